Background: an optimization exercise with open tools, aiming at small area, a short achievable clock period and few clock cycles. Do not read the settings as production practice. In this exercise RTL edits were held to simulation tests only and were not proved equivalent to the original. Runs are listed by start time; runs that overlapped did not see each other's results, and the first one shown may already differ from the original design. Not every run is shown, and edits may drop behaviour that the tests do not exercise. Power and IR drop assume default switching activity.

### flow/design.v
`timescale 1ns / 1ps
module decoder#(
    parameter input_width = 2,
    parameter output_width = 2**input_width
    )(
    input [input_width - 1:0] data_in,
    output [output_width - 1:0] data_out
    );
    genvar i;
    generate
        for (i=0;i<output_width;i=i+1) begin: one_hot
                assign data_out[i] = (data_in==i);
        end
    endgenerate
endmodule
`timescale 1ns / 1ps
module StoreMask(
    input memwrite,
    input [1:0] addr,
    input [2:0] funct3,
    output [3:0] mask
    );
    wire [3:0] mask_Byte;
    wire [3:0] mask_Half = addr[1]? 4'b1100 : 4'b0011;
    decoder d2_4(.data_in(addr), .data_out(mask_Byte));
    assign mask = memwrite ? (
        (funct3 == 3'b000) ? mask_Byte :  
        (funct3 == 3'b001) ? mask_Half :  
        4'b1111) : 4'b0000;  
endmodule
`timescale 1ns / 1ps
module LoadMask(
    input [31:0] mem_data_raw,
    input [1:0] addr,
    input [2:0] funct3,
    output reg [31:0] mem_data
    );
    wire [7:0] byte_data = 
        (addr == 2'b00)? mem_data_raw[7:0] :
        (addr == 2'b01)? mem_data_raw[15:8] :
        (addr == 2'b10)? mem_data_raw[23:16] : mem_data_raw[31:24];
    wire [15:0] half_data = addr[1] ? mem_data_raw[31:16] : mem_data_raw[15:0];
    always@ (*) begin
        case (funct3)
            3'b000: mem_data = {{24{byte_data[7]}}, byte_data};
            3'b001: mem_data = {{16{half_data[15]}}, half_data};
            3'b100: mem_data = {24'b0, byte_data};
            3'b101: mem_data = {16'b0, half_data};
            default: mem_data = mem_data_raw;
        endcase
    end
endmodule
`timescale 1ns / 1ps
module ProgramCounter(
    input clk,
    input reset,
    input stall,
    input j_br,
    input [31:0]bta,
    output reg [31:0] PC_IF,
    output [31:0] PC_next
    );
    assign PC_next = j_br? bta : (stall||reset)? PC_IF : (PC_IF+4);
    always@(posedge clk or posedge reset) begin
        if (reset) begin
            PC_IF <= 32'b0;
        end else begin
            PC_IF <= PC_next;
        end
    end
endmodule
`timescale 1ns / 1ps
module IF_ID_stage(
    input clk,
    input reset,
    input stall,
    input flush,
    input [31:0] PC_IF,
    input [31:0] Instr_IF,
    output reg [31:0] PC_ID,
    output reg [31:0] Instr_ID,
    output reg WBFF
    );
    always@(posedge clk) begin
        if (~stall) begin
            PC_ID <= PC_IF;
            Instr_ID <= Instr_IF;
        end
    end
    always@(posedge clk or posedge reset) begin
        if (reset) begin
            WBFF <= 1;
        end else begin
            if (flush) begin
                WBFF <= 1;
            end else begin
                WBFF <= 0;
            end
        end
    end
endmodule
`timescale 1ns / 1ps
module DecodingUnit(
    input [31:0]Instr_ID,
    output DU_rs1_valid,
    output DU_rs2_valid,
    output [4:0]DU_rs1,
    output [4:0]DU_rs2,
    output [4:0]DU_rd,
    output DU_memread,
    output DU_memwrite,
    output DU_regwrite,
    output DU_j,
    output DU_br,
    output DU_jalr,
    output DU_sub,
    output DU_sra,
    output DU_shdir,
    output DU_Asrc,
    output DU_Bsrc,
    output [2:0]DU_funct3,
    output [2:0]DU_ALUOP,
    output reg [31:0]DU_imm
    );
    reg raw_regwrite;
    wire[6:0] opcode = Instr_ID[6:0];
    wire[6:0] funct7 = Instr_ID[31:25];
    wire[2:0] funct3 = Instr_ID[14:12];
    wire LUI = opcode == 7'b0110111;
    wire AUIPC = opcode == 7'b0010111;
    wire JAL = opcode == 7'b1101111;
    wire JALR = opcode == 7'b1100111;
    wire B_type = opcode == 7'b1100011;
    wire R_type = opcode == 7'b0110011;
    wire I_type = opcode == 7'b0010011;  
    wire L_type = opcode == 7'b0000011;
    wire S_type = opcode == 7'b0100011;
    assign DU_ALUOP[2:0] = (I_type || R_type)? funct3 : 3'b0;  
    assign DU_rd = Instr_ID[11:7];
    assign DU_rs1 = LUI? 5'b0 : Instr_ID[19:15];
    assign DU_rs2 = Instr_ID[24:20];
    assign DU_rs1_valid = ~(LUI || AUIPC || JAL);
    assign DU_rs2_valid = (B_type || S_type || R_type);
    assign DU_sra = funct7 == 7'b0100000;
    assign DU_shdir = funct3 == 3'b001;  
    assign DU_sub = (funct7 == 7'b0100000) & R_type;
    assign DU_memread = L_type;
    assign DU_memwrite = S_type;
    assign DU_j = JAL || JALR;
    assign DU_jalr = JALR;
    assign DU_br = B_type;
    assign DU_regwrite = raw_regwrite && (DU_rd != 5'b0);
    assign DU_Asrc = AUIPC || JAL || JALR;  
    assign DU_Bsrc = ~(R_type || B_type);  
    assign DU_funct3 = funct3;
    always@(*) begin
        raw_regwrite = 0;
        DU_imm = {Instr_ID[31:12], 12'b0};
        if (LUI || AUIPC) begin  
            raw_regwrite = 1;
        end else if (JAL) begin  
            raw_regwrite = 1;
            DU_imm = {{12{Instr_ID[31]}}, Instr_ID[19:12], Instr_ID[20], Instr_ID[30:25], Instr_ID[24:21], 1'b0};
        end else if (B_type) begin  
            DU_imm = {{20{Instr_ID[31]}}, Instr_ID[7], Instr_ID[30:25], Instr_ID[11:8], 1'b0};
        end else if (S_type) begin  
            DU_imm = {{20{Instr_ID[31]}}, Instr_ID[31:25], Instr_ID[11:7]};
        end else if (L_type || I_type || JALR) begin  
            raw_regwrite = 1;
            DU_imm = {{20{Instr_ID[31]}}, Instr_ID[31:20]};
        end else if (R_type) begin  
            raw_regwrite = 1;
        end
    end
endmodule
`timescale 1ns / 1ps
module RegFile(
    input clk,
    input [4:0] rs1,
    input [4:0] rs2,
    input [4:0] rd,
    input [4:0] addr_e,
    input regwrite,
    input [31:0] rd_data,
    output [31:0] rs1_data,
    output [31:0] rs2_data,
    output [31:0] data_e
    );
    reg [31:0] regs [1:31];
    assign rs1_data = (rs1 == 5'b0)? 32'b0 : ((rd == rs1) && regwrite) ? rd_data : regs[rs1];
    assign rs2_data = (rs2 == 5'b0)? 32'b0 : ((rd == rs2) && regwrite) ? rd_data : regs[rs2];
    assign data_e = (addr_e == 5'b0)? 32'b0 : regs[addr_e];
    always@(posedge clk) begin
        if (regwrite)
            regs[rd] <= rd_data;
    end
endmodule
`timescale 1ns / 1ps
module HDU(
    input [4:0] rs1_ID,
    input [4:0] rs2_ID,
    input rs1_valid,
    input rs2_valid,
    input [4:0] rd_EX,
    input memread_EX,
    input regwrite_EX,
    output stall
    );
    assign stall = 
    ( memread_EX && regwrite_EX && rs1_valid && (rs1_ID == rd_EX) )
    ||
    ( memread_EX && regwrite_EX && rs2_valid && (rs2_ID == rd_EX) );
endmodule
`timescale 1ns / 1ps
module ID_EX_stage(
    input clk,
    input reset,
    input stall,
    input flush,
    input WBFF,
    input memread_ID,
    input memwrite_ID,
    input regwrite_ID,
    input j_ID,
    input br_ID,
    input [31:0] PC_ID,
    input [4:0] rs1_ID,
    input [4:0] rs2_ID,
    input [4:0] rd_ID,
    input [31:0] rs1_data_ID,
    input [31:0] rs2_data_ID,
    input jalr_ID,
    input sub_ID,
    input sra_ID,
    input shdir_ID,
    input [2:0] funct3_ID,
    input Asrc_ID,
    input Bsrc_ID,
    input [2:0] ALUOP_ID,
    input [31:0] imm_ID,
    output reg memread_EX,
    output reg memwrite_EX,
    output reg regwrite_EX,
    output reg j_EX,
    output reg br_EX,
    output reg [31:0] PC_EX,
    output reg [4:0] rs1_EX,
    output reg [4:0] rs2_EX,
    output reg [4:0] rd_EX,
    output reg [31:0] rs1_data_EX,
    output reg [31:0] rs2_data_EX,
    output reg jalr_EX,
    output reg sub_EX,
    output reg sra_EX,
    output reg shdir_EX,
    output reg [2:0] funct3_EX,
    output reg Asrc_EX,
    output reg Bsrc_EX,
    output reg [2:0] ALUOP_EX,
    output reg [31:0] imm_EX
    );
    always@(posedge clk or posedge reset) begin
        if (reset) begin
            memread_EX <= 0;
            memwrite_EX <= 0;
            regwrite_EX <= 0;
            j_EX <= 0;
            br_EX <= 0;
        end else begin
            if (flush || WBFF || stall) begin
                memread_EX <= 0;
                memwrite_EX <= 0;
                regwrite_EX <= 0;
                j_EX <= 0;
                br_EX <= 0;
            end else begin
                memread_EX <= memread_ID;
                memwrite_EX <= memwrite_ID;
                regwrite_EX <= regwrite_ID;
                j_EX <= j_ID;
                br_EX <= br_ID;
            end
        end
    end
    always@(posedge clk) begin
        if (~stall) begin
            PC_EX <= PC_ID;
            rs1_EX <= rs1_ID;
            rs2_EX <= rs2_ID;
            rd_EX <= rd_ID;
            rs1_data_EX <= rs1_data_ID;
            rs2_data_EX <= rs2_data_ID;
            jalr_EX <= jalr_ID;
            sub_EX <= sub_ID;
            sra_EX <= sra_ID;
            shdir_EX <= shdir_ID;
            Asrc_EX <= Asrc_ID;
            Bsrc_EX <= Bsrc_ID;
            funct3_EX <= funct3_ID;
            ALUOP_EX <= ALUOP_ID;
            imm_EX <= imm_ID;
        end
    end
endmodule
`timescale 1ns / 1ps
module FU(
    input [4:0] rs1_EX,
    input [4:0] rs2_EX,
    input [31:0] rs1_data_raw,
    input [31:0] rs2_data_raw,
    input regwrite_MEM,
    input regwrite_WB,
    input [4:0] rd_MEM,
    input [4:0] rd_WB,
    input [31:0] rd_data_MEM,
    input [31:0] rd_data_WB,
    output reg [31:0] rs1_data_EX,
    output reg [31:0] rs2_data_EX
    );
    always@ (*) begin
        if (regwrite_MEM && (rs1_EX == rd_MEM)) begin
            rs1_data_EX = rd_data_MEM;
        end else if (regwrite_WB && (rs1_EX == rd_WB)) begin
            rs1_data_EX = rd_data_WB;
        end else begin
            rs1_data_EX = rs1_data_raw;
        end
        if (regwrite_MEM && (rs2_EX == rd_MEM)) begin
            rs2_data_EX = rd_data_MEM;
        end else if (regwrite_WB && (rs2_EX == rd_WB)) begin
            rs2_data_EX = rd_data_WB;
        end else begin
            rs2_data_EX = rs2_data_raw;
        end
    end
endmodule
`timescale 1ns / 1ps
module ALU(
    input [31:0] rs1_data,
    input [31:0] rs2_data,
    input [31:0] PC,
    input [31:0] imm,
    input [2:0] ALUOP,
    input Asrc,
    input Bsrc,
    input sra,
    input shdir,
    input sub,
    input jalr,
    input j,
    input memwrite,
    input memread,
    output [31:0] BTA,
    output EQ,
    output LT,
    output LTU,
    output reg[31:0] Z
    );
    wire [31:0] A_in_PC, B_in_PC, A_in, B_in, Z_add_sub, Z_shift, Z_and, Z_or, Z_xor, Z_slt, Z_sltu;
    assign EQ = A_in == B_in;
    assign LT = $signed(A_in) < $signed(B_in);
    assign LTU = A_in < B_in;
    assign A_in = Asrc? PC : rs1_data;
    assign B_in = j? 32'h4 : Bsrc? imm : rs2_data;
    assign Z_add_sub = sub? (A_in - B_in) : (A_in + B_in);
    assign Z_shift = shdir? (rs1_data << B_in[4:0]) : sra? $signed($signed(rs1_data) >>> B_in[4:0]) : (rs1_data >> B_in[4:0]);
    assign Z_and = A_in & B_in;
    assign Z_or = A_in | B_in;
    assign Z_xor = A_in ^ B_in;
    assign Z_slt = LT? 32'b1 : 32'b0;
    assign Z_sltu = LTU? 32'b1 : 32'b0;
    assign A_in_PC = (jalr||memwrite||memread)? rs1_data : PC;
    assign B_in_PC = imm;
    assign BTA = (A_in_PC + B_in_PC) & {{31{1'b1}}, ~jalr};
    always@(*)begin
        case (ALUOP)
            3'b000: Z = Z_add_sub;
            3'b001: Z = Z_shift;
            3'b010: Z = Z_slt;
            3'b011: Z = Z_sltu;
            3'b100: Z = Z_xor;
            3'b101: Z = Z_shift; 
            3'b110: Z = Z_or;
            3'b111: Z = Z_and;
        endcase 
    end
endmodule
`timescale 1ns / 1ps
module BranchUnit(
    input j,
    input br,
    input [2:0] funct3,
    input EQ,
    input LT,
    input LTU,
    output reg j_br
    );
    always@ (*) begin
        j_br = 0;
        if (j) 
            j_br = 1;
        else if (br) begin
            case (funct3)
                3'b000: j_br = EQ;  
                3'b001: j_br = ~EQ;  
                3'b100: j_br = LT;  
                3'b101: j_br = ~LT;  
                3'b110: j_br = LTU;  
                3'b111: j_br = ~LTU;  
                default: j_br = 0; 
            endcase 
        end
    end
endmodule
`timescale 1ns / 1ps
module EX_MEM_stage(
    input clk,
    input reset,
    input memread_EX,
    input regwrite_EX,
    input [2:0] funct3_EX,
    input [4:0] rd_EX,
    input [31:0] ALU_data_EX,
    output reg memread_MEM,
    output reg regwrite_MEM,
    output reg [2:0] funct3_MEM,
    output reg [4:0] rd_MEM,
    output reg [31:0] ALU_data_MEM
    );
    always@(posedge clk or posedge reset) begin
        if (reset) begin
            memread_MEM <= 0;
            regwrite_MEM <= 0;
        end else begin
            memread_MEM <= memread_EX;
            regwrite_MEM <= regwrite_EX;
        end
    end
    always@(posedge clk) begin
        funct3_MEM <= funct3_EX;
        rd_MEM <= rd_EX;
        ALU_data_MEM <= ALU_data_EX;
    end
endmodule
`timescale 1ns / 1ps
module MEM_WB_stage(
    input clk,
    input reset,
    input regwrite_MEM,
    input [4:0] rd_MEM,
    input memread_MEM,
    input [31:0] ALU_data_MEM,
    input [31:0] mem_data_MEM,
    output reg regwrite_WB,
    output reg [4:0] rd_WB,
    output reg memread_WB, 
    output reg [31:0] mem_data_WB,
    output reg [31:0] ALU_data_WB
    );
    always@(posedge clk or posedge reset) begin
        if (reset) begin
            regwrite_WB <= 0;
        end else begin
            regwrite_WB <= regwrite_MEM;
        end
    end
    always@(posedge clk) begin
        rd_WB <= rd_MEM;
        memread_WB <= memread_MEM;
        ALU_data_WB <= ALU_data_MEM;
        mem_data_WB <= mem_data_MEM;
    end
endmodule
`timescale 1ns / 1ps
module CPU_top(
    input clk,
    input reset,
    output [29:0] imem_waddr,
    input [31:0] imem_rdata,
    output dmem_en,
    output [3:0] dmem_we,
    output [29:0] dmem_waddr,
    output [31:0] dmem_wdata,
    input [31:0] dmem_rdata,
    input [4:0] dbg_addr,
    output [31:0] dbg_data
    );
    wire [31:0] PC_next, PC_IF, Instr_IF;
    wire stall, WBFF, rs1_valid, rs2_valid, memread_ID, memwrite_ID, regwrite_ID;
    wire j_ID, br_ID, jalr_ID, sub_ID, sra_ID, shdir_ID, Asrc_ID, Bsrc_ID;
    wire [2:0] funct3_ID, ALUOP_ID;
    wire [4:0] rs1_ID, rs2_ID, rd_ID;
    wire [31:0] PC_ID, Instr_ID, rs1_data_ID, rs2_data_ID, imm_ID;
    wire j_br, memread_EX, memwrite_EX, regwrite_EX, j_EX, br_EX;
    wire jalr_EX, sub_EX, sra_EX, shdir_EX, Asrc_EX, Bsrc_EX, EQ, LT, LTU;
    wire [2:0] funct3_EX, ALUOP_EX;
    wire [3:0] mask_EX;
    wire [4:0] rs1_EX, rs2_EX, rd_EX;
    wire [31:0] PC_EX, rs1_data_EX_raw, rs2_data_EX_raw, rs1_data_EX, rs2_data_EX, imm_EX, BTA, ALU_data_EX;
    wire memread_MEM, regwrite_MEM;
    wire [2:0] funct3_MEM;
    wire [4:0] rd_MEM;
    wire [31:0] mem_data_raw, ALU_data_MEM, mem_data_MEM;
    wire regwrite_WB, memread_WB;
    wire [4:0] rd_WB;
    wire [31:0] mem_data_WB, ALU_data_WB, rd_data_WB;
    ProgramCounter PC_0 (
    .clk(clk),
    .reset(reset),
    .stall(stall),
    .j_br(j_br),
    .bta(BTA),
    .PC_IF(PC_IF),
    .PC_next(PC_next)
    );
    assign imem_waddr = PC_next[31:2];
    assign Instr_IF = imem_rdata;
    IF_ID_stage IF_ID_stage_0 (
    .clk(clk),
    .reset(reset),
    .stall(stall),
    .flush(j_br),
    .PC_IF(PC_IF),
    .Instr_IF(Instr_IF),
    .PC_ID(PC_ID),
    .Instr_ID(Instr_ID),
    .WBFF(WBFF)
    );
    DecodingUnit DU_0 (
    .Instr_ID(Instr_ID),
    .DU_rs1_valid(rs1_valid),
    .DU_rs2_valid(rs2_valid),
    .DU_rs1(rs1_ID),
    .DU_rs2(rs2_ID),
    .DU_rd(rd_ID),
    .DU_memread(memread_ID),
    .DU_memwrite(memwrite_ID),
    .DU_regwrite(regwrite_ID),
    .DU_j(j_ID),
    .DU_br(br_ID),
    .DU_jalr(jalr_ID),
    .DU_sub(sub_ID),
    .DU_sra(sra_ID),
    .DU_shdir(shdir_ID),
    .DU_funct3(funct3_ID),
    .DU_Asrc(Asrc_ID),
    .DU_Bsrc(Bsrc_ID),
    .DU_ALUOP(ALUOP_ID),
    .DU_imm(imm_ID)
    );
    RegFile RegFile_0 (
        .clk(clk),
        .rs1(rs1_ID),
        .rs2(rs2_ID),
        .rd(rd_WB),
        .addr_e(dbg_addr),
        .regwrite(regwrite_WB),
        .rd_data(rd_data_WB),
        .rs1_data(rs1_data_ID),
        .rs2_data(rs2_data_ID),
        .data_e(dbg_data)
    );
    HDU HDU_0 (
    .rs1_ID(rs1_ID),
    .rs2_ID(rs2_ID),
    .rs1_valid(rs1_valid),
    .rs2_valid(rs2_valid),
    .rd_EX(rd_EX),
    .memread_EX(memread_EX),
    .regwrite_EX(regwrite_EX),
    .stall(stall)
    );
    ID_EX_stage ID_EX_stage_0 (
    .clk(clk),
    .reset(reset),
    .stall(stall),
    .flush(j_br),
    .WBFF(WBFF),
    .memread_ID(memread_ID),
    .memwrite_ID(memwrite_ID),
    .regwrite_ID(regwrite_ID),
    .j_ID(j_ID),
    .br_ID(br_ID),
    .PC_ID(PC_ID),
    .rs1_ID(rs1_ID),
    .rs2_ID(rs2_ID),
    .rd_ID(rd_ID),
    .rs1_data_ID(rs1_data_ID),
    .rs2_data_ID(rs2_data_ID),
    .jalr_ID(jalr_ID),
    .sub_ID(sub_ID),
    .sra_ID(sra_ID),
    .shdir_ID(shdir_ID),
    .funct3_ID(funct3_ID),
    .Asrc_ID(Asrc_ID),
    .Bsrc_ID(Bsrc_ID),
    .ALUOP_ID(ALUOP_ID),
    .imm_ID(imm_ID),
    .memread_EX(memread_EX),
    .memwrite_EX(memwrite_EX),
    .regwrite_EX(regwrite_EX),
    .j_EX(j_EX),
    .br_EX(br_EX),
    .PC_EX(PC_EX),
    .rs1_EX(rs1_EX),
    .rs2_EX(rs2_EX),
    .rd_EX(rd_EX),
    .rs1_data_EX(rs1_data_EX_raw),
    .rs2_data_EX(rs2_data_EX_raw),
    .jalr_EX(jalr_EX),
    .sub_EX(sub_EX),
    .sra_EX(sra_EX),
    .shdir_EX(shdir_EX),
    .funct3_EX(funct3_EX),
    .Asrc_EX(Asrc_EX),
    .Bsrc_EX(Bsrc_EX),
    .ALUOP_EX(ALUOP_EX),
    .imm_EX(imm_EX)
    );
    FU FU_0 (
    .rs1_EX(rs1_EX),
    .rs2_EX(rs2_EX),
    .rs1_data_raw(rs1_data_EX_raw),
    .rs2_data_raw(rs2_data_EX_raw),
    .regwrite_MEM(regwrite_MEM),
    .regwrite_WB(regwrite_WB),
    .rd_MEM(rd_MEM),
    .rd_WB(rd_WB),
    .rd_data_MEM(ALU_data_MEM),
    .rd_data_WB(rd_data_WB),
    .rs1_data_EX(rs1_data_EX),
    .rs2_data_EX(rs2_data_EX)
    );
    ALU ALU_0 (
    .rs1_data(rs1_data_EX),
    .rs2_data(rs2_data_EX),
    .PC(PC_EX),
    .imm(imm_EX),
    .ALUOP(ALUOP_EX),
    .Asrc(Asrc_EX),
    .Bsrc(Bsrc_EX),
    .sra(sra_EX),
    .shdir(shdir_EX),
    .sub(sub_EX),
    .jalr(jalr_EX),
    .j(j_EX),
    .memwrite(memwrite_EX),
    .memread(memread_EX),
    .BTA(BTA),
    .EQ(EQ),
    .LT(LT),
    .LTU(LTU),
    .Z(ALU_data_EX)
    );
    BranchUnit BU_0 (
    .j(j_EX),
    .br(br_EX),
    .funct3(funct3_EX),
    .EQ(EQ),
    .LT(LT),
    .LTU(LTU),
    .j_br(j_br)
    );
    StoreMask StoreMask_0 (
    .memwrite(memwrite_EX),
    .addr(BTA[1:0]),
    .funct3(funct3_EX),
    .mask(mask_EX)
    );
    EX_MEM_stage EX_MEM_stage_0 (
    .clk(clk),
    .reset(reset),
    .memread_EX(memread_EX),
    .regwrite_EX(regwrite_EX),
    .funct3_EX(funct3_EX),
    .rd_EX(rd_EX),
    .ALU_data_EX(ALU_data_EX),
    .memread_MEM(memread_MEM),
    .regwrite_MEM(regwrite_MEM),
    .funct3_MEM(funct3_MEM),
    .rd_MEM(rd_MEM),
    .ALU_data_MEM(ALU_data_MEM)
    );
    assign dmem_en = memread_EX || memwrite_EX;
    assign dmem_we = mask_EX;
    assign dmem_waddr = BTA[31:2];
    assign dmem_wdata = (funct3_EX[1:0] == 2'b00) ? {4{rs2_data_EX[7:0]}} :
                        (funct3_EX[1:0] == 2'b01) ? {2{rs2_data_EX[15:0]}} : rs2_data_EX;
    assign mem_data_raw = dmem_rdata;
    LoadMask LoadMask_0 (
    .mem_data_raw(mem_data_raw),
    .addr(ALU_data_MEM[1:0]),
    .funct3(funct3_MEM),
    .mem_data(mem_data_MEM)
    );
    MEM_WB_stage MEM_WB_stage_0 (
    .clk(clk),
    .reset(reset),
    .regwrite_MEM(regwrite_MEM),
    .rd_MEM(rd_MEM),
    .memread_MEM(memread_MEM),
    .ALU_data_MEM(ALU_data_MEM),
    .mem_data_MEM(mem_data_MEM),
    .regwrite_WB(regwrite_WB),
    .rd_WB(rd_WB),
    .memread_WB(memread_WB),
    .ALU_data_WB(ALU_data_WB),
    .mem_data_WB(mem_data_WB)
    );
    assign rd_data_WB = memread_WB? mem_data_WB : ALU_data_WB;
endmodule
### flow/run.sh
#!/bin/bash
# synth_recipe.tcl (not shown) runs the flow's synth.tcl, then flattens the netlist and writes it again
# the make line also repeats each setting of config.mk as NAME=value (left out here)
make -C /OpenROAD-flow-scripts/flow DESIGN_CONFIG=/design/flow/config.mk WORK_HOME=/design/flow/orfs CLKGATE_MAP_FILE= SYNTH_SCRIPT=/design/flow/synth_recipe.tcl finish
### flow/config.mk
export PLATFORM = sky130hd
export DESIGN_NAME = CPU_top
export DESIGN_NICKNAME = CPU_top
export VERILOG_FILES = /design/flow/design.v
export SDC_FILE = /design/flow/constraint.sdc
export NUM_CORES = 4
export LEC_CHECK = 0
export CAP_MARGIN = 20
export CORE_MARGIN = 2
export CORE_UTILIZATION = 40
export SLEW_MARGIN = 20
### flow/constraint.sdc
create_clock -name core_clock -period 10.5 [get_ports {clk}]
set_input_delay 2.1000 -clock core_clock [delete_from_list [all_inputs] [get_ports {clk}]]
set_output_delay 2.1000 -clock core_clock [all_outputs]
set_load 0.01 [all_outputs]
==> results of run 1 <==
-- worst paths after layout --
| kind | slack [ns] | cells past startpoint | endpoint |
|---|---|---|---|
| min | 0.38 | 0 | MEM_WB_stage_0.rd_WB[3] |
| max in group asynchronous | 8.00 | 2 | EX_MEM_stage_0.memread_MEM |
| min in group asynchronous | 1.87 | 2 | PC_0.PC_IF[12] |
| max | 0.46 | 20 | imem_waddr[20] |
| min reg2reg | 0.38 | 0 | MEM_WB_stage_0.rd_WB[3] |
| max reg2reg | 2.61 | 17 | EX_MEM_stage_0.ALU_data_MEM[31] |
-- area by class of cell --
type                    count  share of cell area
diodes                      6           0.0001646
clock buffers             186             0.04506
clock inverters            98             0.01310
inverters                 151            0.006461
multi-input cells        5031              0.4223
flip-flops and latches   1362              0.4341
well taps                2672             0.03665
repair buffers            423             0.04216
-- cells in the final DEF (no fill, tap or decap), drive strengths merged, types with 20 or more instances in the layout --
cell type / instances
edfxtp: 1211
nand2: 772
a21oi: 558
o21ai: 427
mux2i: 382
nor2: 370
mux4: 353
nor3: 252
o22ai: 249
buf: 226
mux2: 197
clkdlybuf4s50: 195
clkbuf: 188
a211oi: 167
o221ai: 160
inv: 149
ha: 128
a31oi: 120
dfxtp: 110
xnor2: 85
nand3: 81
and3: 79
clkinv: 70
a311oi: 69
a221oi: 63
o31ai: 62
nor2b: 47
xor2: 41
dfrtp: 40
or2: 39
a21o: 37
o211ai: 24
bufinv: 22
a22oi: 21
and2: 20
-- Yosys cell counts, types with 12 or more instances --
cell type	n	area share
buf_4	38	0.0035
buf_2	64	0.0040
a211oi_1	166	0.015
nor2_1	370	0.017
a21o_1	37	0.0034
ha_1	128	0.020
o31ai_1	50	0.0046
nand3_1	80	0.0049
dfrtp_1	40	0.012
xnor2_1	85	0.0092
clkbuf_1	435	0.020
a311oi_1	69	0.0075
nor2b_1	47	0.0036
and3_1	79	0.0061
inv_1	140	0.0065
a22oi_1	21	0.0019
edfxtp_1	1211	0.45
mux4_2	353	0.098
o22ai_1	249	0.019
and2_1	18	0.0014
buf_1	100	0.0046
dfxtp_1	110	0.027
o21a_1	19	0.0018
or3_1	12	0.00093
mux2i_1	382	0.047
a21oi_1	554	0.034
o221ai_1	160	0.017
o21ai_1	13	0.00080
mux2_2	196	0.027
nand2_1	772	0.036
a221oi_1	63	0.0068
nor3_1	242	0.015
o211ai_1	23	0.0021
o21ai_0	412	0.025
nor4_1	13	0.0010
or2_2	37	0.0029
xor2_1	41	0.0044
nand2b_1	16	0.0012
a31oi_1	119	0.0092
nand4_1	14	0.0011
-- power groups by stage --
stage               clock network (mW)  registers [mW]  logic, mW
finish                            5.70            7.04       4.15
global route                      5.92            7.05       4.32
global placement                     0            7.15       3.99
CTS                               5.71            7.04       4.02
floorplan                            0            6.89       2.29
detailed placement                   0            7.14       4.00
-- sequential cells by signal, indices dropped and copies added, names as in the netlist, 32 cells and up --
name / cells
EX_MEM_stage_0.ALU_data_MEM: 32
ID_EX_stage_0.PC_EX: 32
ID_EX_stage_0.imm_EX: 32
ID_EX_stage_0.rs1_data_EX: 32
ID_EX_stage_0.rs2_data_EX: 32
IF_ID_stage_0.Instr_ID: 32
IF_ID_stage_0.PC_ID: 32
MEM_WB_stage_0.ALU_data_WB: 32
MEM_WB_stage_0.mem_data_WB: 32
PC_0.PC_IF: 32
RegFile_0.regs: 992
-- per-layer routing --
metal | wire (um) | up-vias | global-route usage
li1 | - | 27970 | -
met3 | 43050 | 1437 | 0.08258
met2 | 157500 | 5337 | 0.5150
met5 | 127 | - | 0
met1 | 131500 | 33630 | 0.4339
met4 | 30640 | 20 | 0.2396
-- stage by stage --
step | worst slack (ns) | instance area, um2 | power, mW | std cells
after floorplan | 3.087 | 80940 | 9.179 | 7188
after global placement | 1.565 | 85780 | 11.14 | 9635
after detailed placement | 1.386 | 85840 | 11.15 | 9637
after CTS | 0.5146 | 91150 | 16.77 | 9921
after global routing | 0.1941 | 91190 | 17.29 | 9923
final | 0.4643 | 91210 | 16.88 | 9929
-- critical path, stage by stage, from the launching register on --
cell and delay, ns:
dfxtp_2 0.59, buf_4 0.42, mux2_2 0.78, mux2i_1 0.17, o21ai_0 0.88, mux2i_1 0.36
or2_2 0.41, ha_1 0.42, o21ai_1 0.18, nand2b_1 0.07, a31o_2 0.30, a2111oi_4 0.44
o31ai_2 0.08, buf_4 0.18, a21oi_2 0.20, xnor2_1 0.14, nand3_1 0.10, nand3_2 0.15
buf_4 0.32, mux2_2 0.39, clkdlybuf4s50_1 0.49
-- cells by family after synthesis --
family | after synthesis | synth area share
simple gates | 1745 | 0.09628
flops | 1362 | 0.4892
fa+ha+maj | 131 | 0.02053
xor+xnor | 126 | 0.01363
buf+inv | 795 | 0.04027
compound gates | 2097 | 0.1672
mux | 932 | 0.1729
==> results.cfg, run 1 <==
[cts]
cts_resized = 0
cts_buffers = 153
clk_pin_slew_ns = 0.06
clockRootBuffer = clkbuf_16
clk_latency_ns = 0.83
clockBufferDepth = 3
cts_tree = built
post_cts_buffers = 0
clock-sinks = 1362
postCtsHoldBufs = 0
cts_max_level = 4

[sta]
worst_pin_slew_ns = 1.274
finalSetupTns_ns = 0
setup_violations = 0
hold_viol = 0
final.min_clock_period_ns = 10.04
maxSlewViolCount = 0
clock.fmax_mhz = 99.64
fin_crit_sh = 0.9558
holdWs_ns = 0.3824
maxSlewHeadroom = 0.1453
fin_skew_ns = 0.03927
rsz0062_at_grt = false

[critical_path]
arrival_ns = 7.94
endpoint_kind = primary output
start_kind = register
critical_path_class = reg2out
rr_startpoint = MEM_WB_stage_0.memread_WB
crit_start = MEM_WB_stage_0.memread_WB
path_max_fanout = 35
crit_required_ns = 8.40

[die]
die_y_um = 453.8
initial_core_util = 0.4013
die_w_um = 453.8
rows = 165
core-area_mm2 = 0.2017
die-area_mm2 = 0.2060
ios = 200

[global_route]
grt_pass1_wl_um = 501000
track_usage = 0.3422
overflow = 0
grt_start_max_net_pins = 158
antenna_found_initial = 19
grt_pass1_vias = 65570

[route]
wl_per_cell_um = 36.54
wl_um = 362800
drc = 0
vias_per_cell = 6.888
antenna_left = 0
drt_pass1_iterations = 8
drt_iter0_drc = 10300
num_vias = 68390

[pwr]
sw_frac_of_total = 0.3237
p_clk_frac = 0.337
p_switching_mw = 5.464
pwr-share-seq = 0.417
ir_worst_vdd_mv = 0.1305
p_leak_nw = 31.26
p_comb_frac = 0.246
internal_power_mw = 11.42
powerDensity_mw_per_mm2 = 185.1

[synthesis]
synth_nets = 7390
yosysWarnings = 11
synth.avg_cell_area_um2 = 11.26
ys_ff_latch = 1362
synth_cell_type_count = 102
synth_edf_count = 1211
ys_seq_area_frac = 0.4892
postSynthCellCount = 7188
synthArstFlopShare = 0.03010
synth-main-ff-cell = edfxtp_1
synth_area_mm2 = 0.08094

[place]
place_hpwl_um = 232900
place.gp.congestion = 1.018
io_buffers = 199

[layout]
seq_area_mm2 = 0.03960
utilization = 0.4522
fill_cells = 18310
drive_gt1_frac = 0.1633
layout-area-overhead-vs-synth_pct = 12.69
final_nets = 7324
multi_input_area_mm2 = 0.03851

[hold_path]
hp-start = EX_MEM_stage_0.rd_MEM[3]
worstHoldPathType = reg2reg

[status]
outcome = timing/DRC/antenna clean

[flow_run]
cap_violations = 0
Testbench counts, summed over its fixed seeds: cycles 137,665.
==> run 2, diff against run 1 <==
==> flow/design.v (replaced) <==
module StoreMask(
    input [1:0] f3,
    input [1:0] addr,
    input [31:0] data,
    output [3:0] mask,
    output [31:0] wdata
    );
    assign mask = f3[1] ? 4'b1111 :
                  f3[0] ? (addr[1] ? 4'b1100 : 4'b0011) :
                  (4'b0001 << addr);
    assign wdata = f3[1] ? data : f3[0] ? {2{data[15:0]}} : {4{data[7:0]}};
endmodule
module LoadMask(
    input [31:0] raw,
    input [1:0] addr,
    input [2:0] f3,
    output [31:0] data
    );
    wire [15:0] half = addr[1] ? raw[31:16] : raw[15:0];
    wire [7:0]  bt = addr[0] ? half[15:8] : half[7:0];
    assign data = f3[1] ? raw :
                  f3[0] ? {{16{half[15] & ~f3[2]}}, half} :
                          {{24{bt[7] & ~f3[2]}}, bt};
endmodule
module RegFile(
    input clk,
    input [4:0] ra1,
    input [4:0] ra2,
    input [4:0] ra3,
    input we,
    input [4:0] wa,
    input [31:0] wd,
    output [31:0] rd1,
    output [31:0] rd2,
    output [31:0] rd3
    );
    reg [31:0] regs [1:31];
    always @(posedge clk) begin
        if (we)
            regs[wa] <= wd;
    end
    wire [31:1] sel1, sel2, sel3;
    wire [31:0] t1 [0:31];
    wire [31:0] t2 [0:31];
    wire [31:0] t3 [0:31];
    assign t1[0] = 32'd0;
    assign t2[0] = 32'd0;
    assign t3[0] = 32'd0;
    genvar i;
    generate
        for (i = 1; i < 32; i = i + 1) begin : rd
            assign sel1[i] = ra1 == i;
            assign sel2[i] = ra2 == i;
            assign sel3[i] = ra3 == i;
            assign t1[i] = t1[i-1] | ({32{sel1[i]}} & regs[i]);
            assign t2[i] = t2[i-1] | ({32{sel2[i]}} & regs[i]);
            assign t3[i] = t3[i-1] | ({32{sel3[i]}} & regs[i]);
        end
    endgenerate
    assign rd1 = t1[31];
    assign rd2 = t2[31];
    assign rd3 = t3[31];
endmodule
module ALU(
    input [31:0] a,
    input [31:0] b,
    input [31:0] link,
    input sub,
    input sra,
    input s_add, s_slt, s_sltu, s_xor, s_or, s_and, s_sll, s_sr, s_link,
    output [31:0] res
    );
    wire [31:0] sum;
    wire co;
    assign {co, sum} = {1'b0, a} + {1'b0, b ^ {32{sub}}} + {32'd0, sub};
    wire ltu = ~co;
    wire lt  = (a[31] ^ b[31]) ? a[31] : sum[31];
    wire [31:0] sll = a << b[4:0];
    wire [31:0] sr  = $signed({sra & a[31], a}) >>> b[4:0];
    assign res = ({32{s_add}} & sum) |
                 ({32{s_slt}} & {31'd0, lt}) |
                 ({32{s_sltu}} & {31'd0, ltu}) |
                 ({32{s_xor}} & (a ^ b)) |
                 ({32{s_or}} & (a | b)) |
                 ({32{s_and}} & (a & b)) |
                 ({32{s_sll}} & sll) |
                 ({32{s_sr}} & sr) |
                 ({32{s_link}} & link);
endmodule
module BranchUnit(
    input [31:0] a,
    input [31:0] b,
    input k_eq,
    input k_lt,
    input k_ltu,
    output cond
    );
    wire eq = a == b;
    wire ltu = a < b;
    wire lt  = $signed(a) < $signed(b);
    assign cond = (k_eq & eq) | (k_lt & lt) | (k_ltu & ltu);
endmodule
module CPU_top(
    input clk,
    input reset,
    output [29:0] imem_waddr,
    input [31:0] imem_rdata,
    output dmem_en,
    output [3:0] dmem_we,
    output [29:0] dmem_waddr,
    output [31:0] dmem_wdata,
    input [31:0] dmem_rdata,
    input [4:0] dbg_addr,
    output [31:0] dbg_data
    );
    reg  [29:0] pc_d;       
    wire [31:0] ins = imem_rdata;
    wire [4:0] op  = ins[6:2];
    wire [2:0] f3  = ins[14:12];
    wire [4:0] rd  = ins[11:7];
    wire [4:0] rs1 = ins[19:15];
    wire [4:0] rs2 = ins[24:20];
    wire is_lui   = op == 5'b01101;
    wire is_auipc = op == 5'b00101;
    wire is_jal   = op == 5'b11011;
    wire is_jalr  = op == 5'b11001;
    wire is_br    = op == 5'b11000;
    wire is_load  = op == 5'b00000;
    wire is_store = op == 5'b01000;
    wire is_opi   = op == 5'b00100;
    wire is_op    = op == 5'b01100;
    wire use1 = is_jalr | is_br | is_load | is_store | is_opi | is_op;
    wire use2 = is_br | is_store | is_op;
    wire wr   = (is_lui | is_auipc | is_jal | is_jalr | is_load | is_opi | is_op) & (rd != 5'd0);
    wire early1 = is_jalr | is_br | is_load | is_store;
    wire early2 = is_br | is_store;
    reg        e_we, e_load, e_store, e_br, e_jalr;
    reg  [4:0] e_rd;
    reg        m_we, m_load;
    reg  [4:0] m_rd;
    wire m1e = rs1 == e_rd, m2e = rs2 == e_rd;
    wire m1m = rs1 == m_rd, m2m = rs2 == m_rd;
    wire e_ldw = e_we & e_load;
    wire stall = e_ldw & ((early1 & m1e) | (early2 & m2e));
    wire redirect;
    wire [29:0] rtarget;
    wire [31:0] rf1, rf2;
    wire [31:0] wdata;
    RegFile RF (
        .clk(clk),
        .ra1(rs1), .ra2(rs2), .ra3(dbg_addr),
        .we(m_we), .wa(m_rd), .wd(wdata),
        .rd1(rf1), .rd2(rf2), .rd3(dbg_data)
    );
    wire [31:0] r1 = (m_we & m1m) ? wdata : rf1;
    wire [31:0] r2 = (m_we & m2m) ? wdata : rf2;
    wire [31:0] imm_i = {{20{ins[31]}}, ins[31:20]};
    wire [31:0] imm_s = {{20{ins[31]}}, ins[31:25], ins[11:7]};
    wire [31:0] imm_u = {ins[31:12], 12'b0};
    wire [31:0] imm   = (is_lui | is_auipc) ? imm_u : is_store ? imm_s : imm_i;
    wire pred_b = is_br & ins[31];
    wire pred   = is_jal | pred_b;
    wire [10:0] boff = {ins[31], ins[7], ins[30:25], ins[11:9]};
    wire [10:0] blo;
    wire        bc;
    assign {bc, blo} = pc_d[10:0] + boff;
    wire [18:0] bhi_m1 = pc_d[29:11] - 19'd1;
    wire [29:0] btarget = {({19{bc}} & pc_d[29:11]) | ({19{~bc}} & bhi_m1), blo};
    wire [18:0] joff = {ins[31], ins[19:12], ins[20], ins[30:22]};
    wire [18:0] jlo;
    wire        jc;
    assign {jc, jlo} = pc_d[18:0] + joff;
    wire [10:0] jhi_p1 = pc_d[29:19] + 11'd1;
    wire [10:0] jhi_m1 = pc_d[29:19] - 11'd1;
    wire [29:0] jtarget = {({11{jc ^~ ins[31]}} & pc_d[29:19]) | ({11{jc & ~ins[31]}} & jhi_p1) |
                           ({11{~jc & ins[31]}} & jhi_m1), jlo};
    wire [29:0] pc_inc = pc_d + 30'd1;
    wire n_r = ~reset & redirect;
    wire n_s = ~reset & ~redirect & stall;
    wire n_b = ~reset & ~redirect & ~stall & pred_b;
    wire n_j = ~reset & ~redirect & is_jal;
    wire n_i = ~reset & ~redirect & ~stall & ~pred;
    wire [29:0] npc = ({30{n_r}} & rtarget) | ({30{n_s}} & pc_d) | ({30{n_b}} & btarget) |
                      ({30{n_j}} & jtarget) | ({30{n_i}} & pc_inc);
    assign imem_waddr = npc;
    always @(posedge clk or posedge reset) begin
        if (reset) pc_d <= 30'd0;
        else       pc_d <= npc;
    end
    wire alu_op = is_op | is_opi;
    wire sub_d  = (alu_op & (f3 == 3'b010 | f3 == 3'b011)) | (is_op & f3 == 3'b000 & ins[30]);
    reg [31:0] ea, eb, es;
    reg        e_sub, e_sra;
    reg        s_add, s_slt, s_sltu, s_xor, s_or, s_and, s_sll, s_sr, s_link;
    reg        k_eq, k_lt, k_ltu, k_inv;
    reg [1:0]  e_sz;
    reg        e_lu;
    reg        fa, fb, fs;
    wire mv = ~stall & ~redirect;
    always @(posedge clk or posedge reset) begin
        if (reset) begin
            e_we <= 1'b0; e_load <= 1'b0; e_store <= 1'b0; e_br <= 1'b0; e_jalr <= 1'b0;
        end else begin
            e_we    <= mv & wr;
            e_load  <= mv & is_load;
            e_store <= mv & is_store;
            e_br    <= mv & is_br;
            e_jalr  <= mv & is_jalr;
        end
    end
    always @(posedge clk) begin
        e_rd   <= rd;
        e_sz   <= f3[1:0];
        e_lu   <= f3[2];
        k_eq   <= ~f3[2];
        k_lt   <= f3[2] & ~f3[1];
        k_ltu  <= f3[2] & f3[1];
        k_inv  <= f3[0] ^ ins[31];
        e_sub  <= sub_d;
        e_sra  <= ins[30];
        s_add  <= alu_op ? f3 == 3'b000 : ~(is_jal | is_jalr);
        s_slt  <= alu_op & f3 == 3'b010;
        s_sltu <= alu_op & f3 == 3'b011;
        s_xor  <= alu_op & f3 == 3'b100;
        s_or   <= alu_op & f3 == 3'b110;
        s_and  <= alu_op & f3 == 3'b111;
        s_sll  <= alu_op & f3 == 3'b001;
        s_sr   <= alu_op & f3 == 3'b101;
        s_link <= is_jal | is_jalr;
        ea <= use1 ? r1 : is_auipc ? {pc_d, 2'b00} : 32'd0;
        eb <= (is_op | is_br) ? r2 : imm;
        es <= is_store ? r2 : (is_jal | is_jalr | pred_b) ? {pc_inc, 2'b00} : {btarget_fwd, 2'b00};
        fa <= use1 & e_we & m1e;
        fb <= (is_op | is_br) & e_we & m2e;
        fs <= is_store & e_we & m2e;
    end
    wire [18:0] fhi_p1 = pc_d[29:11] + 19'd1;
    wire [29:0] btarget_fwd = {bc ? fhi_p1 : pc_d[29:11], blo};
    reg  [31:0] m_res;
    wire [31:0] ae = fa ? m_res : ea;
    wire [31:0] be = fb ? m_res : eb;
    wire [31:0] se = fs ? m_res : es;
    wire [31:0] al = fa ? wdata : ea;
    wire [31:0] bl = fb ? wdata : eb;
    wire [31:0] res;
    ALU ALU0 (
        .a(al), .b(bl), .link(es), .sub(e_sub), .sra(e_sra),
        .s_add(s_add), .s_slt(s_slt), .s_sltu(s_sltu), .s_xor(s_xor), .s_or(s_or),
        .s_and(s_and), .s_sll(s_sll), .s_sr(s_sr), .s_link(s_link),
        .res(res)
    );
    wire [31:0] addr;
    assign addr = ae + eb;
    wire cond;
    BranchUnit BU (.a(ae), .b(be), .k_eq(k_eq), .k_lt(k_lt), .k_ltu(k_ltu), .cond(cond));
    assign redirect = e_jalr | (e_br & (cond ^ k_inv));
    assign rtarget  = e_jalr ? addr[31:2] : es[31:2];
    wire [3:0]  st_mask;
    wire [31:0] st_data;
    StoreMask SM (.f3(e_sz), .addr(addr[1:0]), .data(se), .mask(st_mask), .wdata(st_data));
    assign dmem_en    = e_load | e_store;
    assign dmem_we    = e_store ? st_mask : 4'd0;
    assign dmem_waddr = addr[31:2];
    assign dmem_wdata = st_data;
    reg [1:0]  m_sz;
    reg        m_lu;
    always @(posedge clk or posedge reset) begin
        if (reset) begin
            m_we <= 1'b0; m_load <= 1'b0;
        end else begin
            m_we   <= e_we;
            m_load <= e_load;
        end
    end
    always @(posedge clk) begin
        m_res <= res;
        m_rd  <= e_rd;
        m_sz  <= e_sz;
        m_lu  <= e_lu;
    end
    wire [31:0] ld_data;
    LoadMask LM (.raw(dmem_rdata), .addr(m_res[1:0]), .f3({m_lu, m_sz}), .data(ld_data));
    assign wdata = m_load ? ld_data : m_res;
endmodule
--- a/flow/config.mk
+++ b/flow/config.mk
@@ -6,6 +6,8 @@
 export NUM_CORES = 4
 export LEC_CHECK = 0
+export ABC_AREA = 1
 export CAP_MARGIN = 20
 export CORE_MARGIN = 2
 export CORE_UTILIZATION = 40
+export SETUP_SLACK_MARGIN = 3
 export SLEW_MARGIN = 20
==> results.cfg, run 2 <==
[status]
outcome = timing/DRC/antenna clean

[synthesis]
synth_edf_count = 992
synth.largest_area_cell = edfxtp_1
postSynthCellCount = 8661
synth_most_common_cell = nand2_1
synth_cell_type_count = 72
synth_top_area_share = 0.4095
ys_ff_latch = 1191
synth_nets = 8926
synth_common_cells = 1653 x nand2_1, 1187 x inv_1, 992 x edfxtp_1, 629 x o22ai_1, 564 x nand3_1
synth.area.top_cells = edfxtp_1 41%, nand2_1 8.5%, inv_1 6.1%
synth.avg_cell_area_um2 = 8.399
synth-main-ff-cell = edfxtp_1
yosysWarnings = 2
ys_seq_area_frac = 0.4668
synthArstFlopShare = 0.03107
synth_area_mm2 = 0.07275

[route]
num_vias = 79880
wl_per_cell_um = 39.45
wl_um = 454900
drt_iter0_drc = 16250
antenna_left = 0
vias_per_cell = 6.928
drc = 0
drt_pass1_iterations = 10

[cts]
clockBufferDepth = 3
cts_max_level = 4
clk_latency_ns = 0.87
cts_tree = built
clock-sinks = 1191
clk_pin_slew_ns = 0.06
cts_buffers = 142
clockRootBuffer = clkbuf_16

[critical_path]
slowest_delay_ns = 0.65
r2r_setup_slack_ns = 4.19
arrival_ns = 5.63
path_max_fanout = 8
reg2reg_to = m_res[18]
start_kind = input port
critical_path_class = in2out
crit_start = dbg_addr[1]
crit_required_ns = 8.40
endpoint_kind = primary output
crit_slowest_cell = clkdlybuf4s50_1
rr_startpoint = m_load
cp_cell_sequence = clkdlybuf4s50_1 > inv_1 > nor2_1 > nand2_1 > nor2_1 > buf_4 > inv_1 > buf_4 > o22ai_1 > a21oi_1 > o221ai_1 > a21oi_1 > o21ai_0 > nor3_1 > nand4_1 > clkdlybuf4s50_1
reg2regPathDepth = 19

[layout]
largest-register = RF.regs
fill_cells = 17540
layout_commonest_cell = nand2_1
seq_area_mm2 = 0.03397
final_nets = 9249
utilization = 0.4737
final_cell_mix = 1629 x nand2_1, 1160 x inv_1, 992 x edfxtp_1
drive_gt1_frac = 0.1063
largest_register_ffs = 992
multi_input_area_mm2 = 0.03363
layout-area-overhead-vs-synth_pct = 17.69

[pwr]
pwr-share-seq = 0.418
ir_worst_vdd_mv = 0.1672
p_switching_mw = 4.494
powerDensity_mw_per_mm2 = 156.2
sw_frac_of_total = 0.3361
p_comb_frac = 0.207
p_clk_frac = 0.375
finalPower_mw = 13.37
internal_power_mw = 8.878
p_leak_nw = 35.00

[sta]
clock.fmax_mhz = 129.3
fin_crit_sh = 0.7365
final.min_clock_period_ns = 7.733
worst_pin_slew_ns = 1.431
holdWs_ns = 0.3523
fin_skew_ns = 0.05350
finalSetupTns_ns = 0
setup_violations = 0
hold_viol = 0
maxSlewHeadroom = 0.03578
maxSlewViolCount = 0
rsz0062_at_grt = true

[global_route]
grt_pass1_vias = 71530
track_usage = 0.4731
overflow = 0
grt_pass1_wl_um = 601300
grt_start_max_net_pins = 70
antenna_found_initial = 60

[place]
io_buffers = 197
place.gp.congestion = 1.079
place_hpwl_um = 328200

[flow_run]
cap_violations = 0

[hold_path]
hold_end = m_lu
worstHoldPathType = reg2reg
hp-start = e_lu
min_path_cells = 0

[die]
ios = 200
die_w_um = 430.5
core-area_mm2 = 0.1807
initial_core_util = 0.4025
rows = 156
die_y_um = 430.5
die-area_mm2 = 0.1853
run 2: power groups by stage:
stage / clock network (mW) / logic (mW) / registers, mW
final: 5.01 / 2.77 / 5.59
after global routing: 5.16 / 2.82 / 5.58
after CTS: 4.98 / 2.60 / 5.57
after detailed placement: 0 / 2.56 / 5.66
after global placement: 0 / 2.56 / 5.67
after floorplan: 0 / 1.25 / 5.58
run 2: worst max-delay path: cells and delay by family:
| family | cells | cell delay (ns) |
|---|---|---|
| buffers and inverters | 6 | 1.92 |
| AND/OR/NAND/NOR | 5 | 0.90 |
| AO/OA/AOI/OAI | 5 | 0.72 |
run 2: per-stage QoR:
stage	cells	cell area, um2	worst slack, ns
after global routing	11480	85480	2.824
final	11530	85610	2.767
after detailed placement	11120	78890	1.796
after global placement	11120	78890	1.810
after CTS	11440	84830	2.877
after floorplan	8661	72750	3.892
run 2: cells by family (layout without fill, tap and decap cells):
family / Yosys count / after routing / synth area share
multiplexers: 9 / 9 / 0.001238
XOR/XNOR: 147 / 147 / 0.01770
buffers and inverters: 1672 / 2114 / 0.08896
other: 0 / 56 / 0
adder cells (fa/ha/maj): 194 / 194 / 0.03378
AO/OA/AOI/OAI: 2332 / 2332 / 0.2071
flip-flops: 1191 / 1191 / 0.4668
AND/OR/NAND/NOR: 3116 / 3117 / 0.1844
run 2: worst max-delay path by stage:
stage | end | cells past startpoint | slack, ns
CTS | imem_waddr[8] | 22 | 2.88
finish | dbg_data[5] | 16 | 2.77
global route | dbg_data[5] | 16 | 2.82
detailed placement | imem_waddr[26] | 16 | 1.80
floorplan | imem_waddr[25] | 16 | 3.89
global placement | imem_waddr[26] | 16 | 1.81
run 2: layer usage:
layer,GRT usage,share of wire
met1,0.6218,0.37
met2,0.6344,0.38
met3,0.1878,0.16
met4,0.3166,0.085
met5,0,0.00070
run 2: layout make-up:
type,count,area share
well taps,2370,0.03464
diodes,56,0.001637
repair buffers,612,0.06505
clock inverters,80,0.008900
clock buffers,184,0.04457
flip-flops and latches,1191,0.3968
multi-input cells,5799,0.3928
inverters,1236,0.05546
repair inverters,2,0.0001754
run 2: what timing repair did:
action / CTS / global route
pin swaps: 18 / 22
setup endpoints to repair: 63 / 60
setup buffers: 49 / 26
hold buffers: 0 / 0
cloned: 7 / 1
resized for setup: 292 / 120
Testbench counts for the RTL of run 2, summed over its fixed seeds: cycles 104,565.
==> run 3, diff against run 2 <==
--- a/flow/design.v
+++ b/flow/design.v
@@ -76,6 +76,15 @@
     wire ltu = ~co;
     wire lt  = (a[31] ^ b[31]) ? a[31] : sum[31];
-    wire [31:0] sll = a << b[4:0];
-    wire [31:0] sr  = $signed({sra & a[31], a}) >>> b[4:0];
+    wire [31:0] ar, sr, srr;
+    genvar k;
+    generate
+        for (k = 0; k < 32; k = k + 1) begin : rv
+            assign ar[k]  = a[31-k];
+            assign srr[k] = sr[31-k];
+        end
+    endgenerate
+    wire [31:0] sin = s_sll ? ar : a;
+    assign sr = $signed({sra & a[31] & ~s_sll, sin}) >>> b[4:0];
+    wire [31:0] sll = srr;
     assign res = ({32{s_add}} & sum) |
                  ({32{s_slt}} & {31'd0, lt}) |
@@ -91,13 +100,11 @@
     input [31:0] a,
     input [31:0] b,
-    input k_eq,
-    input k_lt,
-    input k_ltu,
-    output cond
-    );
-    wire eq = a == b;
-    wire ltu = a < b;
-    wire lt  = $signed(a) < $signed(b);
-    assign cond = (k_eq & eq) | (k_lt & lt) | (k_ltu & ltu);
+    output eq,
+    output lt,
+    output ltu
+    );
+    assign eq  = a == b;
+    assign ltu = a < b;
+    assign lt  = $signed(a) < $signed(b);
 endmodule
 module CPU_top(
@@ -135,5 +142,5 @@
     wire early1 = is_jalr | is_br | is_load | is_store;
     wire early2 = is_br | is_store;
-    reg        e_we, e_load, e_store, e_br, e_jalr;
+    reg        e_we, e_load, e_store, e_br, e_jalr, e_jl;
     reg  [4:0] e_rd;
     reg        m_we, m_load;
@@ -159,28 +166,33 @@
     wire [31:0] imm_u = {ins[31:12], 12'b0};
     wire [31:0] imm   = (is_lui | is_auipc) ? imm_u : is_store ? imm_s : imm_i;
-    wire pred_b = is_br & ins[31];
-    wire pred   = is_jal | pred_b;
+    wire [18:0] hi    = pc_d[29:11];
+    wire [18:0] hi_p1 = pc_d[29:11] + 19'd1;
+    wire [18:0] hi_m1 = pc_d[29:11] - 19'd1;
     wire [10:0] boff = {ins[31], ins[7], ins[30:25], ins[11:9]};
     wire [10:0] blo;
     wire        bc;
     assign {bc, blo} = pc_d[10:0] + boff;
-    wire [18:0] bhi_m1 = pc_d[29:11] - 19'd1;
-    wire [29:0] btarget = {({19{bc}} & pc_d[29:11]) | ({19{~bc}} & bhi_m1), blo};
+    wire [29:0] btarget = {({19{bc}} & hi) | ({19{~bc}} & hi_m1), blo};
+    wire [29:0] btarget_fwd = {({19{bc}} & hi_p1) | ({19{~bc}} & hi), blo};
     wire [18:0] joff = {ins[31], ins[19:12], ins[20], ins[30:22]};
-    wire [18:0] jlo;
+    wire jshort = (ins[31] & (&ins[19:12])) | (~ins[31] & ~(|ins[19:12]));
+    wire [10:0] jlo;
     wire        jc;
-    assign {jc, jlo} = pc_d[18:0] + joff;
-    wire [10:0] jhi_p1 = pc_d[29:19] + 11'd1;
-    wire [10:0] jhi_m1 = pc_d[29:19] - 11'd1;
-    wire [29:0] jtarget = {({11{jc ^~ ins[31]}} & pc_d[29:19]) | ({11{jc & ~ins[31]}} & jhi_p1) |
-                           ({11{~jc & ins[31]}} & jhi_m1), jlo};
+    assign {jc, jlo} = pc_d[10:0] + joff[10:0];
+    wire [29:0] jtarget_s = {({19{jc ^~ ins[31]}} & hi) | ({19{jc & ~ins[31]}} & hi_p1) |
+                             ({19{~jc & ins[31]}} & hi_m1), jlo};
+    wire [29:0] jtarget = pc_d + {{11{ins[31]}}, joff};
+    wire pred_b = is_br & ins[31];
+    wire pred_j = is_jal & jshort;
+    wire pred   = pred_j | pred_b;
+    wire jlong  = is_jal & ~jshort;
     wire [29:0] pc_inc = pc_d + 30'd1;
     wire n_r = ~reset & redirect;
     wire n_s = ~reset & ~redirect & stall;
     wire n_b = ~reset & ~redirect & ~stall & pred_b;
-    wire n_j = ~reset & ~redirect & is_jal;
+    wire n_j = ~reset & ~redirect & pred_j;
     wire n_i = ~reset & ~redirect & ~stall & ~pred;
     wire [29:0] npc = ({30{n_r}} & rtarget) | ({30{n_s}} & pc_d) | ({30{n_b}} & btarget) |
-                      ({30{n_j}} & jtarget) | ({30{n_i}} & pc_inc);
+                      ({30{n_j}} & jtarget_s) | ({30{n_i}} & pc_inc);
     assign imem_waddr = npc;
     always @(posedge clk or posedge reset) begin
@@ -197,8 +209,11 @@
     reg        e_lu;
     reg        fa, fb, fs;
+    reg        f_ee, f_me, f_em;
+    wire fa_d = use1 & e_we & m1e;
+    wire fb_d = (is_op | is_br) & e_we & m2e;
     wire mv = ~stall & ~redirect;
     always @(posedge clk or posedge reset) begin
         if (reset) begin
-            e_we <= 1'b0; e_load <= 1'b0; e_store <= 1'b0; e_br <= 1'b0; e_jalr <= 1'b0;
+            e_we <= 1'b0; e_load <= 1'b0; e_store <= 1'b0; e_br <= 1'b0; e_jalr <= 1'b0; e_jl <= 1'b0;
         end else begin
             e_we    <= mv & wr;
@@ -207,4 +222,5 @@
             e_br    <= mv & is_br;
             e_jalr  <= mv & is_jalr;
+            e_jl    <= mv & jlong;
         end
     end
@@ -219,5 +235,5 @@
         e_sub  <= sub_d;
         e_sra  <= ins[30];
-        s_add  <= alu_op ? f3 == 3'b000 : ~(is_jal | is_jalr);
+        s_add  <= alu_op ? f3 == 3'b000 : ~(pred_j | is_jalr);
         s_slt  <= alu_op & f3 == 3'b010;
         s_sltu <= alu_op & f3 == 3'b011;
@@ -227,17 +243,16 @@
         s_sll  <= alu_op & f3 == 3'b001;
         s_sr   <= alu_op & f3 == 3'b101;
-        s_link <= is_jal | is_jalr;
-        ea <= use1 ? r1 : is_auipc ? {pc_d, 2'b00} : 32'd0;
-        eb <= (is_op | is_br) ? r2 : imm;
-        es <= is_store ? r2 : (is_jal | is_jalr | pred_b) ? {pc_inc, 2'b00} : {btarget_fwd, 2'b00};
-        fa <= use1 & e_we & m1e;
-        fb <= (is_op | is_br) & e_we & m2e;
+        s_link <= pred_j | is_jalr;
+        ea <= use1 ? r1 : (is_auipc | jlong) ? {pc_d, 2'b00} : 32'd0;
+        eb <= (is_op | is_br) ? r2 : jlong ? 32'd4 : imm;
+        es <= is_store ? r2 : (pred_j | is_jalr | pred_b) ? {pc_inc, 2'b00} : jlong ? {jtarget, 2'b00} : {btarget_fwd, 2'b00};
+        f_ee <= ~fa_d & ~fb_d;
+        f_me <= fa_d & ~fb_d;
+        f_em <= ~fa_d & fb_d;
+        fa <= fa_d;
+        fb <= fb_d;
         fs <= is_store & e_we & m2e;
     end
-    wire [18:0] fhi_p1 = pc_d[29:11] + 19'd1;
-    wire [29:0] btarget_fwd = {bc ? fhi_p1 : pc_d[29:11], blo};
     reg  [31:0] m_res;
-    wire [31:0] ae = fa ? m_res : ea;
-    wire [31:0] be = fb ? m_res : eb;
     wire [31:0] se = fs ? m_res : es;
     wire [31:0] al = fa ? wdata : ea;
@@ -250,9 +265,16 @@
         .res(res)
     );
-    wire [31:0] addr;
-    assign addr = ae + eb;
-    wire cond;
-    BranchUnit BU (.a(ae), .b(be), .k_eq(k_eq), .k_lt(k_lt), .k_ltu(k_ltu), .cond(cond));
-    assign redirect = e_jalr | (e_br & (cond ^ k_inv));
+    wire [31:0] addr_e = ea + eb;
+    wire [31:0] addr_m = m_res + eb;
+    wire [31:0] addr = fa ? addr_m : addr_e;
+    wire eq_ee, lt_ee, ltu_ee, eq_me, lt_me, ltu_me, eq_em, lt_em, ltu_em;
+    BranchUnit c_ee (.a(ea), .b(eb), .eq(eq_ee), .lt(lt_ee), .ltu(ltu_ee));
+    BranchUnit c_me (.a(m_res), .b(eb), .eq(eq_me), .lt(lt_me), .ltu(ltu_me));
+    BranchUnit c_em (.a(ea), .b(m_res), .eq(eq_em), .lt(lt_em), .ltu(ltu_em));
+    wire eq  = (f_ee & eq_ee) | (f_me & eq_me) | (f_em & eq_em) | (fa & fb);
+    wire lt  = (f_ee & lt_ee) | (f_me & lt_me) | (f_em & lt_em);
+    wire ltu = (f_ee & ltu_ee) | (f_me & ltu_me) | (f_em & ltu_em);
+    wire cond = (k_eq & eq) | (k_lt & lt) | (k_ltu & ltu);
+    assign redirect = e_jalr | e_jl | (e_br & (cond ^ k_inv));
     assign rtarget  = e_jalr ? addr[31:2] : es[31:2];
     wire [3:0]  st_mask;
==> flow/flow/run.sh (new file) <==
#!/bin/bash
set -euo pipefail
export BUFFER_PORTS_ARGS="-buffer_cell sky130_fd_sc_hd__buf_4"
bash standard.sh > standard.log 2>&1
==> flow/standard.sh (new file) <==
#!/bin/bash
# synth_recipe.tcl (not shown) runs the flow's synth.tcl, then flattens the netlist and writes it again
# the make line also repeats each setting of config.mk as NAME=value (left out here)
make -C /OpenROAD-flow-scripts/flow DESIGN_CONFIG=/design/flow/config.mk WORK_HOME=/design/flow/orfs CLKGATE_MAP_FILE= SYNTH_SCRIPT=/design/flow/synth_recipe.tcl "${@:-finish}"
--- a/flow/config.mk
+++ b/flow/config.mk
@@ -10,4 +10,4 @@
 export CORE_MARGIN = 2
 export CORE_UTILIZATION = 40
-export SETUP_SLACK_MARGIN = 3
+export SETUP_SLACK_MARGIN = 4
 export SLEW_MARGIN = 20
removed: flow/run.sh
==> results.cfg, run 3 <==
[status]
outcome = failed layout checks
checkFailReasons = max-capacitance violations, max-slew violations

[die]
die_y_um = 434.2
initial_core_util = 0.4035
ios = 200
rows = 157
core-area_mm2 = 0.1835
die-area_mm2 = 0.1885
die_w_um = 434.2

[layout]
drive_gt1_frac = 0.1745
layout-area-overhead-vs-synth_pct = 22.87
final_cell_mix = 1557 x nand2_1, 1118 x inv_1, 992 x edfxtp_1
final_cells = 11860
largest_register_ffs = 992
layout_commonest_cell = nand2_1
design_area_mm2 = 0.09095
largest-register = RF.regs
final_nets = 9576

[synthesis]
synth.largest_area_cell = edfxtp_1
ys_ff_latch = 1195
synthArstFlopShare = 0.03180
synth_common_cells = 1608 x nand2_1, 1167 x inv_1, 992 x edfxtp_1, 623 x nand3_1, 565 x o22ai_1
synth_most_common_cell = nand2_1
synth_edf_count = 992
postSynthCellCount = 8736
synth-main-ff-cell = edfxtp_1
synth.area.top_cells = edfxtp_1 40%, nand2_1 8.2%, inv_1 5.9%
synth_nets = 9072
yosysWarnings = 2
synth_top_area_share = 0.4024
synth_cell_type_count = 74
ys_seq_area_frac = 0.4599
synth_area_mm2 = 0.07403
synth.avg_cell_area_um2 = 8.474

[critical_path]
rr_startpoint = m_sz[1]
start_kind = input port
crit_start = dbg_addr[4]
path_max_fanout = 9
critical_path_class = in2out
arrival_ns = 5.05
crit_required_ns = 8.40
endpoint_kind = primary output

[sta]
worst_pin_slew_ns = 1.700
clock.fmax_mhz = 139.9
fin_skew_ns = 0.07580
maxSlewViolCount = 3
rsz0062_at_grt = true
hold_viol = 0
final.min_clock_period_ns = 7.149
maxSlewHeadroom = -0.1392
setup_violations = 0
fin_crit_sh = 0.6809
finalSetupTns_ns = 0

[place]
dpl_cell_area_mm2 = 0.07995
io_buffers = 197
placedCellCount = 11300
place.gp.congestion = 1.128
place_hpwl_um = 348600

[cts]
postCtsHoldBufs = 0
clk_pin_slew_ns = 0.07
cts_max_level = 4
clockBufferDepth = 3
cts_buffers = 145
cts_tree = built
clockRootBuffer = clkbuf_16
clk_latency_ns = 0.87
clock-sinks = 1195

[route]
wl_per_cell_um = 42.71
num_vias = 82670
vias_per_cell = 6.972
drt_pass1_iterations = 17
drt_iter0_drc = 14940
antenna_left = 0
drc = 0
wl_um = 506400

[flow_run]
cap_violations = 2

[global_route]
grt_pass1_wl_um = 657400
track_usage = 0.5194
grt_start_max_net_pins = 65
grt_pass1_vias = 73820
overflow = 0
antenna_found_initial = 73

[pwr]
p_leak_nw = 36.78
powerDensity_mw_per_mm2 = 157.1
ir_worst_vdd_mv = 0.1558
finalPower_mw = 14.29

[hold_path]
hp-start = e_lu
worstHoldPathType = reg2reg
[run 3: cell count changes after synthesis, moves of 17 or more]
cell | before | now
nor2_1 | 509 | 453
inv_2 | 23 | 40
a21oi_1 | 457 | 421
a2111oi_0 | 76 | 113
o22ai_1 | 629 | 565
o221ai_1 | 134 | 180
nand3_1 | 564 | 623
nand2_1 | 1653 | 1608
a211oi_1 | 56 | 35
inv_1 | 1187 | 1167
a221oi_1 | 214 | 239
nor4_1 | 75 | 57
o21ai_0 | 463 | 539
ha_1 | 190 | 261
[run 3: cell families (layout without fill, tap and decap cells)]
logic type / count (synthesis) / count (layout) / share of synthesized area
compound gates: 2392 / 2392 / 0.2109
xor+xnor: 145 / 145 / 0.01716
fa+ha+maj: 265 / 265 / 0.04520
buf+inv: 1669 / 2284 / 0.08725
flops: 1195 / 1195 / 0.4599
mux: 1 / 1 / 0.0001352
other cells: 0 / 42 / 0
simple gates: 3069 / 3070 / 0.1795
[run 3: through the flow]
step	setup WS (ns)	util	hold slack, ns
2_1_floorplan	4.041	-	0.3096
3_3_place_gp	2.247	0.4356	0.3185
3_5_place_dp	2.173	0.4357	0.3233
4_1_cts	3.767	0.4805	0.3342
5_1_grt	3.589	0.4952	0.3345
6_report	3.351	0.4957	0.3358
[run 3: final cells by class]
cell class | instances | area [um2]
clock inverter | 90 | 1094
inverter | 1236 | 4805
antenna | 42 | 105.1
multi-input combinational | 5873 | 36490
timing repair buffer | 787 | 7430
sequential | 1195 | 34130
timing repair inverter | 2 | 13.76
tap | 2464 | 3083
clock buffer | 169 | 3801
fill | 17710 | 92520
[run 3: worst max-delay path: stages]
cell and delay (ns):
buf_16 0.10, buf_4 0.20, buf_12 0.21, nor2_2 0.09, buf_12 0.16, clkinvlp_4 0.10, buf_12 0.15, o21ai_0 0.16
nor4_4 0.92, nand4_1 0.47, buf_4 0.30
[run 3: repair_timing]
item / 4_1_cts / 5_1_grt
gates resized for setup: 468 / 311
endpoints found under the setup margin: 86 / 72
buffers inserted: 118 / 103
pin swaps: 74 / 159
gates cloned: 14 / 9
[run 3: final timing paths]
kind / to / slack (ns) / cells after the start
min reg2reg: m_lu / 0.34 / 0
max reg2reg: m_res[25] / 4.33 / 18
min: m_lu / 0.34 / 0
max in group asynchronous: pc_d[27] / 8.12 / 3
max: dbg_data[17] / 3.35 / 11
min in group asynchronous: e_jl / 1.21 / 2
[run 3: where the power goes]
group	switching [mW]	internal, mW
combinational	2.43	0.828
sequential	0.220	5.47
clock	2.32	3.02
[run 3: per-layer routing]
metal | track usage | wire length (um) | up-vias
met5 | 0.01743 | 565 | -
met4 | 0.5063 | 65010 | 54
met3 | 0.2255 | 72780 | 2657
met2 | 0.7387 | 204200 | 7740
met1 | 0.5703 | 163800 | 39470
li1 | - | - | 32750
Testbench counts for the RTL of run 3, summed over its fixed seeds: cycles 104,565.
==> run 4, diff against run 3 <==
--- a/flow/design.v
+++ b/flow/design.v
@@ -55,10 +55,23 @@
             assign t1[i] = t1[i-1] | ({32{sel1[i]}} & regs[i]);
             assign t2[i] = t2[i-1] | ({32{sel2[i]}} & regs[i]);
-            assign t3[i] = t3[i-1] | ({32{sel3[i]}} & regs[i]);
         end
     endgenerate
     assign rd1 = t1[31];
     assign rd2 = t2[31];
-    assign rd3 = t3[31];
+    wire [31:0] r [0:31];
+    assign r[0] = 32'd0;
+    wire [31:0] grp [0:7];
+    wire [31:0] acc [0:8];
+    assign acc[0] = 32'd0;
+    generate
+        for (i = 1; i < 32; i = i + 1) begin : rr
+            assign r[i] = regs[i];
+        end
+        for (i = 0; i < 8; i = i + 1) begin : gp
+            assign grp[i] = ra3[1] ? (ra3[0] ? r[4*i+3] : r[4*i+2]) : (ra3[0] ? r[4*i+1] : r[4*i]);
+            assign acc[i+1] = acc[i] | ({32{ra3[4:2] == i}} & grp[i]);
+        end
+    endgenerate
+    assign rd3 = acc[8];
 endmodule
 module ALU(
@@ -104,7 +117,8 @@
     output ltu
     );
+    wire [32:0] d = {1'b0, a} + {1'b0, ~b} + 33'd1;
     assign eq  = a == b;
-    assign ltu = a < b;
-    assign lt  = $signed(a) < $signed(b);
+    assign ltu = ~d[32];
+    assign lt  = (a[31] ^ b[31]) ? a[31] : ltu;
 endmodule
 module CPU_top(
@@ -166,22 +180,27 @@
     wire [31:0] imm_u = {ins[31:12], 12'b0};
     wire [31:0] imm   = (is_lui | is_auipc) ? imm_u : is_store ? imm_s : imm_i;
-    wire [18:0] hi    = pc_d[29:11];
-    wire [18:0] hi_p1 = pc_d[29:11] + 19'd1;
-    wire [18:0] hi_m1 = pc_d[29:11] - 19'd1;
+    wire [22:0] hi    = pc_d[29:7];
+    wire [22:0] hi_p1 = pc_d[29:7] + 23'd1;
+    wire [22:0] hi_m1 = pc_d[29:7] - 23'd1;
+    wire [22:0] up_c1_s1 = hi,    up_c1_s0 = hi_p1;
+    wire [22:0] up_c0_s1 = hi_m1, up_c0_s0 = hi;
     wire [10:0] boff = {ins[31], ins[7], ins[30:25], ins[11:9]};
-    wire [10:0] blo;
+    wire bshort = &boff[10:6];                      
+    wire [6:0]  blo;
     wire        bc;
-    assign {bc, blo} = pc_d[10:0] + boff;
-    wire [29:0] btarget = {({19{bc}} & hi) | ({19{~bc}} & hi_m1), blo};
-    wire [29:0] btarget_fwd = {({19{bc}} & hi_p1) | ({19{~bc}} & hi), blo};
+    assign {bc, blo} = pc_d[6:0] + boff[6:0];
+    wire [22:0] bup = ({23{bc}} & up_c1_s1) | ({23{~bc}} & up_c0_s1);
+    wire [29:0] btarget = {bup, blo};
+    wire [29:0] btarget_full = pc_d + {{19{boff[10]}}, boff};
     wire [18:0] joff = {ins[31], ins[19:12], ins[20], ins[30:22]};
-    wire jshort = (ins[31] & (&ins[19:12])) | (~ins[31] & ~(|ins[19:12]));
-    wire [10:0] jlo;
+    wire jshort = (ins[31] & (&joff[17:6])) | (~ins[31] & ~(|joff[17:6]));
+    wire [6:0]  jlo;
     wire        jc;
-    assign {jc, jlo} = pc_d[10:0] + joff[10:0];
-    wire [29:0] jtarget_s = {({19{jc ^~ ins[31]}} & hi) | ({19{jc & ~ins[31]}} & hi_p1) |
-                             ({19{~jc & ins[31]}} & hi_m1), jlo};
-    wire [29:0] jtarget = pc_d + {{11{ins[31]}}, joff};
-    wire pred_b = is_br & ins[31];
+    assign {jc, jlo} = pc_d[6:0] + joff[6:0];
+    wire [22:0] jup1 = ({23{ins[31]}} & up_c1_s1) | ({23{~ins[31]}} & up_c1_s0);
+    wire [22:0] jup0 = ({23{ins[31]}} & up_c0_s1) | ({23{~ins[31]}} & up_c0_s0);
+    wire [22:0] jup  = ({23{jc}} & jup1) | ({23{~jc}} & jup0);
+    wire [29:0] jtarget_s = {jup, jlo};
+    wire pred_b = is_br & bshort;
     wire pred_j = is_jal & jshort;
     wire pred   = pred_j | pred_b;
@@ -232,8 +251,8 @@
         k_lt   <= f3[2] & ~f3[1];
         k_ltu  <= f3[2] & f3[1];
-        k_inv  <= f3[0] ^ ins[31];
+        k_inv  <= f3[0] ^ bshort;
         e_sub  <= sub_d;
         e_sra  <= ins[30];
-        s_add  <= alu_op ? f3 == 3'b000 : ~(pred_j | is_jalr);
+        s_add  <= alu_op ? f3 == 3'b000 : ~(is_jal | is_jalr);
         s_slt  <= alu_op & f3 == 3'b010;
         s_sltu <= alu_op & f3 == 3'b011;
@@ -243,8 +262,8 @@
         s_sll  <= alu_op & f3 == 3'b001;
         s_sr   <= alu_op & f3 == 3'b101;
-        s_link <= pred_j | is_jalr;
+        s_link <= is_jal | is_jalr;
         ea <= use1 ? r1 : (is_auipc | jlong) ? {pc_d, 2'b00} : 32'd0;
-        eb <= (is_op | is_br) ? r2 : jlong ? 32'd4 : imm;
-        es <= is_store ? r2 : (pred_j | is_jalr | pred_b) ? {pc_inc, 2'b00} : jlong ? {jtarget, 2'b00} : {btarget_fwd, 2'b00};
+        eb <= (is_op | is_br) ? r2 : jlong ? {{11{ins[31]}}, joff, 2'b00} : imm;
+        es <= is_store ? r2 : (is_jal | is_jalr | pred_b) ? {pc_inc, 2'b00} : {btarget_full, 2'b00};
         f_ee <= ~fa_d & ~fb_d;
         f_me <= fa_d & ~fb_d;
@@ -277,5 +296,5 @@
     wire cond = (k_eq & eq) | (k_lt & lt) | (k_ltu & ltu);
     assign redirect = e_jalr | e_jl | (e_br & (cond ^ k_inv));
-    assign rtarget  = e_jalr ? addr[31:2] : es[31:2];
+    assign rtarget  = (e_jalr | e_jl) ? addr[31:2] : es[31:2];
     wire [3:0]  st_mask;
     wire [31:0] st_data;
--- a/flow/config.mk
+++ b/flow/config.mk
@@ -10,4 +10,6 @@
 export CORE_MARGIN = 2
 export CORE_UTILIZATION = 40
+export CTS_CLUSTER_DIAMETER = 80
+export CTS_CLUSTER_SIZE = 18
 export SETUP_SLACK_MARGIN = 4
 export SLEW_MARGIN = 20
==> results.cfg, run 4 <==
[status]
outcome = timing/DRC/antenna clean

[route]
drc = 0
highest-signal-layer = met5
wl_um = 450800
antenna_left = 0
num_vias = 82240
wl_met1_um = 150000
wl_per_cell_um = 36.96
wl_met3_um = 62620
drt_pass1_iterations = 10
drt_iter0_drc = 14520
vias_per_cell = 6.743
dr_wl_met2_um = 185100

[place]
dpl_cell_area_mm2 = 0.08161
io_buffers = 197
place.gp.congestion = 1.077
place_hpwl_um = 298000

[synthesis]
synth_cell_type_count = 66
ys_seq_area_frac = 0.4464
synth_edf_count = 992
synth_top_area_share = 0.3906
postSynthCellCount = 9423
synth.area.top_cells = edfxtp_1 39%, nand2_1 8.2%, o21ai_0 7.1%
synth-main-ff-cell = edfxtp_1
synth.largest_area_cell = edfxtp_1
synth_nets = 9755
synth_area_mm2 = 0.07626
ys_ff_latch = 1195
synth_common_cells = 1667 x nand2_1, 1122 x inv_1, 1076 x o21ai_0, 992 x edfxtp_1, 871 x a21oi_1
synthArstFlopShare = 0.03180
synth_most_common_cell = nand2_1
yosysWarnings = 2
synth.avg_cell_area_um2 = 8.093

[die]
rows = 160
die_w_um = 440.6
ios = 200
initial_core_util = 0.4018
die-area_mm2 = 0.1942
core-area_mm2 = 0.1898
die_y_um = 440.6

[global_route]
grt_pass1_vias = 74480
grt_start_max_net_pins = 80
track_usage = 0.4474
antenna_found_initial = 41
overflow = 0
grt_pass1_wl_um = 600100

[critical_path]
slowest_delay_ns = 0.98
crit_buf_inv = 3
arrival_ns = 7.44
path_max_fanout = 25
critPathTopFamily = simple AND/OR/NAND/NOR gates
endpoint_kind = register
crit_required_ns = 11.16
critical_path_class = in2reg
cp_cell_sequence = buf_16 > inv_1 > nand3_1 > inv_2 > a221oi_1 > nand3_1 > nor4_1 > nand4_1 > o21ai_0 > o21ai_0
start_kind = input port
crit_slowest_cell = nand3_1

[layout]
fill_cells = 18410
largest_register_ffs = 992
largest-register = RF.regs
final_cell_mix = 1630 x nand2_1, 1094 x inv_1, 1029 x o21ai_0
drive_gt1_frac = 0.1220
layout-area-overhead-vs-synth_pct = 15.81
final_nets = 9936
layout_commonest_cell = nand2_1
design_area_mm2 = 0.08832

[sta]
hold_viol = 0
rsz0062_at_grt = true
final.min_clock_period_ns = 6.774
maxSlewHeadroom = 0.04293
maxSlewViolCount = 0
finalSetupTns_ns = 0
clock.fmax_mhz = 147.6
worst_pin_slew_ns = 1.424
setup_violations = 0
fin_crit_sh = 0.6451
fin_skew_ns = 0.08735

[pwr]
p_leak_nw = 35.58
powerDensity_mw_per_mm2 = 146.9
ir_worst_vdd_mv = 0.1461

[flow_run]
cap_violations = 0

[cts]
clk_latency_ns = 0.84
clockRootBuffer = clkbuf_16
cts_tree = built
cts_max_level = 3
clockBufferDepth = 3
postCtsHoldBufs = 0
clock-sinks = 1195
clk_pin_slew_ns = 0.08
cts_buffers = 97

[hold_path]
worstHoldPathType = reg2reg
run 4: changes by cell type after synthesis, moves of 25 or more:
cell	delta
a2111oi_0	-73
a21oi_1	+450
a221oi_1	-25
buf_1	+30
clkbuf_1	+96
inv_1	-45
nand2_1	+59
nor2_1	+34
o21ai_0	+537
o221ai_1	-90
o22ai_1	-212
run 4: layout make-up:
class / count / area, um2 / share of cell area
clock inverter: 55 / 787.0 / 0.008911
sequential: 1195 / 34120 / 0.3863
inverter: 1165 / 4493 / 0.05087
clock buffer: 106 / 2481 / 0.02809
timing repair buffer: 609 / 5709 / 0.06464
timing repair inverter: 6 / 51.30 / 0.0005809
antenna: 19 / 47.55 / 0.0005384
tap: 2511 / 3142 / 0.03557
multi-input combinational: 6530 / 37490 / 0.4245
run 4: worst reg2reg max path: cells and delay by family, from the launching register on:
kind                       cells  cell delay, ns
AOI/OAI and AO/OA              5            1.46
xor gates and xnor gates       1            0.17
adders and majority gates      1            0.39
buffers and inverters          5            1.03
DFF                            1            0.54
and+or+nand+nor               12            2.28
run 4: logic make-up after synthesis:
| kind of cell | synth area share |
|---|---|
| XOR/XNOR | 0.01918 |
| adder cells (fa/ha/maj) | 0.04322 |
| AND/OR/NAND/NOR | 0.1730 |
| AO/OA/AOI/OAI | 0.2304 |
| multiplexers | 0.002625 |
| flip-flops | 0.4464 |
| buffers and inverters | 0.08511 |
run 4: path summary, 6_finish.rpt:
check                                    start        end  slack (ns)  cells past startpoint
worst max-delay path            imem_rdata[24]      eb[4]        3.73                     10
min in group asynchronous                reset    pc_d[4]        1.54                      2
max in group asynchronous                reset   pc_d[18]        8.04                      3
worst max register to register        m_res[0]  m_res[17]        4.46                     24
worst min-delay path                      e_lu       m_lu        0.35                      0
worst min register to register            e_lu       m_lu        0.35                      0
run 4: where the power goes:
group,switching (mW),internal [mW]
Clock,2.07,1.92
Combinational,2.44,0.874
Sequential,0.200,5.47
run 4: timing repair:
item / CTS / global route
pin swaps: 30 / 70
hold endpoints to repair: 0 / 0
resized for setup: 220 / 231
endpoints found under the setup margin: 90 / 53
cloned: 29 / 5
buffers inserted: 38 / 48
run 4: through the flow:
| stage | power [mW] | setup WS (ns) | utilization | instances | hold WS (ns) |
|---|---|---|---|---|---|
| 3_5_place_dp | 8.662 | 2.636 | 0.4300 | 11890 | 0.3265 |
| 5_1_grt | 13.21 | 3.953 | 0.4652 | 12180 | 0.3538 |
| 3_3_place_gp | 8.636 | 2.601 | 0.4299 | 11890 | 0.3165 |
| 4_1_cts | 12.66 | 3.879 | 0.4579 | 12120 | 0.3476 |
| 2_1_floorplan | 7.120 | 4.156 | - | 9423 | 0.3096 |
| 6_report | 12.97 | 3.726 | 0.4654 | 12200 | 0.3460 |
run 4: per-layer routing:
| metal | global-route usage | vias up |
|---|---|---|
| met2 | 0.6513 | 7320 |
| met1 | 0.5224 | 38960 |
| met4 | 0.4108 | 14 |
| met3 | 0.1430 | 1972 |
| li1 | - | 33980 |
| met5 | 0.006203 | - |
Testbench counts for the RTL of run 4, summed over its fixed seeds: cycles 104,565.
==> run 5, diff against run 4 <==
--- a/flow/design.v
+++ b/flow/design.v
@@ -206,5 +206,5 @@
     wire pred   = pred_j | pred_b;
     wire jlong  = is_jal & ~jshort;
-    wire [29:0] pc_inc = pc_d + 30'd1;
+    wire [29:0] pc_inc = {(&pc_d[6:0]) ? hi_p1 : hi, pc_d[6:0] + 7'd1};
     wire n_r = ~reset & redirect;
     wire n_s = ~reset & ~redirect & stall;
@@ -228,7 +228,8 @@
     reg        e_lu;
     reg        fa, fb, fs;
-    reg        f_ee, f_me, f_em;
+    reg        f_ee, f_me, k_lts, k_ltus;
     wire fa_d = use1 & e_we & m1e;
     wire fb_d = (is_op | is_br) & e_we & m2e;
+    wire swap = is_br & fb_d & ~fa_d;
     wire mv = ~stall & ~redirect;
     always @(posedge clk or posedge reset) begin
@@ -249,6 +250,8 @@
         e_lu   <= f3[2];
         k_eq   <= ~f3[2];
-        k_lt   <= f3[2] & ~f3[1];
-        k_ltu  <= f3[2] & f3[1];
+        k_lt   <= f3[2] & ~f3[1] & ~swap;
+        k_ltu  <= f3[2] & f3[1] & ~swap;
+        k_lts  <= f3[2] & ~f3[1] & swap;
+        k_ltus <= f3[2] & f3[1] & swap;
         k_inv  <= f3[0] ^ bshort;
         e_sub  <= sub_d;
@@ -264,9 +267,8 @@
         s_link <= is_jal | is_jalr;
         ea <= use1 ? r1 : (is_auipc | jlong) ? {pc_d, 2'b00} : 32'd0;
-        eb <= (is_op | is_br) ? r2 : jlong ? {{11{ins[31]}}, joff, 2'b00} : imm;
+        eb <= is_op ? r2 : is_br ? (swap ? r1 : r2) : jlong ? {{11{ins[31]}}, joff, 2'b00} : imm;
         es <= is_store ? r2 : (is_jal | is_jalr | pred_b) ? {pc_inc, 2'b00} : {btarget_full, 2'b00};
         f_ee <= ~fa_d & ~fb_d;
-        f_me <= fa_d & ~fb_d;
-        f_em <= ~fa_d & fb_d;
+        f_me <= fa_d ^ fb_d;
         fa <= fa_d;
         fb <= fb_d;
@@ -287,12 +289,12 @@
     wire [31:0] addr_m = m_res + eb;
     wire [31:0] addr = fa ? addr_m : addr_e;
-    wire eq_ee, lt_ee, ltu_ee, eq_me, lt_me, ltu_me, eq_em, lt_em, ltu_em;
+    wire eq_ee, lt_ee, ltu_ee, eq_me, lt_me, ltu_me;
     BranchUnit c_ee (.a(ea), .b(eb), .eq(eq_ee), .lt(lt_ee), .ltu(ltu_ee));
     BranchUnit c_me (.a(m_res), .b(eb), .eq(eq_me), .lt(lt_me), .ltu(ltu_me));
-    BranchUnit c_em (.a(ea), .b(m_res), .eq(eq_em), .lt(lt_em), .ltu(ltu_em));
-    wire eq  = (f_ee & eq_ee) | (f_me & eq_me) | (f_em & eq_em) | (fa & fb);
-    wire lt  = (f_ee & lt_ee) | (f_me & lt_me) | (f_em & lt_em);
-    wire ltu = (f_ee & ltu_ee) | (f_me & ltu_me) | (f_em & ltu_em);
-    wire cond = (k_eq & eq) | (k_lt & lt) | (k_ltu & ltu);
+    wire eq  = (f_ee & eq_ee) | (f_me & eq_me) | (fa & fb);
+    wire lt  = (f_ee & lt_ee) | (f_me & lt_me);
+    wire ltu = (f_ee & ltu_ee) | (f_me & ltu_me);
+    wire cond = (k_eq & eq) | (k_lt & lt) | (k_ltu & ltu) |
+                (k_lts & ~lt & ~eq) | (k_ltus & ~ltu & ~eq);
     assign redirect = e_jalr | e_jl | (e_br & (cond ^ k_inv));
     assign rtarget  = (e_jalr | e_jl) ? addr[31:2] : es[31:2];
--- a/flow/config.mk
+++ b/flow/config.mk
@@ -7,5 +7,5 @@
 export LEC_CHECK = 0
 export ABC_AREA = 1
-export CAP_MARGIN = 20
+export CAP_MARGIN = 30
 export CORE_MARGIN = 2
 export CORE_UTILIZATION = 40
@@ -13,3 +13,3 @@
 export CTS_CLUSTER_SIZE = 18
 export SETUP_SLACK_MARGIN = 4
-export SLEW_MARGIN = 20
+export SLEW_MARGIN = 30
==> results.cfg, run 5 <==
[sta]
setup_violations = 0
fin_crit_sh = 0.6312
final.min_clock_period_ns = 6.628
worst_pin_slew_ns = 1.255
maxSlewViolCount = 0
hold_viol = 0
rsz0062_at_grt = true
finalSetupTns_ns = 0
holdWs_ns = 0.3827
fin_skew_ns = 0.1141
clock.fmax_mhz = 150.9
maxSlewHeadroom = 0.1633

[route]
antenna_left = 0
drt_iter0_drc = 14500
drt_pass1_iterations = 13
num_vias = 82300
drc = 0
wl_per_cell_um = 36.32
vias_per_cell = 6.766
wl_um = 441800

[pwr]
powerDensity_mw_per_mm2 = 144.9
p_leak_nw = 35.20
ir_worst_vdd_mv = 0.1497
finalPower_mw = 12.66

[die]
die_w_um = 440.3
initial_core_util = 0.4016
ios = 200
die_y_um = 440.3
rows = 160
die-area_mm2 = 0.1939
core-area_mm2 = 0.1896

[cts]
clockBufferDepth = 3
cts_buffers = 94
clk_latency_ns = 0.82
postCtsHoldBufs = 0
clockRootBuffer = clkbuf_16
clk_pin_slew_ns = 0.07
cts_tree = built
cts_max_level = 3
clock-sinks = 1196

[synthesis]
synth_most_common_cell = nand2_1
synth_top_area_share = 0.3912
synth_cell_type_count = 66
synthArstFlopShare = 0.03177
synth-main-ff-cell = edfxtp_1
yosysWarnings = 2
synth_nets = 9760
ys_seq_area_frac = 0.4474
synth_common_cells = 1740 x nand2_1, 1114 x inv_1, 1103 x o21ai_0, 992 x edfxtp_1, 802 x a21oi_1
synth.area.top_cells = edfxtp_1 39%, nand2_1 8.6%, o21ai_0 7.2%
synth_area_mm2 = 0.07614
synth.avg_cell_area_um2 = 8.050
ys_ff_latch = 1196
synth.largest_area_cell = edfxtp_1
synth_edf_count = 992
postSynthCellCount = 9459

[hold_path]
hp-start = e_load
min_path_cells = 0
worstHoldPathType = reg2reg

[global_route]
antenna_found_initial = 39
grt_pass1_vias = 74410
grt_start_max_net_pins = 79
grtUsageMet2 = 0.6205
overflow = 0
met3_usage = 0.1653
track_usage = 0.4370
top_usage_layer = met2
grt.met1_usage = 0.5218
grt_pass1_wl_um = 591800

[critical_path]
rr_startpoint = m_load
path_max_fanout = 32
start_kind = input port
reg2regPathDepth = 24
crit_start = dbg_addr[2]
endpoint_kind = primary output
arrival_ns = 4.53
crit_required_ns = 8.40
critical_path_class = in2out

[layout]
drive_gt1_frac = 0.1116
utilization = 0.4606
final_cell_mix = 1708 x nand2_1, 1088 x inv_1, 1063 x o21ai_0
final_cells = 12160
final_nets = 9866
largest-register = RF.regs
layout-area-overhead-vs-synth_pct = 14.69
largest_register_ffs = 992
layout_commonest_cell = nand2_1

[flow_run]
cap_violations = 0

[status]
outcome = timing/DRC/antenna clean

[place]
place.gp.congestion = 1.062
io_buffers = 197
placedCellCount = 11890
place_hpwl_um = 295500
[run 5: cell types whose count changed in the layout (fill, tap and decap cells not counted), moves of 12 or more]
cell      delta
a21oi_1     -57
a221oi_1    -20
buf_4       -63
dfxtp_1     +22
ha_1        -25
nand2_1     +78
nand3_1     +24
nand3_2     +12
nand4_1     +13
o21ai_0     +34
or2_2       -13
xor2_1      -21
[run 5: critical path: stages]
cell and delay [ns]:
buf_4 0.15, clkinvlp_4 0.15, nor3_2 0.17, buf_4 0.77, nand2_1 0.25, nand3_4 0.20, a221oi_2 0.05, nand4_1 0.43
buf_4 0.22
[run 5: path summary, 6_finish.rpt]
path	slack, ns	to
max	3.87	dbg_data[3]
min reg2reg	0.38	m_load
min in group asynchronous	1.38	e_we
min	0.38	m_load
max in group asynchronous	8.26	pc_d[28]
max reg2reg	4.39	m_res[26]
[run 5: metrics by stage]
stage / cell area [um2] / setup slack [ns]
floorplan: 76140 / 4.216
global placement: 81120 / 2.712
detailed placement: 81300 / 2.991
CTS: 86050 / 3.936
global route: 87290 / 3.903
finish: 87330 / 3.872
[run 5: logic make-up (layout without fill, tap and decap cells)]
family | after synthesis | in the layout | share of synthesized area
other | 0 | 24 | 0
muxes | 11 | 11 | 0.001446
AOI/OAI and AO/OA | 2963 | 2963 | 0.2300
and+or+nand+nor | 3195 | 3195 | 0.1791
adders and majority gates | 230 | 230 | 0.03819
buffers and inverters | 1726 | 1896 | 0.08803
DFF | 1196 | 1196 | 0.4474
xor gates and xnor gates | 138 | 138 | 0.01587
[run 5: per-layer routing]
metal / up-vias / part of all wire / wire, um
li1: 33880 / - / -
met1: 38680 / 0.34 / 150600
met2: 7609 / 0.40 / 177400
met3: 2111 / 0.15 / 67040
met4: 24 / 0.10 / 46160
met5: - / 0.0015 / 667
[run 5: report_power, final]
part / internal (mW) / switching (mW) / total (mW)
Sequential: 5.47 / 0.186 / 5.65
Combinational: 0.813 / 2.32 / 3.13
Clock: 1.85 / 2.03 / 3.87
[run 5: final cells by class]
cell class	instances	area, um2
Tap cell	2511	3142
Antenna cell	24	60.06
Fill cell	18430	102300
Sequential cell	1196	34080
Timing Repair Buffer	564	5416
Inverter	1165	4507
Timing Repair inverter	7	56.30
Clock buffer	113	2517
Clock inverter	47	589.3
Multi-Input combinational cell	6537	36960
[run 5: repair_timing]
| action | CTS | global route |
|---|---|---|
| gates resized for setup | 175 | 167 |
| setup buffers | 25 | 24 |
| pin swaps | 21 | 30 |
| setup endpoints to repair | 95 | 60 |
| cloned | 27 | 10 |
Testbench counts for the RTL of run 5, summed over its fixed seeds: cycles 104,565.

==> separate check: timing with driven ports <==
No port has a modelled driver above. Below, the same layouts with a new extraction and two added sets of constraints. Step 1 assumes that a clkbuf_16 drives the clock port and a buf_2 every other input. Step 2, shift: input delay + t, output delay - t, t = (earliest + latest rising clock arrival at the registers) / 2. This alone moves slack from input paths to output paths. Three values: ideal ports, drivers, drivers and shift; two values: the first two.
run | t (ns) | setup slack, ns | worst setup path after step 2 | worst slew at a driven data input, ns
run 1 | 0.893 | 0.464 / 0.382 / 1.275 | register to output | 0.07
run 2 | 0.932 | 2.767 / 2.540 / 2.540 | input to output | 0.31
run 3 | 0.927 | 3.351 / 3.266 / 2.947 | input to register | 0.09
run 4 | 0.891 | 3.726 / 3.551 / 2.818 | input to register | 0.34
run 5 | 0.853 | 3.872 / 3.695 / 3.106 | input to register | 0.42
The setup slack of run 4, which loses most, moves by -0.175 ns with the drivers and by -0.908 ns with both steps.
